From an optimization exercise on the open Yosys and OpenROAD flow, aimed at a short achievable clock period and few clock cycles; shortcuts taken in it are not production practice. RTL that was checked went through simulation tests only; none was proved equivalent to the original. The runs stand in the order in which they began. Some may have run side by side, so a run need not build on the results above it, and the first need not be the original design. Some runs may be left out. An edit can pass the tests and still lose a function that they never use. No functional check of the RTL was part of run 1. No driver is modelled on the clock port, so clocking that relies on it looks cheaper here than on a real chip. Power is estimated from default activity; no workload was simulated.

$ cat flow/config.mk
export PLATFORM = sky130hd
export DESIGN_NAME = cpu16_core
export DESIGN_NICKNAME = cpu16_core
export VERILOG_FILES = /design/flow/design.v
export SDC_FILE = /design/flow/constraint.sdc
export NUM_CORES = 4
export LEC_CHECK = 0
export CAP_MARGIN = 20
export CORE_MARGIN = 2
export CORE_UTILIZATION = 40
export PLACE_DENSITY = 0.6
export SETUP_SLACK_MARGIN = 0.2
export SLEW_MARGIN = 20
$ cat flow/constraint.sdc
create_clock -name core_clock -period 8.0 [get_ports {clk}]
set_input_delay 1.6000 -clock core_clock [delete_from_list [all_inputs] [get_ports {clk}]]
set_output_delay 1.6000 -clock core_clock [all_outputs]
set_load 0.01 [all_outputs]
$ cat flow/design.v
`timescale 1ns / 1ps
module PC(
    input  wire        clk,
    input  wire        rst,
    input  wire        pc_write,
    input  wire        pc_en,
    input  wire [15:0] pc_next,
    output reg  [15:0] addr
);
    always @(posedge clk or posedge rst) begin
        if (rst) begin
            addr <= 16'h0000;
        end else if (pc_write) begin
            addr <= pc_next;
        end else if (pc_en) begin
            addr <= addr + 16'd2;
        end
    end
endmodule
`timescale 1ns / 1ps
module Decoder(
    input  wire [15:0] instr,
    output wire [3:0]  op_type,
    output wire [3:0]  RS1,
    output wire [3:0]  RS2,
    output wire [3:0]  RA,
    output wire [7:0]  imm,
    output wire        reg_imm,
    output wire        is_load,
    output wire        is_store,
    output wire        mode  
);
    assign op_type  = instr[15:12];
    assign RS1      = instr[11:8];
    assign RS2      = instr[7:4];
    assign RA       = instr[3:0];
    assign imm      = instr[7:0];
    assign reg_imm  = (op_type == 4'd5) || (op_type == 4'd7) || (op_type == 4'd8);
    assign is_load  = (op_type == 4'd9);
    assign is_store = (op_type == 4'd10);
    assign mode = instr[7];
endmodule
`timescale 1ns / 1ps
module Registers(
    input wire clk,
    input wire rst,
    input wire [3:0] RS1,  
    input wire [3:0] RS2,  
    input wire [3:0] RA,  
    input wire [15:0] write_data,  
    input wire reg_write,  
    input wire IType,
    output wire [15:0] SR1_OUT,  
    output wire [15:0] SR2_OUT  
);
    reg [15:0] Register [15:0];  
    reg [3:0] i;
    always @(posedge clk or posedge rst) begin
        if (rst) begin
            Register[0] <= 16'd0;
            Register[1] <= 16'd0;
            Register[2] <= 16'd0;
            Register[3] <= 16'd0;
            Register[4] <= 16'd0;
            Register[5] <= 16'd0;
            Register[6] <= 16'd0;
            Register[7] <= 16'd0;
            Register[8] <= 16'd0;
            Register[9] <= 16'd0;
            Register[10] <= 16'd0;
            Register[11] <= 16'd0;
            Register[12] <= 16'd0;
            Register[13] <= 16'd0;
            Register[14] <= 16'd0;
            Register[15] <= 16'd0;
        end else if (reg_write) begin
            if (IType) begin
                if (RS1 != 4'd0) begin
                    Register[RS1] <= write_data;
                end
            end else if (RA != 4'd0)begin
                Register[RA] <= write_data;
            end
        end
    end
    assign SR1_OUT = (RS1 == 4'd0) ? 16'd0 : Register[RS1];
    assign SR2_OUT = (RS2 == 4'd0) ? 16'd0 : Register[RS2];
endmodule
`timescale 1ns / 1ps
module ALU(
    input wire [15:0] a,
    input wire [15:0] b,
    input wire [3:0] op_type,  
    input wire one_zero,
    output reg [15:0] alu_result,  
    output reg Zero
);
    always @(*) begin
        case (op_type)
            4'd0: begin
                alu_result = a + b;
            end
            4'd1: begin
                alu_result = a - b;
            end
            4'd2: begin
                alu_result = a | b;
            end
            4'd3: begin
                alu_result = a & b;
            end
            4'd4: begin
                alu_result = (a < b) ? 16'd1 : 16'd0;
            end
            4'd5: begin
                if (one_zero) begin
                    alu_result = a >> b[3:0];
                end else begin
                    alu_result = a << b[3:0];
                end
            end
            4'd6: begin
                alu_result = 16'd0;
            end
            4'd7: begin
                alu_result = a + b;
            end
            4'd8: begin
                alu_result = a - b;
            end
            default: begin
                alu_result = 16'd0;
            end
        endcase
        Zero = (alu_result == 0) ? 1 : 0;
    end
endmodule
`timescale 1ns / 1ps
module Control_Unit (
    input wire clk,
    input wire rst,
    input wire [3:0] op_type,
    input wire reg_imm,
    output reg reg_write,
    output reg IType,
    output reg control_write,
    output reg pc_write,
    output reg pc_en,
    output reg ir_en
);
    reg [2:0] state;
    reg [2:0] next_state;
    parameter FETCH = 3'd0;
    parameter DECODE = 3'd1;
    parameter EXECUTE = 3'd2;
    parameter MEMORY = 3'd3;
    parameter WRITEBACK = 3'd4;
    always @(posedge clk or posedge rst) begin
        if (rst) begin
            state <= FETCH;
        end else begin
            state <= next_state;
        end
    end
    always @(*) begin
        next_state = state;
        reg_write = 0;
        IType = reg_imm;
        control_write = 0;
        pc_write = 0;
        pc_en = 0;
        ir_en = 0;
        case (state)
            FETCH: begin
                pc_en = 1;
                ir_en = 1;
                next_state = DECODE;
            end
            DECODE: begin
                next_state = EXECUTE;
            end
            EXECUTE: begin
                next_state = MEMORY;
            end
            MEMORY: begin
                reg_write = 1;  
                if (op_type == 4'd9) begin
                    next_state = WRITEBACK;
                end else begin
                    next_state = FETCH;
                end
            end
            WRITEBACK: begin
                next_state = FETCH;
            end
        endcase
    end
endmodule
`timescale 1ns / 1ps
module cpu16_core (
    input  wire        clk,
    input  wire        rst,
    output wire [15:0] imem_addr,
    input  wire [15:0] imem_data,
    output wire        retire_valid,
    output wire [3:0]  retire_rd,
    output wire [15:0] retire_data
);
    wire [15:0] addr;
    wire [15:0] instr_mem;
    reg  [15:0] instr;
    wire [3:0]  op_type;
    wire [3:0]  RS1, RS2, RA;
    wire [7:0]  imm;
    wire        reg_imm;
    wire        is_load, is_store;
    wire [15:0] SR1_OUT, SR2_OUT;
    wire [15:0] alu_result;
    wire pc_en;
    wire ir_en;
    wire mode;
    wire        reg_write, IType, control_write, pc_write;
    wire [15:0] pc_next = 16'd0;
    wire one_zero = (op_type == 4'd5) ? mode : 1'b0;
    wire [15:0] b = IType ? {8'd0, imm} : SR2_OUT;
    PC pc_inst (
        .clk(clk),
        .rst(rst),
        .pc_write(pc_write),
        .pc_en(pc_en),
        .pc_next(pc_next),
        .addr(addr)
    );
    assign imem_addr = addr;
    assign instr_mem = imem_data;
    always @(posedge clk or posedge rst) begin
        if (rst) begin
            instr <= 16'h0000;
        end else if (ir_en) begin
            instr <= instr_mem;
        end
    end
    Decoder dec_inst (
        .instr(instr),
        .op_type(op_type),
        .RS1(RS1),
        .RS2(RS2),
        .RA(RA),
        .imm(imm),
        .reg_imm(reg_imm),
        .is_load(is_load),
        .is_store(is_store),
        .mode(mode)
    );
    Registers reg_inst (
        .clk(clk),
        .rst(rst),
        .RS1(RS1),
        .RS2(RS2),
        .RA(RA),
        .IType(IType),
        .write_data(alu_result),
        .reg_write(reg_write),
        .SR1_OUT(SR1_OUT),
        .SR2_OUT(SR2_OUT)
    );
    ALU alu_inst (
        .a(SR1_OUT),
        .b(b),
        .op_type(op_type),
        .one_zero(one_zero),
        .alu_result(alu_result),
        .Zero()
    );
    Control_Unit ctrl_inst (
        .clk(clk),
        .rst(rst),
        .op_type(op_type),
        .reg_imm(reg_imm),
        .reg_write(reg_write),
        .IType(IType),
        .control_write(control_write),
        .pc_write(pc_write),
        .pc_en(pc_en),
        .ir_en(ir_en)
    );
    assign retire_valid = reg_write;
    assign retire_rd    = IType ? RS1 : RA;
    assign retire_data  = alu_result;
endmodule
$ cat flow/run.sh
#!/bin/bash
# synth_recipe.tcl (not shown) runs the flow's synth.tcl, then flattens the netlist and writes it again
# the make line also repeats each setting of config.mk as NAME=value (left out here)
make -C /OpenROAD-flow-scripts/flow DESIGN_CONFIG=/design/flow/config.mk WORK_HOME=/design/flow/orfs CLKGATE_MAP_FILE= SYNTH_SCRIPT=/design/flow/synth_recipe.tcl finish
==> metrics list, run 1 <==
* Total I/O pin count: 55
- In the synthesized netlist the async set-or-reset flop fraction comes to 100.0%.
- Of the cells placed in the final design, the portion with a size suffix greater than 1 is 15.69%.
- The layout has 4421 filler cells.
- Run status: no timing/DRC/antenna violations
* Most common flop cell mapped by yosys: sky130_fd_sc_hd__dfrtp_1
- Core footprint: 45380 µm²
* Total nets after synthesis: ~2200
- The H-tree generated during clock tree synthesis spans 2 levels.
- Initial drt markers: approximately 2400
* Clk Latency, worst-skew pair: 0.56 ns
- TritonCTS built the clock tree.
* Relative slew slack: between 20% and 30%
- The number of antenna diodes in the final layout is 0.
- Startpoint types: flip-flop
- The count of final hold-check violations is 0.
* Max Freq: 129.6 MHz
- Number of register bits inferred by synthesis: 274
- Final weighted congestion in routability-driven placement: 1.011
* Via count: 17960
* Sum of routed wire length over all layers: ~81000 µm
* Number of pins with negative max-slew slack in the final report: 0
- The tool flagged a number of max-cap violations equal to 0.
- Via/cell ratio: 6.474
- STA classifies the critical path endpoint as a primary output.
* Min-Delay Path Class: reg -> reg
- The net count of the finished layout is 2220.
* Count of antenna-violating nets left after detailed routing: 0
- Dominant cell type by area after synthesis: sky130_fd_sc_hd__dfrtp_1
- HPWL Detailed: 57030 µm
- Vias in the first global route: 17050
- For the pin with the worst max-slew slack, the measured transition is 1.172 ns.
* Post-Syn Area per Cell: around 8.7 µm²
- In this run, post-CTS hold repair placed 0 buffers.
- Counting along the longest clock path gives a buffer depth of 3.
- Post-synth EDFFs: 0
- Height of the die: around 220 µm
- Netlist area before placement: 18400 µm²
- In the post-synthesis netlist, the biggest area contributors are sky130_fd_sc_hd__dfrtp_1, sky130_fd_sc_hd__a21oi_1, sky130_fd_sc_hd__nor2_1, sky130_fd_sc_hd__mux2i_1, sky130_fd_sc_hd__mux2_2.
- The library cell used most frequently in the layout, excluding fill and tap cells, is sky130_fd_sc_hd__dfrtp_1.
- Count of yosys warnings during synthesis: 6
- Clock-pin slew was measured on the worst setup and hold paths at 0.07 ns.
- Capture instance of the worst register-to-register path: reg_inst.Register[4][11]
- Entering global routing, the biggest net connects 153 pins.
* Worst setup slack for register-to-register paths: 2.33 ns
- Die ar.: 47720 µm²
* Cts bufs inserted: 34
- Post-Syn Instances: around 2100
- For this run, design rule violations remaining after detail routing come to 0.
* Standard-cell row count: 78
* Proportion of synthesized chip area in sequential cells: between 30% and 40%
* Timing startpoint of the critical path: instr[5]
* Minimum period implied by the final worst setup slack: around 7.7 ns
* Max Clock Skew: 0.02073 ns
* Critical R2R Launch: instr[5]
* Final period utilization: between 90% and 100%
- Top cell type's share of synthesized area: 37.27%
- Number of input and output port buffers inserted: 53
- Setup Total Neg Slack: 0 ns
- The startpoint identified for the worst hold timing path is pc_inst.addr[5].
* Hold path endpoint: pc_inst.addr[5]
- Critical path type: reg -> out
- R2R cell count: 19
- Counting instances, the worst hold path has a depth of 1.
- Compared with the post-synthesis result, the final layout area differs by 15.02%.
* Starting utilization of the core area: 40.53%
- Chip Width: 218.4 µm
* Worst path required time: ~6.4 ns
- Along the worst path, the maximum fanout reaches 15.
* Total setup violations reported at the end of the flow: 0
- In the layout the commonest cells are sky130_fd_sc_hd__dfrtp_1, sky130_fd_sc_hd__nor2_1, sky130_fd_sc_hd__a21oi_1, sky130_fd_sc_hd__nand2_1, sky130_fd_sc_hd__buf_4.
* Distinct cell type count of the synthesized netlist: 100
* GRT overflow: 0
* Crit path arrival time: 6.12 ns
- Across every metal layer, demand over resource in global routing totals 33.75%.
- The clock drives 274 sinks.
- Before antenna repair, the detailed router went through 6 iterations.
- Antenna violations before repair: 1
- In the final routed layout, each cell accounts on average for 29.17 µm.
- Setup repair after global routing could not meet its margin everywhere.
- Wire length of the first global-routing pass: approximately 120000 µm
- Clock Tree Root: sky130_fd_sc_hd__clkbuf_16
[through the flow]
| stage | std cells | util (%) | area, µm² | setup slack (ns) | hold slack [ns] |
|---|---|---|---|---|---|
| global route | 2774 | 46.63 | 21160 | 0.1974 | 0.5342 |
| finish | 2774 | 46.63 | 21160 | 0.2837 | 0.4924 |
| detailed placement | 2708 | 43.60 | 19790 | 0.5283 | 0.4837 |
| floorplan | 2121 | - | 18400 | 1.925 | 0.4590 |
| global placement | 2708 | 43.60 | 19780 | 0.4843 | 0.4606 |
| CTS | 2772 | 46.31 | 21010 | 0.1936 | 0.4950 |
[worst max-delay path by stage]
stage	end	slack, ns
5_1_grt	retire_data[13]	0.20
3_3_place_gp	retire_data[15]	0.48
2_1_floorplan	retire_data[15]	1.93
6_report	retire_data[11]	0.28
4_1_cts	retire_data[15]	0.19
3_5_place_dp	retire_data[15]	0.53
[sequential cells by signal, indices dropped and copies added (netlist names)]
name,flops
reg_inst.Register,240
ctrl_inst.state,3
instr,16
pc_inst.addr,15
[layer usage]
layer | track usage [%] | share of wire [%]
met3 | 8.295 | 10
met5 | 0 | 0.016
met4 | 15.71 | 5.3
met2 | 51.59 | 43
met1 | 44.85 | 41
[cell usage after synthesis (8+ instances only)]
library cell and number:
sky130_fd_sc_hd__buf_4 13, sky130_fd_sc_hd__mux2_2 71, sky130_fd_sc_hd__or2_2 9, sky130_fd_sc_hd__a22oi_1 74
sky130_fd_sc_hd__and3_1 11, sky130_fd_sc_hd__a222oi_1 13, sky130_fd_sc_hd__a31oi_1 37, sky130_fd_sc_hd__nand2_1 167
sky130_fd_sc_hd__nor2_1 222, sky130_fd_sc_hd__ha_1 50, sky130_fd_sc_hd__a221oi_1 15, sky130_fd_sc_hd__buf_6 11
sky130_fd_sc_hd__o211ai_1 11, sky130_fd_sc_hd__dfrtp_1 274, sky130_fd_sc_hd__o21ai_0 110, sky130_fd_sc_hd__a211oi_1 13
sky130_fd_sc_hd__a22o_1 18, sky130_fd_sc_hd__a32oi_1 20, sky130_fd_sc_hd__nand2b_1 20, sky130_fd_sc_hd__inv_1 83
sky130_fd_sc_hd__mux2i_1 81, sky130_fd_sc_hd__nand3b_1 8, sky130_fd_sc_hd__a21o_1 12, sky130_fd_sc_hd__buf_2 56
sky130_fd_sc_hd__a221o_1 18, sky130_fd_sc_hd__o221ai_1 11, sky130_fd_sc_hd__nor2b_1 34, sky130_fd_sc_hd__xnor2_1 15
sky130_fd_sc_hd__o22ai_1 10, sky130_fd_sc_hd__o31ai_1 9, sky130_fd_sc_hd__nor3_1 33, sky130_fd_sc_hd__nand4_1 22
sky130_fd_sc_hd__nand3_1 91, sky130_fd_sc_hd__a21oi_1 218, sky130_fd_sc_hd__clkbuf_1 92
[timing repair]
item / CTS / global route
resized for setup: 3 / 27
endpoints found under the setup margin: 4 / 11
pin swaps: 1 / 2
setup buffers: 4 / 1
[critical path: stages, from the launching register on]
cell	delay, ns
sky130_fd_sc_hd__dfrtp_2	0.55
sky130_fd_sc_hd__nand2b_1	0.29
sky130_fd_sc_hd__nor3_2	0.06
sky130_fd_sc_hd__buf_4	0.23
sky130_fd_sc_hd__a222oi_1	0.38
sky130_fd_sc_hd__nand3_1	0.15
sky130_fd_sc_hd__o211ai_1	0.52
sky130_fd_sc_hd__o21ai_0	0.31
sky130_fd_sc_hd__ha_2	0.50
sky130_fd_sc_hd__nor2_1	0.09
sky130_fd_sc_hd__nor2_1	0.10
sky130_fd_sc_hd__o211ai_1	0.15
sky130_fd_sc_hd__o41ai_2	0.31
sky130_fd_sc_hd__buf_4	0.19
sky130_fd_sc_hd__nand2b_1	0.07
sky130_fd_sc_hd__a221o_1	0.30
sky130_fd_sc_hd__a21oi_1	0.44
sky130_fd_sc_hd__o21ai_2	0.33
sky130_fd_sc_hd__clkdlybuf4s50_1	0.57
[area by class of cell]
| type | instances | area [µm²] | share of cell area [%] |
|---|---|---|---|
| sequential | 274 | 6873 | 32.48 |
| clock buffer | 39 | 910.9 | 4.305 |
| inverter | 88 | 342.8 | 1.620 |
| tap | 600 | 750.7 | 3.548 |
| clock inverter | 21 | 279.0 | 1.319 |
| multi-input combinational | 1581 | 10520 | 49.70 |
| timing repair buffer | 171 | 1486 | 7.025 |
[cells by family after synthesis]
kind of cell | synth area share (%)
simple gates | 16.98
compound gates | 25.53
buf+inv | 6.550
xor+xnor | 0.9046
other cells | 0.02039
flops | 37.27
mux | 9.121
fa+ha+maj | 3.619
Power of run 1 is left out: the tool's default activity adds up to more than one toggle a clock period on the data nets, which glitch-free logic cannot reach.
==> run 2, diff against run 1 <==
==> flow/design.v (replaced) <==
`timescale 1ns / 1ps
module PC(
    input  wire        clk,
    input  wire        rst,
    output reg  [15:0] addr,
    output reg         go
);
    always @(posedge clk or posedge rst) begin
        if (rst) begin
            addr <= 16'h0000;
            go   <= 1'b0;
        end else begin
            addr <= addr + 16'd2;
            go   <= 1'b1;
        end
    end
endmodule
`timescale 1ns / 1ps
module Decoder(
    input  wire [15:0] instr,
    output wire [3:0]  src1,
    output wire [3:0]  src2,
    output wire [3:0]  rd,
    output wire        itype,
    output wire [7:0]  imm,
    output wire        sel_add,
    output wire        sel_sub,
    output wire        sel_or,
    output wire        sel_and,
    output wire        sel_slt,
    output wire        sel_shl,
    output wire        sel_shr
);
    wire [3:0] op = instr[15:12];
    assign src1  = instr[11:8];
    assign src2  = instr[7:4];
    assign imm   = instr[7:0];
    assign itype = (op == 4'd5) || (op == 4'd7) || (op == 4'd8);
    assign rd    = itype ? instr[11:8] : instr[3:0];
    assign sel_add = (op == 4'd0) || (op == 4'd7);
    assign sel_sub = (op == 4'd1) || (op == 4'd8);
    assign sel_or  = (op == 4'd2);
    assign sel_and = (op == 4'd3);
    assign sel_slt = (op == 4'd4);
    assign sel_shl = (op == 4'd5) && !instr[7];
    assign sel_shr = (op == 4'd5) &&  instr[7];
endmodule
`timescale 1ns / 1ps
module Registers(
    input  wire        clk,
    input  wire        rst,
    input  wire [3:0]  RS1,
    input  wire [3:0]  RS2,
    input  wire [3:0]  RA,
    input  wire [15:0] write_data,
    input  wire        reg_write,
    output wire [15:0] SR1_OUT,
    output wire [15:0] SR2_OUT
);
    wire [15:0] r [0:15];
    assign r[0] = 16'd0;
    genvar g;
    generate
        for (g = 1; g < 16; g = g + 1) begin : gr
            reg [15:0] q;
            always @(posedge clk or posedge rst) begin
                if (rst)
                    q <= 16'd0;
                else if (reg_write && RA == g)
                    q <= write_data;
            end
            assign r[g] = q;
        end
    endgenerate
    assign SR1_OUT = r[RS1];
    assign SR2_OUT = r[RS2];
endmodule
`timescale 1ns / 1ps
module ALU(
    input  wire [15:0] a,
    input  wire [15:0] b,
    input  wire [3:0]  shamt,
    input  wire        sel_add,
    input  wire        sel_sub,
    input  wire        sel_or,
    input  wire        sel_and,
    input  wire        sel_slt,
    input  wire        sel_shl,
    input  wire        sel_shr,
    output wire [15:0] alu_result
);
    wire [15:0] sum  = a + b;
    wire [15:0] diff = a - b;
    wire        lt   = a < b;
    wire [15:0] shl  = a << shamt;
    wire [15:0] shr  = a >> shamt;
    assign alu_result = ({16{sel_add}} & sum)
                      | ({16{sel_sub}} & diff)
                      | ({16{sel_or }} & (a | b))
                      | ({16{sel_and}} & (a & b))
                      | {15'd0, sel_slt & lt}
                      | ({16{sel_shl}} & shl)
                      | ({16{sel_shr}} & shr);
endmodule
`timescale 1ns / 1ps
module Control_Unit (
    input  wire [3:0] src,
    input  wire       src_used,
    input  wire       ex_v,
    input  wire [3:0] ex_rd,
    input  wire       wb_v,
    input  wire [3:0] wb_rd,
    output wire       fwd,
    output wire       byp
);
    wire nz = (src != 4'd0);
    assign fwd = src_used && nz && ex_v && (ex_rd == src);
    assign byp = nz && wb_v && (wb_rd == src);
endmodule
`timescale 1ns / 1ps
module cpu16_core (
    input  wire        clk,
    input  wire        rst,
    output wire [15:0] imem_addr,
    input  wire [15:0] imem_data,
    output wire        retire_valid,
    output wire [3:0]  retire_rd,
    output wire [15:0] retire_data
);
    wire go;
    PC pc_inst (
        .clk(clk),
        .rst(rst),
        .addr(imem_addr),
        .go(go)
    );
    reg [15:0] ir;
    reg        ir_v;
    always @(posedge clk or posedge rst) begin
        if (rst) ir_v <= 1'b0;
        else     ir_v <= go;
    end
    always @(posedge clk) ir <= imem_data;
    wire [3:0] src1, src2, rd;
    wire       itype;
    wire [7:0] imm;
    wire       d_add, d_sub, d_or, d_and, d_slt, d_shl, d_shr;
    Decoder dec_inst (
        .instr(ir),
        .src1(src1),
        .src2(src2),
        .rd(rd),
        .itype(itype),
        .imm(imm),
        .sel_add(d_add),
        .sel_sub(d_sub),
        .sel_or(d_or),
        .sel_and(d_and),
        .sel_slt(d_slt),
        .sel_shl(d_shl),
        .sel_shr(d_shr)
    );
    reg        ex_v;
    reg [3:0]  ex_rd;
    reg        wb_v;
    reg [3:0]  wb_rd;
    reg [15:0] res;
    wire [15:0] rf1, rf2;
    Registers reg_inst (
        .clk(clk),
        .rst(rst),
        .RS1(src1),
        .RS2(src2),
        .RA(wb_rd),
        .write_data(res),
        .reg_write(wb_v),
        .SR1_OUT(rf1),
        .SR2_OUT(rf2)
    );
    wire fwd1, byp1, fwd2, byp2;
    Control_Unit hz1 (
        .src(src1), .src_used(1'b1),
        .ex_v(ex_v), .ex_rd(ex_rd), .wb_v(wb_v), .wb_rd(wb_rd),
        .fwd(fwd1), .byp(byp1)
    );
    Control_Unit hz2 (
        .src(src2), .src_used(!itype),
        .ex_v(ex_v), .ex_rd(ex_rd), .wb_v(wb_v), .wb_rd(wb_rd),
        .fwd(fwd2), .byp(byp2)
    );
    wire [15:0] opa = byp1 ? res : rf1;
    wire [15:0] opb = itype ? {8'd0, imm} : (byp2 ? res : rf2);
    reg [15:0] ex_a, ex_b;
    reg        ex_fa, ex_fb;
    reg [3:0]  ex_sh;
    reg        ex_add, ex_sub, ex_or, ex_and, ex_slt, ex_shl, ex_shr;
    always @(posedge clk or posedge rst) begin
        if (rst) ex_v <= 1'b0;
        else     ex_v <= ir_v;
    end
    always @(posedge clk) begin
        ex_rd  <= rd;
        ex_a   <= opa;
        ex_b   <= opb;
        ex_fa  <= fwd1;
        ex_fb  <= fwd2;
        ex_sh  <= imm[3:0];
        ex_add <= d_add;
        ex_sub <= d_sub;
        ex_or  <= d_or;
        ex_and <= d_and;
        ex_slt <= d_slt;
        ex_shl <= d_shl;
        ex_shr <= d_shr;
    end
    wire [15:0] x = ex_fa ? res : ex_a;
    wire [15:0] y = ex_fb ? res : ex_b;
    wire [15:0] alu_result;
    ALU alu_inst (
        .a(x),
        .b(y),
        .shamt(ex_sh),
        .sel_add(ex_add),
        .sel_sub(ex_sub),
        .sel_or(ex_or),
        .sel_and(ex_and),
        .sel_slt(ex_slt),
        .sel_shl(ex_shl),
        .sel_shr(ex_shr),
        .alu_result(alu_result)
    );
    always @(posedge clk or posedge rst) begin
        if (rst) wb_v <= 1'b0;
        else     wb_v <= ex_v;
    end
    always @(posedge clk) begin
        wb_rd <= ex_rd;
        res   <= alu_result;
    end
    assign retire_valid = wb_v;
    assign retire_rd    = wb_rd;
    assign retire_data  = res;
endmodule
--- a/flow/config.mk
+++ b/flow/config.mk
@@ -6,8 +6,10 @@
 export NUM_CORES = 4
 export LEC_CHECK = 0
+export ABC_CLOCK_PERIOD_IN_PS = 2000
 export CAP_MARGIN = 20
 export CORE_MARGIN = 2
 export CORE_UTILIZATION = 40
 export PLACE_DENSITY = 0.6
-export SETUP_SLACK_MARGIN = 0.2
+export SETUP_SLACK_MARGIN = 5
 export SLEW_MARGIN = 20
+export TNS_END_PERCENT = 100
==> run 2 against run 1 <==
Effect of this change: flip-flop and latch count is 70 higher; synthesized cell count is 6.6% lower; wire length is 4.3% higher; clock-buffer cell count is 21 higher; design area is 13% higher; die area is 11% higher; clock skew hardly changed; fmax grew to 2.5 times the previous value; global-route usage is 2.4 points lower; via count is 1.0% higher; hold slack worse by 0.14 ns; utilization is 1.1 points higher.
==> metrics list, run 2 <==
- Actual slew at the worst max-slew pin: approximately 1.3 ns
- The register with the most flip-flops in the layout has 240 of them.
- Clock slew at the register clock pins of the worst setup and hold paths: 0.06 ns
- Buffers from clock root to sink, at most: 3
- Worst Hold Depth: 0
- Hold repair after CTS inserted 0 buffers.
- The count of pins over their slew limit was 0.
- The region available for standard cell placement spans 50270 µm².
- Height of the die: 229.8 µm
- Setup violations remaining at the end of the flow were counted as 0.
- Min-Delay Path Class: reg -> reg
- The top cell type by area accounts for 31.78% of the synthesized area.
* Worst setup slack for register-to-register paths: roughly 5.0 ns
- Overall power of the completed layout: 0.006942 W
* Final weighted congestion in routability-driven placement: 0.9542
* Crit path arrival time: roughly 3.5 ns
- The setup path with the least slack is of type reg -> reg.
- Cts bufs inserted: 41
- Number of nets in the final layout: 2082
- Final hold violation count: 0
- Initial drt markers: approximately 2700
- The cell sitting at the root of the clock tree is a sky130_fd_sc_hd__clkbuf_16.
- Wires add up to 84430 µm.
* HPWL Detailed: 52610 µm
* Leakage power: between 10 and 15 nW
* Critical path's largest stage delay: roughly 0.37 ns
- Via count: 18140
* Most instantiated cells after synthesis: sky130_fd_sc_hd__mux2_2, sky130_fd_sc_hd__dfrtp_1, sky130_fd_sc_hd__nor2_1, sky130_fd_sc_hd__nand2_1, sky130_fd_sc_hd__clkbuf_1
- Most common flop cell mapped by yosys: sky130_fd_sc_hd__dfrtp_1
- Max cap viols: 0
- Via/cell ratio: 6.665
- Synthesis handed over a netlist of 1982 instances.
* Run status: no timing/DRC/antenna violations
* Vias in the first global route: 17910
- Minimum period implied by the final worst setup slack: slightly above 3 ns
- Netlist area before placement: 20400 µm²
* Setup Total Neg Slack: 0 ns
- Maximum number of pins on one net before global-route repair: 181
- In this run the critical register-to-register path is launched from ex_fa.
- Number of levels the H-tree was split into: 2
* Clock tree from TritonCTS: built
- Distinct cell type count of the synthesized netlist: 79
* Detailed Routing Iterations Pass 1: 8
- The first global-routing pass estimated 122700 µm of wire.
- The initial antenna violation count came to 3.
* Top cells by area, synth: sky130_fd_sc_hd__dfrtp_1, sky130_fd_sc_hd__mux2_2, sky130_fd_sc_hd__dfxtp_1, sky130_fd_sc_hd__mux4_2, sky130_fd_sc_hd__mux2i_1
- Most frequent cell after synthesis: sky130_fd_sc_hd__mux2_2
- Once routing completed, OpenROAD measured the worst setup slack at 4.951 ns.
- The path with the worst hold slack has its endpoint at ir_v.
- The clock arrives with 0.02106 ns of skew.
- Clk Latency, worst-skew pair: 0.59 ns
- Pin placement for this block handled 55 I/O pins.
* Post-synth EDFFs: 0
* Number of register bits inferred by synthesis: 344
- Slowest cell on the critical path: sky130_fd_sc_hd__fa_2
- Average wire per standard cell: 31.02 µm
- Sequence of cells on the critical path: buf_12 -> mux2i_4 -> inv_2 -> ha_4 -> fa_2 -> a211oi_2 -> o21bai_2 -> a211o_2 -> a221o_1 -> a21oi_2 -> xnor2_1 -> a211o_1
- Input and output buffers added on the ports amount to 53.
* FILL cells: about 4600
- R2R cell count: 12
* Area overhead of the layout relative to synthesis: 17.70%
* Clk sinks: 344
- Pre-CTS WS: approximately 4.2 ns
* Capture instance of the worst register-to-register path: res[14]
* Highest net fanout along the worst path: 8
- From left edge to right edge, the die measures approximately 230 µm.
- Relative slew slack: 11.86%
- Fraction of registers with async set/reset: 75.29%
- Most frequent standard cell in the layout excluding fill and tap cells: sky130_fd_sc_hd__mux2_2
- Total power density per cell area: 289.2 nW/µm²
- Based on the critical path, the design can be clocked at up to 328.0 MHz.
- Post-Syn Area per Cell: 10.29 µm²
- Global-route total usage across every layer: 31.36%
- Count of antenna-violating nets left after detailed routing: 0
- Source of the worst hold timing path: pc_inst.go
* Post-layout util: between 40 and 50%
- When the netlist entered floorplanning its net count stood at 2051.
- Unrepaired setup endpoints after global routing: yes
- For this run the aggregate overflow at the end of global routing stands at 0.
- The biggest area contributor in the post-synthesis netlist is sky130_fd_sc_hd__dfrtp_1.
* Ratio of cells with drive above 1 in the final layout: 29.91%
* Die ar.: 52810 µm²
- Final period utilization: between 30% and 40%
- Once the floorplan was initialized, standard cells occupied about two fifths of the core.
- For this run, design rule violations remaining after detail routing come to 0.
- IR analysis of the VDD net gives a maximum drop of 163.1 µV.
* Startpoint types: flip-flop
* Count of yosys warnings during synthesis: 3
* Capturing element type of the critical path: flip-flop
* Commonest non-fill, non-tap cells in the layout: sky130_fd_sc_hd__mux2_2, sky130_fd_sc_hd__dfrtp_1, sky130_fd_sc_hd__nor2_1, sky130_fd_sc_hd__nand2_1, sky130_fd_sc_hd__a22oi_1
* Standard-cell row count: 82
- Worst path required time: 8.46 ns
- reg_inst.gr.q holds more flip-flops than any other register.
- Summing the sequential cell areas from Yosys gives 40.12% of the chip area.
-- run 2: how the worst max path moves through the flow --
stage                 from              to  cells after the start  slack, ns
floorplan              rst            ex_v                      1       2.99
global placement     ex_fb         res[14]                     11       4.17
detailed placement  res[1]         res[13]                     10       4.19
CTS                 res[9]  retire_data[9]                      1       4.93
global route         ex_fa         res[12]                     13       4.89
finish               ex_fa         res[14]                     12       4.95
-- run 2: what timing repair did --
| action | 4_1_cts | 5_1_grt |
|---|---|---|
| setup endpoints to repair | 67 | 36 |
| pin swaps | 9 | 9 |
| gates cloned | 4 | 1 |
| gates resized for setup | 138 | 45 |
| buffers inserted | 38 | 9 |
-- run 2: critical path, delay by kind of cell (launching register included) --
| kind | cells | cell delay (ns) |
|---|---|---|
| compound gates | 6 | 1.49 |
| fa+ha+maj | 2 | 0.55 |
| flops | 1 | 0.36 |
| mux | 1 | 0.26 |
| buf+inv | 2 | 0.20 |
| xor+xnor | 1 | 0.09 |
-- run 2: cells by family after synthesis --
logic type / synth area share, %
XOR/XNOR: 1.847
adder cells (fa/ha/maj): 3.202
buffers and inverters: 4.883
multiplexers: 23.37
other: 0.03682
flip-flops: 40.12
AND/OR/NAND/NOR: 9.914
AO/OA/AOI/OAI: 16.62
-- run 2: cell type report --
class                      instances  area (µm²)  share of cell area (%)
antenna                            4       10.01                 0.04169
multi-input combinational       1397       11640                   48.49
sequential                       344        8267                   34.43
clock buffer                      60        1240                   5.165
clock inverter                    16       142.6                  0.5942
inverter                          76       290.3                   1.209
tap                              672       840.8                   3.502
timing repair buffer             153        1575                   6.562
-- run 2: stage by stage --
step / instance area (µm²) / std cells / hold slack (ns)
3_3_place_gp: 21600 / 2589 / 0.3331
6_report: 24010 / 2722 / 0.3499
4_1_cts: 23700 / 2708 / 0.3531
5_1_grt: 24000 / 2718 / 0.3602
3_5_place_dp: 21600 / 2590 / 0.3402
2_1_floorplan: 20480 / 1982 / 0.3312
-- run 2: layer usage --
metal,wire (µm),vias up,GRT usage (%)
li1,-,7465,-
met1,32420,9028,39.47
met2,37450,1284,48.90
met3,9037,365,8.495
met4,5520,0,17.34
met5,0,-,0
-- run 2: power breakdown --
| group | internal [W] | switching (W) |
|---|---|---|
| Combinational | 0.00106 | 0.00133 |
| Clock | 0.00114 | 0.000780 |
| Sequential | 0.00219 | 0.000439 |
Testbench counts for the RTL of run 2, summed over its fixed seeds: cycles 48,024.
==> run 3, diff against run 2 <==
--- a/flow/design.v
+++ b/flow/design.v
@@ -24,11 +24,11 @@
     output wire        itype,
     output wire [7:0]  imm,
-    output wire        sel_add,
-    output wire        sel_sub,
-    output wire        sel_or,
-    output wire        sel_and,
-    output wire        sel_slt,
-    output wire        sel_shl,
-    output wire        sel_shr
+    output wire        is_add,    
+    output wire        is_sub,    
+    output wire        is_or,
+    output wire        is_and,
+    output wire        is_slt,
+    output wire        is_shl,
+    output wire        is_shr
 );
     wire [3:0] op = instr[15:12];
@@ -38,11 +38,11 @@
     assign itype = (op == 4'd5) || (op == 4'd7) || (op == 4'd8);
     assign rd    = itype ? instr[11:8] : instr[3:0];
-    assign sel_add = (op == 4'd0) || (op == 4'd7);
-    assign sel_sub = (op == 4'd1) || (op == 4'd8);
-    assign sel_or  = (op == 4'd2);
-    assign sel_and = (op == 4'd3);
-    assign sel_slt = (op == 4'd4);
-    assign sel_shl = (op == 4'd5) && !instr[7];
-    assign sel_shr = (op == 4'd5) &&  instr[7];
+    assign is_add = (op == 4'd0) || (op == 4'd7);
+    assign is_sub = (op == 4'd1) || (op == 4'd8);
+    assign is_or  = (op == 4'd2);
+    assign is_and = (op == 4'd3);
+    assign is_slt = (op == 4'd4);
+    assign is_shl = (op == 4'd5) && !instr[7];
+    assign is_shr = (op == 4'd5) &&  instr[7];
 endmodule
 `timescale 1ns / 1ps
@@ -78,28 +78,23 @@
 `timescale 1ns / 1ps
 module ALU(
-    input  wire [15:0] a,
-    input  wire [15:0] b,
+    input  wire [15:0] x,
+    input  wire [15:0] k,
+    input  wire [15:0] h,
+    input  wire        ci,
     input  wire [3:0]  shamt,
-    input  wire        sel_add,
-    input  wire        sel_sub,
-    input  wire        sel_or,
-    input  wire        sel_and,
-    input  wire        sel_slt,
-    input  wire        sel_shl,
-    input  wire        sel_shr,
-    output wire [15:0] alu_result
-);
-    wire [15:0] sum  = a + b;
-    wire [15:0] diff = a - b;
-    wire        lt   = a < b;
-    wire [15:0] shl  = a << shamt;
-    wire [15:0] shr  = a >> shamt;
-    assign alu_result = ({16{sel_add}} & sum)
-                      | ({16{sel_sub}} & diff)
-                      | ({16{sel_or }} & (a | b))
-                      | ({16{sel_and}} & (a & b))
-                      | {15'd0, sel_slt & lt}
-                      | ({16{sel_shl}} & shl)
-                      | ({16{sel_shr}} & shr);
+    output wire [15:0] sum,
+    output wire        co,
+    output wire [15:0] or_r,
+    output wire [15:0] and_r,
+    output wire [15:0] shl,
+    output wire [15:0] shr
+);
+    wire [16:0] s = {1'b0, x} + {1'b0, k} + {16'd0, ci};
+    assign sum   = x ^ h ^ (s[15:0] ^ x ^ k);
+    assign co    = s[16];
+    assign or_r  = x | k;
+    assign and_r = x & k;
+    assign shl   = x << shamt;
+    assign shr   = x >> shamt;
 endmodule
 `timescale 1ns / 1ps
@@ -153,11 +148,11 @@
         .itype(itype),
         .imm(imm),
-        .sel_add(d_add),
-        .sel_sub(d_sub),
-        .sel_or(d_or),
-        .sel_and(d_and),
-        .sel_slt(d_slt),
-        .sel_shl(d_shl),
-        .sel_shr(d_shr)
+        .is_add(d_add),
+        .is_sub(d_sub),
+        .is_or(d_or),
+        .is_and(d_and),
+        .is_slt(d_slt),
+        .is_shl(d_shl),
+        .is_shr(d_shr)
     );
     reg        ex_v;
@@ -191,8 +186,19 @@
     wire [15:0] opa = byp1 ? res : rf1;
     wire [15:0] opb = itype ? {8'd0, imm} : (byp2 ? res : rf2);
-    reg [15:0] ex_a, ex_b;
-    reg        ex_fa, ex_fb;
+    wire        both  = fwd1 & fwd2;
+    wire        fx    = fwd1 | fwd2;
+    wire        swap  = fwd2 & !fwd1;
+    wire [15:0] other = swap ? opa : opb;
+    wire        subl  = d_sub | d_slt;
+    wire [15:0] k     = subl ? ~other : other;
+    wire [15:0] h     = (d_sub & swap) ? other : k;
+    wire        ci    = subl & !swap;
+    reg [15:0] ex_a, ex_k, ex_h;
+    reg        ex_ci;
     reg [3:0]  ex_sh;
-    reg        ex_add, ex_sub, ex_or, ex_and, ex_slt, ex_shl, ex_shr;
+    reg        s_sum_r, s_sum_a, s_or_r, s_or_a, s_and_r, s_and_a;
+    reg        s_shl_r, s_shl_a, s_shr_r, s_shr_a;
+    reg        s_lt_r, s_lt_a, s_ltinv;
+    reg        s_dbl, s_same;
     always @(posedge clk or posedge rst) begin
         if (rst) ex_v <= 1'b0;
@@ -200,34 +206,50 @@
     end
     always @(posedge clk) begin
-        ex_rd  <= rd;
-        ex_a   <= opa;
-        ex_b   <= opb;
-        ex_fa  <= fwd1;
-        ex_fb  <= fwd2;
-        ex_sh  <= imm[3:0];
-        ex_add <= d_add;
-        ex_sub <= d_sub;
-        ex_or  <= d_or;
-        ex_and <= d_and;
-        ex_slt <= d_slt;
-        ex_shl <= d_shl;
-        ex_shr <= d_shr;
-    end
-    wire [15:0] x = ex_fa ? res : ex_a;
-    wire [15:0] y = ex_fb ? res : ex_b;
-    wire [15:0] alu_result;
-    ALU alu_inst (
-        .a(x),
-        .b(y),
-        .shamt(ex_sh),
-        .sel_add(ex_add),
-        .sel_sub(ex_sub),
-        .sel_or(ex_or),
-        .sel_and(ex_and),
-        .sel_slt(ex_slt),
-        .sel_shl(ex_shl),
-        .sel_shr(ex_shr),
-        .alu_result(alu_result)
-    );
+        ex_rd   <= rd;
+        ex_a    <= opa;
+        ex_k    <= k;
+        ex_h    <= h;
+        ex_ci   <= ci;
+        ex_sh   <= imm[3:0];
+        s_sum_r <= (d_add | d_sub) & fx & !both;
+        s_sum_a <= (d_add | d_sub) & !fx;
+        s_or_r  <= d_or  & fx & !both;
+        s_or_a  <= d_or  & !fx;
+        s_and_r <= d_and & fx & !both;
+        s_and_a <= d_and & !fx;
+        s_shl_r <= d_shl & fx;
+        s_shl_a <= d_shl & !fx;
+        s_shr_r <= d_shr & fx;
+        s_shr_a <= d_shr & !fx;
+        s_lt_r  <= d_slt & fx & !both;
+        s_lt_a  <= d_slt & !fx;
+        s_ltinv <= !swap;
+        s_dbl   <= d_add & both;
+        s_same  <= (d_or | d_and) & both;
+    end
+    wire [15:0] sum_r, or_r, and_r, shl_r, shr_r;
+    wire [15:0] sum_a, or_a, and_a, shl_a, shr_a;
+    wire        co_r, co_a;
+    ALU alu_r (
+        .x(res), .k(ex_k), .h(ex_h), .ci(ex_ci), .shamt(ex_sh),
+        .sum(sum_r), .co(co_r), .or_r(or_r), .and_r(and_r),
+        .shl(shl_r), .shr(shr_r)
+    );
+    ALU alu_a (
+        .x(ex_a), .k(ex_k), .h(ex_h), .ci(ex_ci), .shamt(ex_sh),
+        .sum(sum_a), .co(co_a), .or_r(or_a), .and_r(and_a),
+        .shl(shl_a), .shr(shr_a)
+    );
+    wire lt_r = co_r ^ s_ltinv;
+    wire lt_a = co_a ^ s_ltinv;
+    wire [15:0] alu_result =
+          ({16{s_sum_r}} & sum_r) | ({16{s_sum_a}} & sum_a)
+        | ({16{s_or_r }} & or_r ) | ({16{s_or_a }} & or_a )
+        | ({16{s_and_r}} & and_r) | ({16{s_and_a}} & and_a)
+        | ({16{s_shl_r}} & shl_r) | ({16{s_shl_a}} & shl_a)
+        | ({16{s_shr_r}} & shr_r) | ({16{s_shr_a}} & shr_a)
+        | {15'd0, (s_lt_r & lt_r) | (s_lt_a & lt_a)}
+        | ({16{s_dbl}} & {res[14:0], 1'b0})
+        | ({16{s_same}} & res);
     always @(posedge clk or posedge rst) begin
         if (rst) wb_v <= 1'b0;
==> run 3 against run 2 <==
Effect of this change: still clean on timing, DRC and antenna; sequential power increased by 23%; setup slack got worse by 0.030 ns; fmax decreased by 0.97%; utilization decreased by 1.5 points; critical path type unchanged; critical endpoint is now ex_k[6]; largest cell class unchanged; highest routed layer is now met5.
==> metrics list, run 3 <==
- Area overhead of the layout relative to synthesis: 14.47%
- Summed over all cells, the static leakage comes to 11.02 nW.
* Max reg flops: 240
* Number of pins with negative max-slew slack in the final report: 0
* Core footprint: 57700 µm²
- At the pin with the least slew margin, the transition time is 1.215 ns.
- Dividing the detail-routed wire length by the instance count gives just over 30 µm.
- Relative slew slack: 18.69%
- The average instance in the mapped netlist occupies 9.621 µm².
- In this run the worst path has a maximum fanout of 57.
* Initial drt markers: 3036
- Die ar.: between 60000 and 70000 µm²
- Cts bufs inserted: 42
- Crit path arrival time: 3.52 ns
- Most frequent cell after synthesis: sky130_fd_sc_hd__dfrtp_1
- After clock tree synthesis, the clock-pin slew on the worst setup and hold paths is 0.06 ns.
- The floorplan step set the die width to 245.4 µm.
- Commonest non-fill, non-tap cells in the layout: sky130_fd_sc_hd__dfrtp_1, sky130_fd_sc_hd__nand2_1, sky130_fd_sc_hd__mux2_2, sky130_fd_sc_hd__o21ai_0, sky130_fd_sc_hd__nor2_1
- Final period utilization: between 30% and 40%
* Combinational share of power: 40.6%
* Net switching share of the total power: 40.56%
- Buffers from clock root to sink, at most: 3
- Synthesis inferred around 370 register bits.
- The worst setup path is captured at a flip-flop.
* Max Freq: around 320 MHz
- Uppermost routed layer: met5
- Number of levels the H-tree was split into: 2
* Height of the die: roughly 250 µm
- In this run, flip-flops and latches consume between 30% and 40% of the power.
* Count of yosys warnings during synthesis: 3
- Most instantiated cells after synthesis: sky130_fd_sc_hd__dfrtp_1, sky130_fd_sc_hd__nand2_1, sky130_fd_sc_hd__mux2_2, sky130_fd_sc_hd__o21ai_0, sky130_fd_sc_hd__nor2_1
- Top cell type's share of synthesized area: between 20% and 30%
- Proportion of synthesized chip area in sequential cells: 37.09%
- The routed design uses 11830 µm of met3 wire.
- In this run the power density over the cells is between 300 and 400 nW/µm².
- Net load switching power: 0.003592 W
- Ratio of cells with drive above 1 in the final layout: between 20% and 30%
* Detailed Routing Iterations Pass 1: 7
- The net count of the finished layout is ~2500.
- For this design the top-level I/O count stands at 55.
- Worst vdd ir: 187.9 µV
* Most frequent standard cell in the layout excluding fill and tap cells: sky130_fd_sc_hd__dfrtp_1
- Counting flops with an async set or reset pin after synthesis yields a share of 70.57%.
* Number of input and output port buffers inserted: 53
- Dominant cell type by area after synthesis: sky130_fd_sc_hd__dfrtp_1
- Antenna violations before repair: 2
- In the final layout, the multi-input gates occupy 13610 µm².
- Unrepaired setup endpoints after global routing: yes
- The congestion estimate from routability-driven global placement came to roughly 1.1.
* Number of hold-repair buffers added at the cts stage: 0
* Global-route total usage across every layer: about a third
- HPWL Detailed: 66900 µm
- Metal-1 WL: 37190 µm
* Sequential cell area in the final layout: 8740 µm²
* Distinct cell type count of the synthesized netlist: 95
* Vias in the first global route: 20800
- FILL cells: 5426
- Once the floorplan was initialized, standard cells occupied 40.39% of the core.
- Clk sinks: 367
* Worst path required time: 8.45 ns
* Startpoint types: flip-flop
- Proportion of power drawn by the clock network: 22.8%
- Min-Delay Path Class: reg -> reg
* Setup Total Neg Slack: 0 ns
- After detailed routing, the number of remaining DRC violations is 0.
- Count of antenna-violating nets left after detailed routing: 0
- Setup violations remaining at the end of the flow were counted as 0.
- Synthesis produced a netlist whose cell count is 2422.
- Wire segments on met2 add up to 43010 µm in the final route.
* Max cap viols: 0
- After synthesis, the cell types taking the most area are sky130_fd_sc_hd__dfrtp_1, sky130_fd_sc_hd__dfxtp_1, sky130_fd_sc_hd__mux2_2, sky130_fd_sc_hd__mux2i_1, sky130_fd_sc_hd__ha_1.
- Final hold violation count: 0
- The internal portion of the total power is approximately 0.0053 W.
- Via count: 21630
- In this run the cell area of the synthesized design comes to 23300 µm².
- Wire length of the first global-routing pass: 143500 µm
- Most common flop cell mapped by yosys: sky130_fd_sc_hd__dfrtp_1
- After detailed routing, the number of vias per cell comes to 6.735.
- Entering global routing, the biggest net connects 142 pins.
* Clock tree from TritonCTS: built
* Max Clock Skew: ~0.028 ns
* GRT overflow: 0
- Setup slack on the critical path of the routed design comes to 4.921 ns.
- Post-synth EDFFs: 0
- The critical path is of the reg -> reg type.
- The routed design could run at a clock period as short as 3.079 ns.
- The run finished with no timing, DRC or antenna violations.
* Standard-cell row count: slightly below 90
* Pre-CTS WS: 4.168 ns
* Clk Latency, worst-skew pair: ~0.6 ns
* Sum of routed wire length over all layers: 99560 µm
- Largest reg by FF count: reg_inst.gr.q
- Counting every net in the synthesized netlist gives 2509.
- Clock tree synthesis selected as its root buffer the cell sky130_fd_sc_hd__clkbuf_16.
[run 3: changes by cell type after synthesis, sizes merged, moves of 16 or more]
cell | before | now
nand2 | 108 | 210
o21ai | 77 | 164
mux2 | 278 | 192
xnor2 | 34 | 89
o22ai | 15 | 50
xor2 | 9 | 43
nand3 | 47 | 75
buf | 60 | 87
mux2i | 78 | 102
dfxtp | 85 | 108
a222oi | 23 | 3
ha | 49 | 65
[run 3: layer usage]
metal / track usage [%] / up-vias
li1: - / 8934
met5: 0 / -
met1: 40.74 / 10490
met3: 8.469 / 527
met2: 49.34 / 1678
met4: 19.00 / 2
[run 3: area by class of cell]
type                       instances  area share [%]
sequential                       367           32.77
inverter                          74           1.112
clock inverter                    14          0.5348
clock buffer                      63           4.813
tap                              765           3.589
multi-input combinational       1781           51.01
antenna                            3         0.02815
timing repair buffer             144           6.145
[run 3: logic make-up (layout without fill, tap and decap cells)]
group,count (synthesis),after routing,share of synthesized area (%)
XOR/XNOR,132,132,4.962
adder cells (fa/ha/maj),69,69,3.834
other,2,5,0.03223
AO/OA/AOI/OAI,650,650,19.61
buffers and inverters,274,295,5.488
AND/OR/NAND/NOR,606,606,12.58
multiplexers,322,322,16.40
flip-flops,367,367,37.09
[run 3: final timing paths]
kind / slack [ns] / startpoint / end / cells after the start
worst max-delay path: 4.92 / ir[6] / ex_k[6] / 6
worst min-delay path: 0.35 / ir_v / ex_v / 0
worst max register to register: 4.92 / ir[6] / ex_k[6] / 6
worst min register to register: 0.35 / ir_v / ex_v / 0
max in group asynchronous: 5.40 / rst / pc_inst.addr[1] / 3
min in group asynchronous: 1.31 / rst / reg_inst.gr[12].q[9] / 2
[run 3: power groups by stage]
stage                     combinational, W  sequential, W  clock, W
after floorplan                    0.00228        0.00288         0
after global placement             0.00310        0.00320         0
after detailed placement           0.00315        0.00320         0
after CTS                          0.00338        0.00318   0.00204
after global routing               0.00382        0.00328   0.00212
final                              0.00360        0.00324   0.00202
[run 3: critical path, cell delays in order (launching register included)]
cell and delay [ns]:
sky130_fd_sc_hd__dfxtp_2 0.47, sky130_fd_sc_hd__buf_8 0.39, sky130_fd_sc_hd__nor2b_1 0.88, sky130_fd_sc_hd__a32oi_1 0.21, sky130_fd_sc_hd__a31oi_1 0.57, sky130_fd_sc_hd__o22ai_2 0.20
sky130_fd_sc_hd__xnor2_1 0.16
[run 3: what timing repair did]
item                       CTS  global route
buffers inserted            12            13
setup endpoints to repair   87            45
gates resized for setup    149            41
pin swaps                    1             0
gates cloned                 6             3
[run 3: per-stage QoR]
step	hold WS (ns)	total power [W]	instances	utilization, %	area, µm²
floorplan	0.3312	0.005158	2422	-	23300
global placement	0.3399	0.006296	3097	42.13	24310
detailed placement	0.3395	0.006356	3097	42.13	24310
CTS	0.3497	0.008607	3192	45.67	26350
global route	0.3599	0.009220	3208	46.22	26670
finish	0.3466	0.008858	3211	46.23	26670
Testbench counts for the RTL of run 3, summed over its fixed seeds: cycles 48,024.
==> run 4, diff against run 3 <==
--- a/flow/design.v
+++ b/flow/design.v
@@ -50,6 +50,6 @@
     input  wire        clk,
     input  wire        rst,
-    input  wire [3:0]  RS1,
-    input  wire [3:0]  RS2,
+    input  wire [15:1] sel1,
+    input  wire [15:1] sel2,
     input  wire [3:0]  RA,
     input  wire [15:0] write_data,
@@ -58,6 +58,8 @@
     output wire [15:0] SR2_OUT
 );
-    wire [15:0] r [0:15];
-    assign r[0] = 16'd0;
+    wire [15:0] t1 [0:15];
+    wire [15:0] t2 [0:15];
+    assign t1[0] = 16'd0;
+    assign t2[0] = 16'd0;
     genvar g;
     generate
@@ -70,9 +72,10 @@
                     q <= write_data;
             end
-            assign r[g] = q;
+            assign t1[g] = t1[g-1] | ({16{sel1[g]}} & q);
+            assign t2[g] = t2[g-1] | ({16{sel2[g]}} & q);
         end
     endgenerate
-    assign SR1_OUT = r[RS1];
-    assign SR2_OUT = r[RS2];
+    assign SR1_OUT = t1[15];
+    assign SR2_OUT = t2[15];
 endmodule
 `timescale 1ns / 1ps
@@ -100,16 +103,23 @@
 `timescale 1ns / 1ps
 module Control_Unit (
-    input  wire [3:0] src,
-    input  wire       src_used,
-    input  wire       ex_v,
-    input  wire [3:0] ex_rd,
-    input  wire       wb_v,
-    input  wire [3:0] wb_rd,
-    output wire       fwd,
-    output wire       byp
-);
-    wire nz = (src != 4'd0);
-    assign fwd = src_used && nz && ex_v && (ex_rd == src);
-    assign byp = nz && wb_v && (wb_rd == src);
+    input  wire [3:0]  src,
+    input  wire        src_used,
+    input  wire        v1,
+    input  wire [3:0]  rd1,
+    input  wire        v2,
+    input  wire [3:0]  rd2,
+    output wire        fwd,
+    output wire        byp,
+    output wire [15:1] sel
+);
+    wire nz = src_used && (src != 4'd0);
+    assign fwd = nz && v1 && (rd1 == src);
+    assign byp = nz && v2 && (rd2 == src);
+    genvar j;
+    generate
+        for (j = 1; j < 16; j = j + 1) begin : s
+            assign sel[j] = src_used && (src == j);
+        end
+    endgenerate
 endmodule
 `timescale 1ns / 1ps
@@ -130,11 +140,4 @@
         .go(go)
     );
-    reg [15:0] ir;
-    reg        ir_v;
-    always @(posedge clk or posedge rst) begin
-        if (rst) ir_v <= 1'b0;
-        else     ir_v <= go;
-    end
-    always @(posedge clk) ir <= imem_data;
     wire [3:0] src1, src2, rd;
     wire       itype;
@@ -142,5 +145,5 @@
     wire       d_add, d_sub, d_or, d_and, d_slt, d_shl, d_shr;
     Decoder dec_inst (
-        .instr(ir),
+        .instr(imem_data),
         .src1(src1),
         .src2(src2),
@@ -156,15 +159,59 @@
         .is_shr(d_shr)
     );
-    reg        ex_v;
-    reg [3:0]  ex_rd;
-    reg        wb_v;
-    reg [3:0]  wb_rd;
-    reg [15:0] res;
+    reg         ir_v;
+    reg  [3:0]  ir_rd;
+    reg         ex_v;
+    reg  [3:0]  ex_rd;
+    reg         wb_v;
+    reg  [3:0]  wb_rd;
+    reg  [15:0] res;
+    wire        fwd1, byp1, fwd2, byp2;
+    wire [15:1] sel1, sel2;
+    Control_Unit hz1 (
+        .src(src1), .src_used(1'b1),
+        .v1(ir_v), .rd1(ir_rd), .v2(ex_v), .rd2(ex_rd),
+        .fwd(fwd1), .byp(byp1), .sel(sel1)
+    );
+    Control_Unit hz2 (
+        .src(src2), .src_used(!itype),
+        .v1(ir_v), .rd1(ir_rd), .v2(ex_v), .rd2(ex_rd),
+        .fwd(fwd2), .byp(byp2), .sel(sel2)
+    );
+    wire swap = fwd2 & !fwd1;
+    reg  [15:1] ir_s1, ir_s2;      
+    reg         ir_b1, ir_b2;      
+    reg         ir_it;             
+    reg  [7:0]  ir_imm;
+    reg         ir_f1, ir_f2, ir_swap;
+    reg         ir_add, ir_sub, ir_or, ir_and, ir_slt, ir_shl, ir_shr;
+    always @(posedge clk or posedge rst) begin
+        if (rst) ir_v <= 1'b0;
+        else     ir_v <= go;
+    end
+    always @(posedge clk) begin
+        ir_rd   <= rd;
+        ir_s1   <= sel1;
+        ir_s2   <= sel2;
+        ir_b1   <= byp1;
+        ir_b2   <= byp2;
+        ir_it   <= itype;
+        ir_imm  <= imm;
+        ir_f1   <= fwd1;
+        ir_f2   <= fwd2;
+        ir_swap <= swap;
+        ir_add  <= d_add;
+        ir_sub  <= d_sub;
+        ir_or   <= d_or;
+        ir_and  <= d_and;
+        ir_slt  <= d_slt;
+        ir_shl  <= d_shl;
+        ir_shr  <= d_shr;
+    end
     wire [15:0] rf1, rf2;
     Registers reg_inst (
         .clk(clk),
         .rst(rst),
-        .RS1(src1),
-        .RS2(src2),
+        .sel1(ir_s1),
+        .sel2(ir_s2),
         .RA(wb_rd),
         .write_data(res),
@@ -173,25 +220,13 @@
         .SR2_OUT(rf2)
     );
-    wire fwd1, byp1, fwd2, byp2;
-    Control_Unit hz1 (
-        .src(src1), .src_used(1'b1),
-        .ex_v(ex_v), .ex_rd(ex_rd), .wb_v(wb_v), .wb_rd(wb_rd),
-        .fwd(fwd1), .byp(byp1)
-    );
-    Control_Unit hz2 (
-        .src(src2), .src_used(!itype),
-        .ex_v(ex_v), .ex_rd(ex_rd), .wb_v(wb_v), .wb_rd(wb_rd),
-        .fwd(fwd2), .byp(byp2)
-    );
-    wire [15:0] opa = byp1 ? res : rf1;
-    wire [15:0] opb = itype ? {8'd0, imm} : (byp2 ? res : rf2);
-    wire        both  = fwd1 & fwd2;
-    wire        fx    = fwd1 | fwd2;
-    wire        swap  = fwd2 & !fwd1;
-    wire [15:0] other = swap ? opa : opb;
-    wire        subl  = d_sub | d_slt;
-    wire [15:0] k     = subl ? ~other : other;
-    wire [15:0] h     = (d_sub & swap) ? other : k;
-    wire        ci    = subl & !swap;
+    wire [15:0] opa   = ir_b1 ? res : rf1;
+    wire [15:0] opb   = ir_it ? {8'd0, ir_imm} : (ir_b2 ? res : rf2);
+    wire [15:0] other = ir_swap ? opa : opb;
+    wire        subl  = ir_sub | ir_slt;
+    wire        both  = ir_f1 & ir_f2;
+    wire        fx    = ir_f1 | ir_f2;
+    wire [15:0] k     = other ^ {16{subl}};
+    wire [15:0] h     = other ^ {16{subl & !(ir_sub & ir_swap)}};
+    wire        ci    = subl & !ir_swap;
     reg [15:0] ex_a, ex_k, ex_h;
     reg        ex_ci;
@@ -206,25 +241,25 @@
     end
     always @(posedge clk) begin
-        ex_rd   <= rd;
+        ex_rd   <= ir_rd;
         ex_a    <= opa;
         ex_k    <= k;
         ex_h    <= h;
         ex_ci   <= ci;
-        ex_sh   <= imm[3:0];
-        s_sum_r <= (d_add | d_sub) & fx & !both;
-        s_sum_a <= (d_add | d_sub) & !fx;
-        s_or_r  <= d_or  & fx & !both;
-        s_or_a  <= d_or  & !fx;
-        s_and_r <= d_and & fx & !both;
-        s_and_a <= d_and & !fx;
-        s_shl_r <= d_shl & fx;
-        s_shl_a <= d_shl & !fx;
-        s_shr_r <= d_shr & fx;
-        s_shr_a <= d_shr & !fx;
-        s_lt_r  <= d_slt & fx & !both;
-        s_lt_a  <= d_slt & !fx;
-        s_ltinv <= !swap;
-        s_dbl   <= d_add & both;
-        s_same  <= (d_or | d_and) & both;
+        ex_sh   <= ir_imm[3:0];
+        s_sum_r <= (ir_add | ir_sub) & fx & !both;
+        s_sum_a <= (ir_add | ir_sub) & !fx;
+        s_or_r  <= ir_or  & fx & !both;
+        s_or_a  <= ir_or  & !fx;
+        s_and_r <= ir_and & fx & !both;
+        s_and_a <= ir_and & !fx;
+        s_shl_r <= ir_shl & fx;
+        s_shl_a <= ir_shl & !fx;
+        s_shr_r <= ir_shr & fx;
+        s_shr_a <= ir_shr & !fx;
+        s_lt_r  <= ir_slt & fx & !both;
+        s_lt_a  <= ir_slt & !fx;
+        s_ltinv <= !ir_swap;
+        s_dbl   <= ir_add & both;
+        s_same  <= (ir_or | ir_and) & both;
     end
     wire [15:0] sum_r, or_r, and_r, shl_r, shr_r;
==> flow/flow/run.sh (new file) <==
#!/bin/bash
set -euo pipefail
here=$(pwd)
bash standard.sh \
  SETUP_SLACK_MARGIN=5.7 \
  SYNTH_SCRIPT="$here/flow/synth.tcl" \
  ADDER_MAP_FILE= \
  PRE_CTS_TCL="$here/flow/cts_root.tcl" \
  finish > standard_flow.log 2>&1
==> flow/flow/abc_delay.script (new file) <==
strash
dch -f
map -D 100
buffer -c
upsize -c
dnsize -c
==> flow/flow/cts_root.tcl (new file) <==
rename clock_tree_synthesis my_orig_clock_tree_synthesis
proc clock_tree_synthesis {args} {
  my_orig_clock_tree_synthesis {*}$args
  remove_clock_root_buffer
}

proc crb_out_net {inst} {
  foreach it [$inst getITerms] {
    if {[$it isOutputSignal] && [$it getNet] ne "NULL"} { return [$it getNet] }
  }
  return "NULL"
}
proc crb_in_iterm {inst} {
  foreach it [$inst getITerms] {
    if {[$it isInputSignal] && [$it getNet] ne "NULL"} { return $it }
  }
  return "NULL"
}
proc crb_is_buf {inst} {
  return [string match "sky130_fd_sc_hd__clkbuf_*" [[$inst getMaster] getName]]
}

proc remove_clock_root_buffer {} {
  set block [ord::get_db_block]
  set port_net [$block findNet clk]
  if {$port_net eq "NULL"} { puts "remove_clock_root_buffer: no clock net"; return }
  set sinks [$port_net getITerms]
  if {[llength $sinks] != 1} { puts "remove_clock_root_buffer: clock port has [llength $sinks] sinks, skip"; return }
  set root [[lindex $sinks 0] getInst]
  if {![crb_is_buf $root]} { puts "remove_clock_root_buffer: root is not a buffer, skip"; return }
  set root_net [crb_out_net $root]
  set loads {}
  set dummies {}
  foreach it [$root_net getITerms] {
    if {[$it isOutputSignal]} continue
    set inst [$it getInst]
    if {[crb_out_net $inst] eq "NULL" && [string match "clkload*" [$inst getName]]} { lappend dummies $inst; continue }
    if {![crb_is_buf $inst]} { puts "remove_clock_root_buffer: root drives [$inst getName], skip"; return }
    lappend loads $it
  }
  if {[llength $loads] < 1 || [llength $loads] > 4} { puts "remove_clock_root_buffer: root drives [llength $loads] buffers, skip"; return }
  foreach d $dummies { odb::dbInst_destroy $d }
  foreach it $loads {
    $it disconnect
    $it connect $port_net
  }
  odb::dbInst_destroy $root
  odb::dbNet_destroy $root_net
  puts "remove_clock_root_buffer: clock port now drives [llength $loads] clock buffers directly; removed the root buffer and [llength $dummies] dummy loads"
}
==> flow/flow/synth.tcl (new file) <==
# The standard flow's synthesis (synth_recipe.tcl: ORFS synth.tcl without the fsm and
# share passes, flattened, function nets renamed), with one change: the
# final technology mapping runs ABC with a delay-driven script
# (abc_delay.script) in place of ORFS's abc_speed.script. Registers are
# untouched: ABC maps only the logic between them.
set ::own_abc_script [file join [file dirname [file normalize [info script]]] abc_delay.script]
proc synth {args} { yosys synth -nofsm -noshare {*}$args }
proc abc {args} {
  set i [lsearch -exact $args -script]
  if {$i >= 0} { lset args [expr {$i + 1}] $::own_abc_script }
  yosys abc {*}$args
}
source $::env(SCRIPTS_DIR)/synth.tcl
# left out here: clear keep_hierarchy, flatten, clean up, hide names made inside functions, write 1_2_yosys.v
==> flow/standard.sh (new file) <==
#!/bin/bash
# synth_recipe.tcl (not shown) runs the flow's synth.tcl, then flattens the netlist and writes it again
# the make line also repeats each setting of config.mk as NAME=value (left out here)
make -C /OpenROAD-flow-scripts/flow DESIGN_CONFIG=/design/flow/config.mk WORK_HOME=/design/flow/orfs CLKGATE_MAP_FILE= SYNTH_SCRIPT=/design/flow/synth_recipe.tcl "${@:-finish}"
--- a/flow/config.mk
+++ b/flow/config.mk
@@ -6,5 +6,4 @@
 export NUM_CORES = 4
 export LEC_CHECK = 0
-export ABC_CLOCK_PERIOD_IN_PS = 2000
 export CAP_MARGIN = 20
 export CORE_MARGIN = 2
removed: flow/run.sh
==> run 4 against run 3 <==
Effect of this change: still clean on timing, DRC and antenna; combinational power is 31% lower; first-iteration DRC count shrank 6.3%; clock power increased by 5%; wire length is 1.2% higher; flip-flop and latch count grew 39; fmax rose by 20%; via count increased by 7.7%; sequential share of layout area rose by 3.2 points; utilization is 1.7 points higher.
==> metrics list, run 4 <==
- Max reg flops: 240
- Average wire per standard cell: 26.70 µm
- Overall power of the completed layout: a little under 0.008 W
* Capturing element type of the critical path: primary output
- Net load switching power: 0.003095 W
- From synthesis to final layout, the design area changed by 18.32%.
* Leakage power: 11.09 nW
- STA puts the critical path data required time at between 6 and 7 ns.
- After detailed placement, the design holds a cell count of 3605.
- Across all register-to-register paths, the minimum setup slack is about 5.5 ns.
- Before antenna repair, the detailed router went through 9 iterations.
- Largest reg by FF count: reg_inst.gr.q
- Clock tree from TritonCTS: built
- Top cells by area, synth: sky130_fd_sc_hd__dfrtp_1, sky130_fd_sc_hd__dfxtp_1, sky130_fd_sc_hd__nand2_1, sky130_fd_sc_hd__nor2_1, sky130_fd_sc_hd__o21ai_0
- Starting utilization of the core area: 40.51%
* Clk Latency, worst-skew pair: about 0.43 ns
- For the worst flop-to-flop path, the logic depth is 8.
* Post-Syn Area per Cell: 7.588 µm²
- Drc violations: 0
* Hold path endpoint: ir_v
- For this run, asynchronously set or reset flops after synthesis account for 63.79%.
- Startpoint types: flip-flop
- Run status: no timing/DRC/antenna violations
- Cell internal power was estimated by the tool at 0.004684 W.
- Final weighted congestion in routability-driven placement: approximately 1
- Unrepaired setup endpoints after global routing: yes
* Initial drt markers: 2846
* Count of non-filler cells in the finished layout: between 3000 and 4000
- Most common flop cell mapped by yosys: sky130_fd_sc_hd__dfrtp_1
* Cts bufs inserted: 46
* Total power density per cell area: slightly below 300 nW/µm²
- Worst vdd ir: slightly above 200 µV
- Standard-cell row count: 86
- At the end of the flow, the number of nets in the layout was between 3000 and 4000.
- Max cap viols: 0
- The count of final hold-check violations is 0.
* Height of the die: between 200 and 250 µm
- Chip Width: around 240 µm
* HPWL Detailed: 68160 µm
- Total nets after synthesis: about 3000
* Via/cell ratio: 6.170
- The worst path uses 32.14% of the clock period.
* Max Freq: a little under 400 MHz
- Setup Total Neg Slack: 0 ns
* Actual slew at the worst max-slew pin: roughly 1.1 ns
- Worst Hold Depth: 0
- The endpoint identified for the worst register-to-register timing path is res[12].
- Proportion of power drawn by the clock network: 27.4%
- Most frequent standard cell in the layout excluding fill and tap cells: sky130_fd_sc_hd__nand2_1
* Netlist area before placement: 22320 µm²
- Number of input and output port buffers inserted: 53
* Net switching share of the total power: 39.78%
* Global-route total usage across every layer: around 34%
- Source of the worst hold timing path: pc_inst.go
* Die ar.: 57700 µm²
- Sum of routed wire length over all layers: slightly above 100000 µm
- Setup violations remaining at the end of the flow were counted as 0.
- GRT overflow: 0
- Post-synth EDFFs: 0
* Count of antenna-violating nets left after detailed routing: 0
- Via count: 23280
- In the synthesized netlist, the cells that appear most often are sky130_fd_sc_hd__nand2_1, sky130_fd_sc_hd__nor2_1, sky130_fd_sc_hd__dfrtp_1, sky130_fd_sc_hd__o21ai_0, sky130_fd_sc_hd__a21oi_1.
- The Yosys step of the flow raised 3 warnings.
- Synthesis produced a netlist whose cell count is 2941.
* Commonest non-fill, non-tap cells in the layout: sky130_fd_sc_hd__nand2_1, sky130_fd_sc_hd__nor2_1, sky130_fd_sc_hd__dfrtp_1, sky130_fd_sc_hd__o21ai_0, sky130_fd_sc_hd__a21oi_1
- Most frequent cell after synthesis: sky130_fd_sc_hd__nand2_1
- Vias in the first global route: 22100
- Combinational logic burns 32.0% of the power.
- Entering global routing, the biggest net connects 94 pins.
- Core footprint: 55090 µm²
* Min-Delay Path Class: reg -> reg
* Proportion of synthesized chip area in sequential cells: 42.23%
- After layout, the minimum clock period comes to 2.571 ns.
- The first global-routing pass estimated 145200 µm of wire.
- Post-layout util: 47.93%
- Top cell type's share of synthesized area: 29.04%
- Synthesis inferred 406 register bits.
* Clk sinks: 406
- Relative contribution of sequential cells to total power: 40.6%
- For the final database, setup skew stands at between 0.03 and 0.04 ns.
* Dominant cell type by area after synthesis: sky130_fd_sc_hd__dfrtp_1
- After clock tree synthesis, the clock-pin slew on the worst setup and hold paths is 0.06 ns.
- Along the worst path, the maximum fanout reaches 3.
- Ratio of cells with drive above 1 in the final layout: 15.08%
- 55 I/O pins were placed.
- The count of pins over their slew limit came to 0.
* Number of hold-repair buffers added at the cts stage: 0
- The worst register-to-register path begins at res[11].
- Relative slew slack: between 20% and 30%
- The setup path with the least slack is of type reg -> out.
* Crit path arrival time: a little under 1 ns
- The initial antenna violation count is 0.
- FILL cells: around 5500
- Distinct cell type count of the synthesized netlist: 75
-- run 4: metal layers --
layer  wire length [µm]  global-route usage, %  vias to the layer above
met4               7243                  20.37                        0
li1                   -                      -                    10320
met2              45430                  54.99                     1504
met1              38280                  42.69                    11100
met5                  0                      0                        -
met3               9799                  6.751                      356
-- run 4: worst max path at each step --
stage	from	endpoint	slack, ns	cells past startpoint
after floorplan	rst	ex_v	2.99	1
after global placement	rst	reg_inst.gr[13].q[13]	4.08	4
after detailed placement	rst	reg_inst.gr[14].q[14]	4.01	4
after CTS	res[11]	retire_data[11]	5.41	2
after global routing	res[11]	retire_data[11]	5.41	2
final	res[11]	retire_data[11]	5.43	2
-- run 4: critical path, cell delays in order, from the launching register on --
cell                      delay [ns]
sky130_fd_sc_hd__dfxtp_2        0.33
sky130_fd_sc_hd__buf_12         0.13
sky130_fd_sc_hd__buf_6          0.12
-- run 4: power groups by stage --
stage | logic, W | clock network, W | registers [W]
final | 0.00249 | 0.00213 | 0.00316
after global routing | 0.00271 | 0.00223 | 0.00321
after CTS | 0.00234 | 0.00214 | 0.00312
after detailed placement | 0.00216 | 0 | 0.00319
after global placement | 0.00212 | 0 | 0.00318
after floorplan | 0.00154 | 0 | 0.00296
-- run 4: metrics by stage --
stage          cell area [µm²]  hold WS [ns]  setup WS (ns)
3_3_place_gp             23380        0.3351          4.081
5_1_grt                  26400        0.3639          5.414
4_1_cts                  25830        0.3610          5.410
3_5_place_dp             23380        0.3462          4.012
2_1_floorplan            22380        0.3311          2.986
6_report                 26400        0.3619          5.429
-- run 4: cell families after synthesis --
kind of cell	Yosys count	synth area share, %
compound gates	921	25.76
xor+xnor	62	2.433
buf+inv	427	8.208
flops	406	42.23
mux	4	0.1794
other cells	2	0.03365
simple gates	1119	21.16
-- run 4: area by class of cell --
cell class	count	area, µm²	share of cell area, %
well taps	748	935.9	3.545
multi-input cells	2108	11500	43.54
diodes	1	2.502	0.009477
clock buffers	66	1400	5.303
flip-flops and latches	406	9502	35.99
repair buffers	194	1912	7.241
repair inverters	1	7.507	0.02843
inverters	233	984.7	3.729
clock inverters	16	162.7	0.6160
-- run 4: timing repair --
| action | in CTS | in global routing |
|---|---|---|
| resized for setup | 320 | 108 |
| pin swaps | 3 | 14 |
| setup endpoints to repair | 355 | 267 |
| buffers inserted | 52 | 23 |
| cloned | 5 | 5 |
Testbench counts for the RTL of run 4, summed over its fixed seeds: cycles 48,024.
==> run 5, diff against run 4 <==
--- a/flow/design.v
+++ b/flow/design.v
@@ -3,15 +3,16 @@
     input  wire        clk,
     input  wire        rst,
-    output reg  [15:0] addr,
+    output wire [15:0] addr,
     output reg         go
 );
+    reg [15:1] a;
+    always @(posedge clk) begin
+        if (rst) a <= 15'd0;
+        else     a <= a + 15'd1;
+    end
+    assign addr = {a, 1'b0};
     always @(posedge clk or posedge rst) begin
-        if (rst) begin
-            addr <= 16'h0000;
-            go   <= 1'b0;
-        end else begin
-            addr <= addr + 16'd2;
-            go   <= 1'b1;
-        end
+        if (rst) go <= 1'b0;
+        else     go <= 1'b1;
     end
 endmodule
@@ -52,7 +53,6 @@
     input  wire [15:1] sel1,
     input  wire [15:1] sel2,
-    input  wire [3:0]  RA,
+    input  wire [15:1] we,
     input  wire [15:0] write_data,
-    input  wire        reg_write,
     output wire [15:0] SR1_OUT,
     output wire [15:0] SR2_OUT
@@ -69,5 +69,5 @@
                 if (rst)
                     q <= 16'd0;
-                else if (reg_write && RA == g)
+                else if (we[g])
                     q <= write_data;
             end
@@ -165,5 +165,8 @@
     reg         wb_v;
     reg  [3:0]  wb_rd;
-    reg  [15:0] res;
+    reg  [15:0] res;        
+    reg  [15:0] wb_data;    
+    reg  [15:0] out_data;   
+    reg  [15:1] wb_we;      
     wire        fwd1, byp1, fwd2, byp2;
     wire [15:1] sel1, sel2;
@@ -214,12 +217,11 @@
         .sel1(ir_s1),
         .sel2(ir_s2),
-        .RA(wb_rd),
-        .write_data(res),
-        .reg_write(wb_v),
+        .we(wb_we),
+        .write_data(wb_data),
         .SR1_OUT(rf1),
         .SR2_OUT(rf2)
     );
-    wire [15:0] opa   = ir_b1 ? res : rf1;
-    wire [15:0] opb   = ir_it ? {8'd0, ir_imm} : (ir_b2 ? res : rf2);
+    wire [15:0] opa   = ir_b1 ? wb_data : rf1;
+    wire [15:0] opb   = ir_it ? {8'd0, ir_imm} : (ir_b2 ? wb_data : rf2);
     wire [15:0] other = ir_swap ? opa : opb;
     wire        subl  = ir_sub | ir_slt;
@@ -287,4 +289,11 @@
         | ({16{s_dbl}} & {res[14:0], 1'b0})
         | ({16{s_same}} & res);
+    wire [15:1] we_n;
+    genvar j;
+    generate
+        for (j = 1; j < 16; j = j + 1) begin : wdec
+            assign we_n[j] = ex_v && (ex_rd == j);
+        end
+    endgenerate
     always @(posedge clk or posedge rst) begin
         if (rst) wb_v <= 1'b0;
@@ -293,8 +302,11 @@
     always @(posedge clk) begin
         wb_rd <= ex_rd;
+        wb_we <= we_n;
         res   <= alu_result;
+        wb_data  <= alu_result & {16{|we_n}};
+        out_data <= alu_result & {16{ex_v}};
     end
     assign retire_valid = wb_v;
     assign retire_rd    = wb_rd;
-    assign retire_data  = res;
+    assign retire_data  = out_data;
 endmodule
==> run 5 against run 4 <==
Effect of this change: still clean; sequential power up 14%; largest power group unchanged; clock power up 9%; highest routed layer is now met5; hold slack worse by 0.0057 ns; via count up 4.6%; synthesized area up 4.2%; first-iteration DRC count up 37%; register-to-register slack better by 0.15 ns; flip-flop and latch count up 47; power up 8.1%; sequential share of layout area up 1.6 points; combinational power about the same.
==> metrics list, run 5 <==
- The synthesized netlist devotes 25.74% of its cell area to compound gates.
- Number of register bits inferred by synthesis: 453
- Number of nets in the final layout: between 3000 and 4000
- The count of pins over their slew limit was 0.
- After layout, the worst path uses 32.46% of the clock period.
- Once routing completed, OpenROAD measured the worst setup slack at 5.403 ns.
* Count of yosys warnings during synthesis: 3
- Clock slew at the register clock pins of the worst setup and hold paths: 0.06 ns
- Area share of and/or/nand/nor cells after synthesis: 19.30%
- Maximum number of pins on one net before global-route repair: 67
- Height of the die: about 250 µm
- Post-synthesis mux area share: less than 1%
- Critical R2R Launch: s_or_a
- Timing startpoint of the critical path: wb_v
- Post-synth EDFFs: 0
- The floorplan step set the die width to 245.1 µm.
* Design area: 27860 µm²
- Max cap viols: 0
- Prior to clock tree synthesis, the placed netlist has a worst setup slack of roughly 4.3 ns.
* Max reg flops: 240
- Clk Latency, worst-skew pair: 0.44 ns
- Yosys attributes the largest share of cell area to sky130_fd_sc_hd__dfrtp_1, sky130_fd_sc_hd__dfxtp_1, sky130_fd_sc_hd__nand2_1, sky130_fd_sc_hd__o21ai_0, sky130_fd_sc_hd__nor2_1.
- In the final layout, the share of cells above drive strength 1 is 17.18%.
- Run status: no timing/DRC/antenna violations
- Combinational share of power: 29.5%
- Synthesized-area fraction occupied by adder cells: 0%
- Post-Syn Area per Cell: 7.630 µm²
* Post-Syn Instances: 3047
- Minimum period implied by the final worst setup slack: 2.597 ns
- Die ar.: around 60000 µm²
- Min-Delay Path Class: reg -> reg
* Clk sinks: 453
- Unrepaired setup endpoints after global routing: yes
* Most instantiated cells after synthesis: sky130_fd_sc_hd__nand2_1, sky130_fd_sc_hd__nor2_1, sky130_fd_sc_hd__o21ai_0, sky130_fd_sc_hd__inv_1, sky130_fd_sc_hd__a21oi_1
- Across the routed clock network, the largest skew measured is 0.05772 ns.
* Net load switching power: 0.003307 W
* Cts bufs inserted: 49
- STA classifies the critical path endpoint as a primary output.
- In this run the power density over the cells is 302.0 nW/µm².
- For the worst setup path, the data required time is 6.40 ns.
* Proportion of synthesized chip area in sequential cells: 44.26%
* Starting utilization of the core area: just over 40%
- Antenna violations before repair: 2
* Total setup violations reported at the end of the flow: 0
* Dominant cell type by area after synthesis: sky130_fd_sc_hd__dfrtp_1
- Worst vdd ir: approximately 210 µV
- Sequence of cells on the critical path: buf_6
- Standard-cell row count: 88
- The congestion estimate from routability-driven global placement came to 1.015.
- After routing, the total negative slack on setup checks comes to 0 ns.
- Family with the most delay on the worst path: flip-flops
* Main combinational cell family by area after synthesis: compound AO/OA/AOI/OAI gates
- Source of the worst hold timing path: pc_inst.go
- The count of final hold-check violations is 0.
* Clock tree from TritonCTS: built
- The worst pin sits at a relative slew slack of 37.05%.
* Number of hold-repair buffers added at the cts stage: 0
* Actual slew at the worst max-slew pin: around 0.94 ns
* Total I/O pin count: 55
* Critical path type: reg -> out
* Worst setup slack for register-to-register paths: ~5.6 ns
* Drc violations: 0
- Count of non-filler cells in the finished layout: 3915
- Slowest cell on the critical path: sky130_fd_sc_hd__dfrtp_2
* XOR/XNOR Fraction of Synth Area: 2.217%
* Netlist area before placement: 23250 µm²
- For this run the aggregate overflow at the end of global routing stands at 0.
- In this run the biggest area consumer among cell types represents 26.26% of the synthesized area.
- After floorplanning, the core was sized to cover 57590 µm².
- Via count: 24360
* Largest reg by FF count: reg_inst.gr.q
- Commonest non-fill, non-tap cells in the layout: sky130_fd_sc_hd__nand2_1, sky130_fd_sc_hd__nor2_1, sky130_fd_sc_hd__inv_1, sky130_fd_sc_hd__o21ai_0, sky130_fd_sc_hd__dfrtp_1
- Placed cell count: 3745
- Highest net fanout along the worst path: 1
- Post-placement cell area: 24550 µm²
* Buffers and inverters on the worst path: 1
* Average wire per standard cell: 27.25 µm
- Across every metal layer, demand over resource in global routing totals 34.61%.
- Sum of routed wire length over all layers: 106700 µm
- Internal power consumption: just over 0.005 W
- sky130_fd_sc_hd__nand2_1 is the most common cell in the netlist.
- Initial drt markers: 3908
- Relative to the synthesized area, the layout overhead comes to 19.82%.
- On the worst path, the slowest cell contributes a delay of 0.45 ns.
- Most frequent standard cell in the layout excluding fill and tap cells: sky130_fd_sc_hd__nand2_1
* Relative contribution of sequential cells to total power: 42.9%
- The worst setup path is launched from a flip-flop.
- Net switching is between 30% and 40% of the power.
- Crit path arrival time: 1.00 ns
- Distinct cell type count of the synthesized netlist: 67
- The count of nets left with antenna violations once routing finished came out at 0.
* Fraction of registers with async set/reset: between 50 and 60%
* Proportion of power drawn by the clock network: 27.6%
- Vias in the first global route: 22770
- Number of input and output port buffers inserted: 53
- Once detailed placement completed, the half-perimeter wirelength came to 73140 µm.
- The first global-routing pass estimated ~150000 µm of wire.
* Max Freq: 385.1 MHz
* Most common flop cell mapped by yosys: sky130_fd_sc_hd__dfrtp_1
- For this run, the detailed router's first-pass iteration total came to 6.
* Total nets after synthesis: 3065
- Using the TritonRoute via totals, the vias-per-cell ratio works out to 6.221.
- The analysis attributes to cell leakage a power of approximately 12 nW.
[run 5: cell families (layout without fill, tap and decap cells)]
| kind of cell | after synthesis | in the layout |
|---|---|---|
| AO/OA/AOI/OAI | 966 | 966 |
| XOR/XNOR | 58 | 58 |
| buffers and inverters | 467 | 569 |
| flip-flops | 453 | 453 |
| AND/OR/NAND/NOR | 1090 | 1090 |
| other | 2 | 3 |
| multiplexers | 11 | 11 |
[run 5: per-stage QoR]
stage / total power (W) / utilization [%] / hold WS (ns)
after floorplan: 0.004876 / - / 0.3290
after global placement: 0.005733 / 42.63 / 0.3425
after detailed placement: 0.005777 / 42.63 / 0.3442
after CTS: 0.008177 / 47.03 / 0.3577
after global routing: 0.008813 / 48.37 / 0.3694
final: 0.008413 / 48.37 / 0.3562
[run 5: cell type report]
type / count / area [µm²]
timing repair inverter: 4 / 40.04
tap: 765 / 957.2
clock inverter: 20 / 229.0
inverter: 297 / 1222
multi-input combinational: 2127 / 11770
antenna: 1 / 2.502
fill: 5571 / 29730
timing repair buffer: 178 / 1723
sequential: 453 / 10470
clock buffer: 70 / 1446
[run 5: timing repair]
| action | 4_1_cts | 5_1_grt |
|---|---|---|
| gates cloned | 8 | 3 |
| setup buffers | 29 | 39 |
| resized for setup | 387 | 167 |
| pin swaps | 8 | 38 |
| setup endpoints to repair | 406 | 124 |
[run 5: power by group through the flow]
stage	logic, W	clock network, W	registers, W
final	0.00248	0.00232	0.00361
after detailed placement	0.00221	0	0.00357
after CTS	0.00228	0.00234	0.00355
after global placement	0.00217	0	0.00356
after floorplan	0.00162	0	0.00326
after global routing	0.00270	0.00245	0.00366
[run 5: path summary, 6_finish.rpt]
path	cells after the start	endpoint
setup / recovery	1	retire_valid
hold / removal	0	ir_v
setup reg to reg	9	wb_data[6]
hold reg to reg	0	ir_v
max in group asynchronous	3	reg_inst.gr[1].q[1]
min in group asynchronous	2	reg_inst.gr[7].q[3]
[run 5: per-layer routing]
metal / wire length (µm) / up-vias / global-route usage, %
met5: 24 / - / 0
met4: 5208 / 4 / 14.26
met3: 13550 / 342 / 9.053
met2: 43500 / 1679 / 49.68
met1: 44400 / 11640 / 49.02
li1: - / 10690 / -
Testbench counts for the RTL of run 5, summed over its fixed seeds: cycles 48,024.
==> run 6, diff against run 5 <==
--- a/flow/design.v
+++ b/flow/design.v
@@ -82,4 +82,5 @@
 module ALU(
     input  wire [15:0] x,
+    input  wire [15:0] xs,
     input  wire [15:0] k,
     input  wire [15:0] h,
@@ -98,6 +99,6 @@
     assign or_r  = x | k;
     assign and_r = x & k;
-    assign shl   = x << shamt;
-    assign shr   = x >> shamt;
+    assign shl   = xs << shamt;
+    assign shr   = xs >> shamt;
 endmodule
 `timescale 1ns / 1ps
@@ -166,4 +167,5 @@
     reg  [3:0]  wb_rd;
     reg  [15:0] res;        
+    reg  [15:0] res_sh;     
     reg  [15:0] wb_data;    
     reg  [15:0] out_data;   
@@ -269,10 +271,10 @@
     wire        co_r, co_a;
     ALU alu_r (
-        .x(res), .k(ex_k), .h(ex_h), .ci(ex_ci), .shamt(ex_sh),
+        .x(res), .xs(res_sh), .k(ex_k), .h(ex_h), .ci(ex_ci), .shamt(ex_sh),
         .sum(sum_r), .co(co_r), .or_r(or_r), .and_r(and_r),
         .shl(shl_r), .shr(shr_r)
     );
     ALU alu_a (
-        .x(ex_a), .k(ex_k), .h(ex_h), .ci(ex_ci), .shamt(ex_sh),
+        .x(ex_a), .xs(ex_a), .k(ex_k), .h(ex_h), .ci(ex_ci), .shamt(ex_sh),
         .sum(sum_a), .co(co_a), .or_r(or_a), .and_r(and_a),
         .shl(shl_a), .shr(shr_a)
@@ -304,4 +306,5 @@
         wb_we <= we_n;
         res   <= alu_result;
+        res_sh   <= alu_result & {16{(ir_shl | ir_shr) & (ir_f1 | ir_f2)}};
         wb_data  <= alu_result & {16{|we_n}};
         out_data <= alu_result & {16{ex_v}};
--- a/flow/flow/run.sh
+++ b/flow/flow/run.sh
@@ -3,5 +3,5 @@
 here=$(pwd)
 bash standard.sh \
-  SETUP_SLACK_MARGIN=5.7 \
+  SETUP_SLACK_MARGIN=6.0 \
   SYNTH_SCRIPT="$here/flow/synth.tcl" \
   ADDER_MAP_FILE= \
==> run 6 against run 5 <==
Effect of this change: still clean on timing, DRC and antenna; setup slack better by 0.058 ns; cell count is 4.1% higher; flip-flop and latch count is 16 higher; synthesized area is 1.8% higher; largest cell class unchanged; largest power group unchanged.
==> metrics list, run 6 <==
- The worst setup path is captured at a primary output.
* Distinct cell type count of the synthesized netlist: 75
- Antenna violations before repair: 2
* Actual slew at the worst max-slew pin: 0.9052 ns
* Total nets after synthesis: 3077
- TritonCTS built the clock tree.
* Standard-cell row count: a little under 90
- The floorplan step set the die width to about 250 µm.
- Highest net fanout along the worst path: 1
- Most instantiated cells after synthesis: sky130_fd_sc_hd__nand2_1, sky130_fd_sc_hd__nor2_1, sky130_fd_sc_hd__a21oi_1, sky130_fd_sc_hd__inv_1, sky130_fd_sc_hd__o21ai_0
- Counting I/O delays and the setup requirement, the final critical path takes 2.539 ns.
* Max Freq: 393.9 MHz
* Count of yosys warnings during synthesis: 3
* Clk sinks: 469
- Worst path required time: 6.40 ns
- Dominant cell type by area after synthesis: sky130_fd_sc_hd__dfrtp_1
* Number of pins with negative max-slew slack in the final report: 0
- The congestion estimate from routability-driven global placement came to 1.024.
* Detailed Routing Iterations Pass 1: 7
- Area overhead of the layout relative to synthesis: 35.47%
* Crit path arrival time: 0.94 ns
- Starting utilization of the core area: 40.25%
* Via count: between 20000 and 30000
* Post-Syn Area per Cell: just under 8 µm²
- Initial drt markers: 3393
* Commonest non-fill, non-tap cells in the layout: sky130_fd_sc_hd__nand2_1, sky130_fd_sc_hd__nor2_1, sky130_fd_sc_hd__a21oi_1, sky130_fd_sc_hd__dfrtp_1, sky130_fd_sc_hd__inv_1
- reg_inst.gr.q holds more flip-flops than any other register.
- Setup slack of the critical path after layout: 5.461 ns
- After synthesis, flip-flops and latches occupy roughly 45% of the total area.
* Clock slew at the register clock pins of the worst setup and hold paths: 0.06 ns
* Post-Syn Instances: 3059
- Via/cell ratio: around 6.3
- Family with the most delay on the worst path: flip-flops
- The later pin in the worst-skew pair is clocked with a latency of 0.43 ns.
* Design area: 32060 µm²
- After synthesis the netlist holds a flip-flop and latch count of about 470.
- Core footprint: 58800 µm²
- After detailed routing, the total wire length is 110900 µm.
* Total I/O pin count: 55
- FILL cells: between 5000 and 6000
- After synthesis, the largest area contributor takes up 25.80% of total cell area.
- After global routing the overflow that remains totals 0.
* Sequential cell area in the final layout: 10850 µm²
* Slowest cell on the critical path: sky130_fd_sc_hd__dfxtp_4
- Netlist area before placement: 23660 µm²
- Max-cap violations in this run came to 0.
* Critical path type: reg -> out
- The floorplan step defined a die boundary enclosing 61120 µm².
- In this run the worst hold path is classified as reg -> reg.
* Top cells by area, synth: sky130_fd_sc_hd__dfrtp_1, sky130_fd_sc_hd__dfxtp_1, sky130_fd_sc_hd__nand2_1, sky130_fd_sc_hd__nor2_1, sky130_fd_sc_hd__a21oi_1
- In this run the static leakage power is about 13 nW.
- IR analysis of the VDD net gives a maximum drop of 180.4 µV.
- In this run the cell area measured after placement is 25000 µm².
* Unrepaired setup endpoints after global routing: yes
- The via count of the first global-routing pass is 24240.
- Traced cell by cell, the critical path runs through buf_6.
- Critical path's largest stage delay: 0.40 ns
- Total setup violations reported at the end of the flow: 0
* Total area of multi-input combinational cells: 13730 µm²
- Setup Total Neg Slack: 0 ns
- Max reg flops: 240
- For this run, the total global-route usage over all layers was measured as 35.35%.
- Average wire per standard cell: 27.22 µm
- Cts bufs inserted: 51
* Post-synth EDFFs: 0
* Count of antenna-violating nets left after detailed routing: 0
- Final hold violation count: 0
* Fraction of registers with async set/reset: 52.03%
- Once detailed placement completed, the half-perimeter wirelength came to 69300 µm.
* Buffers and inverters on the worst path: 1
- By instance count, the leading cell after synthesis is sky130_fd_sc_hd__nand2_1.
- Across the routed clock network, the largest skew measured is around 0.025 ns.
- Relative slew slack: 39.65%
* Final period utilization: 31.73%
- In this run the vertical extent of the chip is 247.2 µm.
- Ratio of cells with drive above 1 in the final layout: 28.96%
* Overall power of the completed layout: 0.008925 W
- The final layout contains 3276 nets.
- Most frequent standard cell in the layout excluding fill and tap cells: sky130_fd_sc_hd__nand2_1
- Dividing total power by cell area gives a power density of 278.4 nW/µm².
* Number of input and output port buffers inserted: 53
* Pre-CTS WS: 4.083 ns
* Wire length of the first global-routing pass: 159600 µm
- The worst setup path is launched from a flip-flop.
* Most common flop cell mapped by yosys: sky130_fd_sc_hd__dfrtp_1
- The run finished with no timing, DRC or antenna violations.
- For this run, design rule violations remaining after detail routing come to 0.
* Maximum number of pins on one net before global-route repair: between 60 and 70
[run 6: area by class of cell]
type	instances	share of cell area, %
Clock buffer	81	4.840
Multi-Input combinational cell	2134	42.84
Inverter	280	3.934
Sequential cell	469	33.85
Tap cell	773	3.017
Clock inverter	14	0.5855
Timing Repair Buffer	316	10.68
Antenna cell	2	0.01561
Timing Repair inverter	7	0.2459
[run 6: power breakdown]
part	leakage, nW	switching, W	internal [W]
clock network	0.853	0.000997	0.00143
logic	7.56	0.00172	0.00104
registers	4.88	0.000726	0.00301
[run 6: metal layers]
metal,global-route usage [%],wire length [µm],vias up
met5,0,13,-
met4,23.88,8425,2
met3,7.217,12000,475
met2,55.03,49030,1800
met1,44.19,41460,12110
li1,-,-,11100
[run 6: what timing repair did]
item | CTS | global route
setup buffers | 128 | 67
gates cloned | 21 | 4
endpoints found under the setup margin | 453 | 162
resized for setup | 826 | 290
pin swaps | 130 | 132
endpoints found under the hold margin | 0 | 0
hold buffers | 0 | 0
[run 6: worst paths after layout]
check | end | cells past startpoint | start | slack, ns
hold / removal | ex_sh[3] | 0 | ir_imm[3] | 0.35
hold reg to reg | ex_sh[3] | 0 | ir_imm[3] | 0.35
setup reg to reg | wb_data[10] | 11 | ex_sh[0] | 5.70
setup / recovery | retire_data[15] | 1 | out_data[15] | 5.46
max in group asynchronous | reg_inst.gr[3].q[9] | 3 | rst | 6.16
min in group asynchronous | reg_inst.gr[9].q[1] | 2 | rst | 1.18
[run 6: per-stage QoR]
stage | hold slack, ns | util (%) | instances
floorplan | 0.3290 | - | 3059
global placement | 0.3359 | 42.52 | 3759
detailed placement | 0.3395 | 42.52 | 3759
CTS | 0.3499 | 51.29 | 4003
global route | 0.3569 | 54.51 | 4074
finish | 0.3466 | 54.52 | 4076
[run 6: kinds of logic (layout without fill, tap and decap cells)]
logic type             after synthesis  in the layout  share of synthesized area, %
AND/OR/NAND/NOR                   1068           1068                         18.80
AO/OA/AOI/OAI                      998            998                         26.22
flip-flops                         469            469                         44.84
buffers and inverters              456            698                         7.656
XOR/XNOR                            63             63                         2.332
multiplexers                         3              3                        0.1269
other                                2              4                       0.03174
Testbench counts for the RTL of run 6, summed over its fixed seeds: cycles 48,024.
==> run 7, diff against run 6 <==
--- a/flow/flow/cts_root.tcl
+++ b/flow/flow/cts_root.tcl
@@ -48,3 +48,31 @@
   odb::dbNet_destroy $root_net
   puts "remove_clock_root_buffer: clock port now drives [llength $loads] clock buffers directly; removed the root buffer and [llength $dummies] dummy loads"
+  swap_clock_tree_buffers $port_net
 }
+
+# The buffers the clock port drives become buf_16, which switch faster
+# than clkbuf_16 at these loads.
+proc swap_clock_tree_buffers {port_net} {
+  set db [ord::get_db]
+  set master [$db findMaster sky130_fd_sc_hd__buf_16]
+  if {$master eq "NULL"} { puts "swap_clock_tree_buffers: no buf_16"; return }
+  set n 0
+  set todo [list $port_net]
+  while {[llength $todo]} {
+    set net [lindex $todo 0]
+    set todo [lrange $todo 1 end]
+    foreach it [$net getITerms] {
+      if {[$it isOutputSignal]} continue
+      set inst [$it getInst]
+      if {![crb_is_buf $inst]} continue
+      set out [crb_out_net $inst]
+      if {$out eq "NULL"} continue
+      # only the first level, the buffers the port drives
+      if {$net eq $port_net} {
+        $inst swapMaster $master
+        incr n
+      }
+    }
+  }
+  puts "swap_clock_tree_buffers: $n clock buffers now buf_16"
+}
==> run 7 against run 6 <==
Effect of this change: first-iteration DRC count is 2.4% lower; fmax rose by 1.1%; synthesized cell count is the same; flip-flop and latch count is the same; critical endpoint unchanged; cell count shrank 0.22%; combinational power down 2%.
==> metrics list, run 7 <==
* Run status: no timing/DRC/antenna violations
* Via count: between 20000 and 30000
- Overall power of the completed layout: 0.008907 W
- Unrepaired setup endpoints after global routing: yes
* Max cap viols: 0
- Worst setup slack for register-to-register paths: about 5.5 ns
- Most common flop cell mapped by yosys: sky130_fd_sc_hd__dfrtp_1
- The first TritonRoute pass finished after 9 iterations.
- Post-Syn Instances: approximately 3000
* Total setup violations reported at the end of the flow: 0
* Cts bufs inserted: 51
* Number of input and output port buffers inserted: 53
* Clk sinks: around 470
- The register with the most flip-flops in the final layout is reg_inst.gr.q.
- The largest single stage delay on the critical path is 0.40 ns.
* Combinational share of power: 30.4%
* Highest net fanout along the worst path: 1
* Number of pins with negative max-slew slack in the final report: 0
* Global-route total usage across every layer: 35.50%
* Maximum number of pins on one net before global-route repair: 46
* Most instantiated cells after synthesis: sky130_fd_sc_hd__nand2_1, sky130_fd_sc_hd__nor2_1, sky130_fd_sc_hd__a21oi_1, sky130_fd_sc_hd__inv_1, sky130_fd_sc_hd__o21ai_0
- Routability-driven placement finished with a final weighted congestion of 1.024.
* Post-Syn Area per Cell: 7.736 µm²
* Top cells by area, synth: sky130_fd_sc_hd__dfrtp_1, sky130_fd_sc_hd__dfxtp_1, sky130_fd_sc_hd__nand2_1, sky130_fd_sc_hd__nor2_1, sky130_fd_sc_hd__a21oi_1
- Commonest non-fill, non-tap cells in the layout: sky130_fd_sc_hd__nand2_1, sky130_fd_sc_hd__nor2_1, sky130_fd_sc_hd__a21oi_1, sky130_fd_sc_hd__dfrtp_1, sky130_fd_sc_hd__inv_1
- Most frequent cell after synthesis: sky130_fd_sc_hd__nand2_1
* Chip Width: ~250 µm
- Initial drt markers: 3311
* Top cell type's share of synthesized area: 25.80%
* Min-Delay Path Class: reg -> reg
* Proportion of power drawn by the clock network: 27.4%
- In this run the vertical extent of the chip is roughly 250 µm.
- After clock tree synthesis, the clock-pin slew on the worst setup and hold paths is 0.06 ns.
* Worst path required time: 6.40 ns
- Capture instance of the worst register-to-register path: wb_data[10]
* Fraction of registers with async set/reset: 52.03%
- The synthesized design contains 469 register bits.
* Clock tree from TritonCTS: built
* Sum of routed wire length over all layers: between 100000 and 150000 µm
- Net load switching power: 0.003438 W
- Internal power consumption: between 0.005 and 0.006 W
* Wire length of the first global-routing pass: 160100 µm
- The worst setup path is captured at a primary output.
* Net switching share of the total power: just under 40%
- Hold path endpoint: ir_v
- The register with the most flip-flops in the layout has 240 of them.
* Core footprint: 58800 µm²
* Post-synth EDFFs: 0
- Total area of multi-input combinational cells: 13830 µm²
* Most frequent standard cell in the layout excluding fill and tap cells: sky130_fd_sc_hd__nand2_1
- Proportion of synthesized chip area in sequential cells: 44.84%
- Vias in the first global route: between 20000 and 25000
* Buffers and inverters on the worst path: 1
* Relative slew slack: approximately two fifths
- Global routing finished with a remaining overflow of 0.
* Max Clock Skew: 0.02432 ns
- Critical path type: reg -> out
- The worst hold path was traced through 0 stages.
* R2R cell count: 12
- Final hold violation count: 0
- Dividing the detail-routed via count by the number of cells gives ~6.3.
* HPWL Detailed: ~69000 µm
- Clock latency on the worst-skew pair, taken at its later pin, is slightly above 0.4 ns.
- Across all setup checks in the final design, the least slack found is about 5.5 ns.
- Number of hold-repair buffers added at the cts stage: 0
* Number of nets in the final layout: 3267
* Standard-cell row count: 89
- Counting I/O delays and the setup requirement, the final critical path takes 2.512 ns.
* Drc violations: 0
- Synthesis instantiated 75 different standard cells from the library.
- Setup Total Neg Slack: 0 ns
* Dominant cell type by area after synthesis: sky130_fd_sc_hd__dfrtp_1
- Sequential cell area in the final layout: 10830 µm²
* Ratio of cells with drive above 1 in the final layout: 28.28%
- Actual slew at the worst max-slew pin: 0.9046 ns
- FILL cells: 5304
* Sequence of cells on the critical path: buf_6
* Final period utilization: 31.39%
* Slowest cell on the critical path: sky130_fd_sc_hd__dfxtp_4
* Total I/O pin count: 55
- Source of the worst hold timing path: pc_inst.go
* Netlist area before placement: 23660 µm²
- Die ar.: 61120 µm²
- Relative contribution of sequential cells to total power: a little over two fifths
- Max Freq: between 300 and 400 MHz
* Leakage power: 13.28 nW
- The worst setup path is launched from a flip-flop.
* Count of antenna-violating nets left after detailed routing: 0
- The number of nets handed over by synthesis was between 3000 and 4000.
* Starting utilization of the core area: 40.25%
- Area overhead of the layout relative to synthesis: 35.61%
- The worst-case IR drop observed on VDD is 183.4 µV.
- The startpoint identified for the worst register-to-register timing path is ex_sh[0].
* Average wire per standard cell: 27.46 µm
- Family with the most delay on the worst path: flip-flops
* Antenna violations before repair: 3
* Total power density per cell area: 277.6 nW/µm²
- OpenSTA, run right after detailed placement, puts the worst setup slack at ~4.1 ns.
* Crit path arrival time: 0.91 ns
- Yosys printed 3 warnings.
## run 7: worst max path at each step
stage,start,to,slack [ns],depth (start not counted)
2_1_floorplan,rst,pc_inst.a[11],5.46,4
3_3_place_gp,rst,reg_inst.gr[5].q[5],4.16,3
3_5_place_dp,rst,reg_inst.gr[1].q[5],4.08,3
4_1_cts,out_data[15],retire_data[15],5.47,1
5_1_grt,ex_sh[0],wb_data[10],5.44,12
6_report,out_data[15],retire_data[15],5.49,1
## run 7: cells by family after synthesis
family | share of synthesized area (%)
muxes | 0.1269
other | 0.03174
DFF | 44.84
and+or+nand+nor | 18.80
xor gates and xnor gates | 2.332
buffers and inverters | 7.656
AOI/OAI and AO/OA | 26.22
## run 7: power by group through the flow
stage | clock network (W) | logic (W) | registers [W]
floorplan | 0 | 0.00155 | 0.00338
global placement | 0 | 0.00203 | 0.00367
detailed placement | 0 | 0.00207 | 0.00368
CTS | 0.00247 | 0.00247 | 0.00368
global route | 0.00257 | 0.00295 | 0.00379
finish | 0.00244 | 0.00271 | 0.00375
## run 7: through the flow
stage | utilization, % | cells | hold WS, ns | instance area [µm²]
3_5_place_dp | 42.52 | 3759 | 0.3395 | 25000
6_report | 54.58 | 4067 | 0.3482 | 32090
2_1_floorplan | - | 3059 | 0.3290 | 23900
4_1_cts | 51.44 | 4005 | 0.3499 | 30240
5_1_grt | 54.57 | 4065 | 0.3557 | 32080
3_3_place_gp | 42.52 | 3759 | 0.3359 | 25000
## run 7: area by class of cell
type / instances / share of cell area [%]
multi-input cells: 2134 / 43.10
flip-flops and latches: 469 / 33.76
repair buffers: 308 / 10.54
clock buffers: 81 / 4.866
inverters: 280 / 3.899
well taps: 773 / 3.014
clock inverters: 14 / 0.5849
repair inverters: 6 / 0.2183
diodes: 2 / 0.01560
## run 7: metal layers
metal	GRT usage [%]	part of all wire [%]
met3	7.782	11
met5	0	0.0081
met1	44.21	37
met4	22.68	7.7
met2	55.68	44
## run 7: repair_timing
action | 4_1_cts | 5_1_grt
resized for setup | 830 | 305
gates cloned | 20 | 1
pin swaps | 146 | 154
setup endpoints to repair | 453 | 167
buffers inserted | 131 | 59
==> run 8, diff against run 7 <==
--- a/flow/design.v
+++ b/flow/design.v
@@ -86,5 +86,6 @@
     input  wire [15:0] h,
     input  wire        ci,
-    input  wire [3:0]  shamt,
+    input  wire [3:0]  shl_amt,
+    input  wire [3:0]  shr_amt,
     output wire [15:0] sum,
     output wire        co,
@@ -99,6 +100,6 @@
     assign or_r  = x | k;
     assign and_r = x & k;
-    assign shl   = xs << shamt;
-    assign shr   = xs >> shamt;
+    assign shl   = xs << shl_amt;
+    assign shr   = xs >> shr_amt;
 endmodule
 `timescale 1ns / 1ps
@@ -235,5 +236,5 @@
     reg [15:0] ex_a, ex_k, ex_h;
     reg        ex_ci;
-    reg [3:0]  ex_sh;
+    reg [3:0]  ex_shl_r, ex_shr_r, ex_shl_a, ex_shr_a;    
     reg        s_sum_r, s_sum_a, s_or_r, s_or_a, s_and_r, s_and_a;
     reg        s_shl_r, s_shl_a, s_shr_r, s_shr_a;
@@ -250,5 +251,8 @@
         ex_h    <= h;
         ex_ci   <= ci;
-        ex_sh   <= ir_imm[3:0];
+        ex_shl_r <= ir_imm[3:0] & {4{ir_shl & fx}};
+        ex_shr_r <= ir_imm[3:0] & {4{ir_shr & fx}};
+        ex_shl_a <= ir_imm[3:0] & {4{ir_shl & !fx}};
+        ex_shr_a <= ir_imm[3:0] & {4{ir_shr & !fx}};
         s_sum_r <= (ir_add | ir_sub) & fx & !both;
         s_sum_a <= (ir_add | ir_sub) & !fx;
@@ -271,10 +275,10 @@
     wire        co_r, co_a;
     ALU alu_r (
-        .x(res), .xs(res_sh), .k(ex_k), .h(ex_h), .ci(ex_ci), .shamt(ex_sh),
+        .x(res), .xs(res_sh), .k(ex_k), .h(ex_h), .ci(ex_ci), .shl_amt(ex_shl_r), .shr_amt(ex_shr_r),
         .sum(sum_r), .co(co_r), .or_r(or_r), .and_r(and_r),
         .shl(shl_r), .shr(shr_r)
     );
     ALU alu_a (
-        .x(ex_a), .xs(ex_a), .k(ex_k), .h(ex_h), .ci(ex_ci), .shamt(ex_sh),
+        .x(ex_a), .xs(ex_a), .k(ex_k), .h(ex_h), .ci(ex_ci), .shl_amt(ex_shl_a), .shr_amt(ex_shr_a),
         .sum(sum_a), .co(co_a), .or_r(or_a), .and_r(and_a),
         .shl(shl_a), .shr(shr_a)
@@ -310,6 +314,17 @@
         out_data <= alu_result & {16{ex_v}};
     end
-    assign retire_valid = wb_v;
-    assign retire_rd    = wb_rd;
-    assign retire_data  = out_data;
+    reg        rt_v;
+    reg [3:0]  rt_rd;
+    reg [15:0] rt_data;
+    always @(posedge clk or posedge rst) begin
+        if (rst) rt_v <= 1'b0;
+        else     rt_v <= wb_v;
+    end
+    always @(posedge clk) begin
+        rt_rd   <= wb_rd;
+        rt_data <= out_data;
+    end
+    assign retire_valid = rt_v;
+    assign retire_rd    = rt_rd;
+    assign retire_data  = rt_data;
 endmodule
==> run 8 against run 7 <==
Effect of this change: via count shrank 1.7%; synthesized area grew 3.6%; flip-flop and latch count grew 33; critical path depth is the same; design area is essentially flat; power grew 5.4%; clock-buffer cell count grew 1.
==> metrics list, run 8 <==
- Leaving out fill and tap cells, the most frequent cells in the layout are sky130_fd_sc_hd__nand2_1, sky130_fd_sc_hd__nor2_1, sky130_fd_sc_hd__a21oi_1, sky130_fd_sc_hd__dfrtp_1, sky130_fd_sc_hd__buf_4.
- Area overhead of the layout relative to synthesis: 31.06%
- At the worst endpoint, the required time is 6.40 ns.
- Sequence of cells on the critical path: buf_6
- Summed over all layers, the global routing overflow is 0.
- The congestion estimate from routability-driven global placement came to 1.044.
- TritonCTS built the clock tree.
- Summing over every cut layer, the via total after detailed routing is 25180.
- Post-placement cell area: 25830 µm²
- Total setup violations reported at the end of the flow: 0
- Startpoint types: flip-flop
* Critical path type: reg -> out
- Minimum period implied by the final worst setup slack: 2.514 ns
* Max cap viols: 0
* Dominant cell type by area after synthesis: sky130_fd_sc_hd__dfrtp_1
- Top cell type's share of synthesized area: 25.02%
- Drc violations: 0
- Count of non-filler cells in the finished layout: 4139
* Largest reg by FF count: reg_inst.gr.q
* Number of pins with negative max-slew slack in the final report: 0
- On the worst path, the slowest cell contributes a delay of 0.37 ns.
- Net load switching power: between 0.003 and 0.004 W
- Clock slew at the register clock pins of the worst setup and hold paths: 0.06 ns
* Initial drt markers: 2975
- The initial utilization of the core area, before any placement, comes to 40.53%.
- With fillers left out, the area of the finished cells amounts to 32120 µm².
- Setup slack of the critical path after layout: 5.486 ns
* Ratio of cells with drive above 1 in the final layout: between 20% and 30%
- Fraction of registers with async set/reset: about 50%
- The die is 251.5 µm wide.
- Counting flops and latches in the post-synthesis netlist gives 502.
* Actual slew at the worst max-slew pin: approximately 0.96 ns
- In this run, flip-flops and latches consume 42.4% of the power.
- Synthesis handed over a netlist of ~3100 instances.
- The count of final hold-check violations came to 0.
- Summed over all nets, the half-perimeter wirelength after detailed placement is 70530 µm.
* Combinational share of power: 30.7%
- Min-Delay Path Class: reg -> reg
* Vias in the first global route: 23670
- Antenna violations before repair: 2
- Height of the die: 251.5 µm
* Most frequent standard cell in the layout excluding fill and tap cells: sky130_fd_sc_hd__nand2_1
- Entering global routing, the biggest net connects 45 pins.
- VDD sags by at most 208.9 µV.
* Proportion of synthesized chip area in sequential cells: 46.01%
- Global-route total usage across every layer: 32.36%
- In this run the worst path has a maximum fanout of 1.
* Max reg flops: 240
- Placed cell count: 3826
* Distinct cell type count of the synthesized netlist: 73
* Run status: no timing/DRC/antenna violations
- Slowest cell on the critical path: sky130_fd_sc_hd__dfrtp_1
- In the synthesized netlist the dominant register cell turns out to be sky130_fd_sc_hd__dfxtp_1.
- The first TritonRoute pass finished after 9 iterations.
- Top cells by area, synth: sky130_fd_sc_hd__dfrtp_1, sky130_fd_sc_hd__dfxtp_1, sky130_fd_sc_hd__nand2_1, sky130_fd_sc_hd__nor2_1, sky130_fd_sc_hd__a21oi_1
* Count of antenna-violating nets left after detailed routing: 0
- Clk Latency, worst-skew pair: 0.42 ns
* Buffers and inverters on the worst path: 1
* Post-synth EDFFs: 0
- Crit path arrival time: 0.91 ns
- Number of nets in the final layout: 3334
- Cts bufs inserted: 55
* Total I/O pin count: 55
* Post-Syn Area per Cell: 7.849 µm²
- Unrepaired setup endpoints after global routing: yes
* Netlist area before placement: 24510 µm²
* Wire length of the first global-routing pass: 152600 µm
- Max Freq: around 400 MHz
* Most instantiated cells after synthesis: sky130_fd_sc_hd__nand2_1, sky130_fd_sc_hd__nor2_1, sky130_fd_sc_hd__a21oi_1, sky130_fd_sc_hd__dfxtp_1, sky130_fd_sc_hd__inv_1
* Clk sinks: 502
- Leakage power: 13.02 nW
- Core footprint: 60470 µm²
- Via/cell ratio: 6.084
- Cell internal power was estimated by the tool at 0.005753 W.
- Average wire per standard cell: 25.84 µm
- Number of input and output port buffers inserted: 53
- Standard-cell row count: 90
* Family with the most delay on the worst path: flip-flops
- On the final layout, the worst clock skew is between 0.04 and 0.05 ns.
- Summed over all failing endpoints, the final setup total negative slack is 0 ns.
* Final period utilization: 31.43%
- Capturing element type of the critical path: primary output
- Pre-CTS WS: 4.022 ns
* Total power density per cell area: 292.4 nW/µm²
* Sum of routed wire length over all layers: 106900 µm
- The Yosys step of the flow raised 3 warnings.
- In this run the tightest slew margin relative to its limit is between 30% and 40%.
- Die ar.: ~63000 µm²
* Proportion of power drawn by the clock network: between 20% and 30%
- The number of antenna diodes in the final layout is 0.
* Most frequent cell after synthesis: sky130_fd_sc_hd__nand2_1
* Number of hold-repair buffers added at the cts stage: 0
- Net switching is about 39% of the power.
* Total nets after synthesis: 3140
run 8: final cells by class:
class	count	area, µm²
clock buffers	82	1568
clock inverters	15	201.4
fillers	5514	28350
inverters	264	1212
multi-input cells	2181	13680
flip-flops and latches	502	11530
well taps	782	978.4
repair buffers	307	2890
repair inverters	6	62.56
run 8: worst paths after layout:
path                                  start               endpoint  slack (ns)  cells past startpoint
worst max-delay path                   rt_v           retire_valid        5.49                      1
max in group asynchronous               rst  reg_inst.gr[15].q[15]        6.20                      3
worst min-delay path            out_data[6]             rt_data[6]        0.32                      0
worst max register to register  ex_shl_a[0]            wb_data[14]        5.92                      8
min in group asynchronous               rst                   wb_v        1.18                      2
worst min register to register  out_data[6]             rt_data[6]        0.32                      0
run 8: timing repair:
item	CTS	global route
pin swaps	64	137
gates cloned	6	3
setup buffers	108	99
endpoints found under the setup margin	445	148
gates resized for setup	633	425
run 8: per-layer routing:
metal  vias to the layer above  routed length (µm)  global-route usage, %  share of wire (%)
met5                         -                  13                      0              0.012
met4                         2                8224                  21.79                7.7
met3                       433                9065                  5.354                8.5
met2                      1485               48870                  52.10                 46
met1                     12000               40770                  39.99                 38
li1                      11260                   -                      -                  -
run 8: logic make-up after synthesis:
| group | Yosys count | synth area share, % |
|---|---|---|
| AOI/OAI and AO/OA | 985 | 24.97 |
| muxes | 10 | 0.4085 |
| DFF | 502 | 46.01 |
| xor gates and xnor gates | 66 | 2.420 |
| buffers and inverters | 439 | 7.163 |
| other | 2 | 0.03065 |
| and+or+nand+nor | 1118 | 19.00 |
run 8: metrics by stage:
stage | hold slack [ns] | power, W | utilization, %
after floorplan | 0.3096 | 0.005196 | -
after detailed placement | 0.3121 | 0.006047 | 42.71
after global routing | 0.3287 | 0.009831 | 53.11
final | 0.3246 | 0.009391 | 53.11
after CTS | 0.3253 | 0.008870 | 49.13
after global placement | 0.3104 | 0.005980 | 42.71
run 8: power groups by stage:
stage                     clock (W)  combinational [W]  sequential, W
after floorplan                   0            0.00161        0.00359
after CTS                   0.00254            0.00245        0.00389
after global routing        0.00266            0.00313        0.00404
after global placement            0            0.00210        0.00388
final                       0.00252            0.00289        0.00399
after detailed placement          0            0.00215        0.00389
Testbench counts for the RTL of run 8, summed over its fixed seeds: cycles 48,032.
==> run 9, diff against run 8 <==
--- a/flow/flow/cts_root.tcl
+++ b/flow/flow/cts_root.tcl
@@ -51,10 +51,14 @@
 }
 
-# The buffers the clock port drives become buf_16, which switch faster
-# than clkbuf_16 at these loads.
+# The buffers the clock port drives become buf_16, and the buffers below
+# them (the leaves, which drive the registers) become buf_8, or buf_12 for
+# a leaf with more than 16 loads: at these loads they switch faster than
+# clkbuf_16, and buf_8 loads the level above less.
 proc swap_clock_tree_buffers {port_net} {
   set db [ord::get_db]
-  set master [$db findMaster sky130_fd_sc_hd__buf_16]
-  if {$master eq "NULL"} { puts "swap_clock_tree_buffers: no buf_16"; return }
+  set b16 [$db findMaster sky130_fd_sc_hd__buf_16]
+  set b12 [$db findMaster sky130_fd_sc_hd__buf_12]
+  set b8 [$db findMaster sky130_fd_sc_hd__buf_8]
+  if {$b16 eq "NULL" || $b12 eq "NULL" || $b8 eq "NULL"} { puts "swap_clock_tree_buffers: missing buffer"; return }
   set n 0
   set todo [list $port_net]
@@ -68,11 +72,14 @@
       set out [crb_out_net $inst]
       if {$out eq "NULL"} continue
-      # only the first level, the buffers the port drives
       if {$net eq $port_net} {
-        $inst swapMaster $master
-        incr n
+        lappend todo $out
+        $inst swapMaster $b16
+      } else {
+        set loads [expr {[llength [$out getITerms]] - 1}]
+        if {$loads > 16} { $inst swapMaster $b12 } else { $inst swapMaster $b8 }
       }
+      incr n
     }
   }
-  puts "swap_clock_tree_buffers: $n clock buffers now buf_16"
+  puts "swap_clock_tree_buffers: $n clock buffers swapped"
 }
==> run 9 against run 8 <==
Effect of this change: still clean; synthesized cell count unchanged; synthesized area unchanged; combinational power up 2%; power down 4.1%; clock-buffer cell count unchanged; sequential power about the same; hold slack worse by 0.0028 ns; clock skew up 0.0061 ns; clock power down 17%; cell count about the same; critical endpoint unchanged.
==> metrics list, run 9 <==
* Netlist area before placement: roughly 25000 µm²
* Max cap viols: 0
- The number of clock buffers added by TritonCTS is 55.
- Cells with a size suffix above 1 make up 28.90% of the layout.
* Core footprint: slightly above 60000 µm²
* Inserted Diodes: 0
- Highest net fanout along the worst path: 1
- From left edge to right edge, the die measures 251.5 µm.
- The initialized floorplan defines 90 standard-cell rows.
- For this run, the register share of the synthesized area comes to between 40% and 50%.
- Total power density per cell area: 282.5 nW/µm²
* Worst setup slack for register-to-register paths: between 5 and 6 ns
- Initial drt markers: 2880
- Dominant cell type by area after synthesis: sky130_fd_sc_hd__dfrtp_1
* Number of hold-repair buffers added at the cts stage: 0
- The commonest cells after synthesis are sky130_fd_sc_hd__nand2_1, sky130_fd_sc_hd__nor2_1, sky130_fd_sc_hd__a21oi_1, sky130_fd_sc_hd__dfxtp_1, sky130_fd_sc_hd__inv_1.
- In this run the number of cells on the critical path is 1.
* Number of register bits inferred by synthesis: roughly 500
* Actual slew at the worst max-slew pin: about 1 ns
- The count of pins over their slew limit came to 0.
* Critical R2R Launch: ex_a[5]
* Via count: roughly 25000
- For this run, the slowest stage of the critical path takes 0.38 ns.
- Minimum period implied by the final worst setup slack: 2.483 ns
- From synthesis to final layout, the design area changed by 30.12%.
- Count of yosys warnings during synthesis: 3
* Unrepaired setup endpoints after global routing: yes
- Worst vdd ir: 199.6 µV
- Final hold slack: 0.3218 ns
* Post-synth EDFFs: 0
- Summed over all nets, the half-perimeter wirelength after detailed placement is between 70000 and 80000 µm.
- The slowest stage of the critical path belongs to the cell sky130_fd_sc_hd__dfrtp_1.
- The internal power of the cells totals 0.005364 W.
* Crit path arrival time: 0.88 ns
- The count of cells in the finished layout, fillers not included, comes to 4138.
- Distinct cell type count of the synthesized netlist: 73
* Clk sinks: between 500 and 600
* Final weighted congestion in routability-driven placement: 1.044
- Buffers and inverters on the worst path: 1
* Starting utilization of the core area: 40.53%
* Startpoint types: flip-flop
- FILL cells: about 5600
* Most frequent standard cell in the layout excluding fill and tap cells: sky130_fd_sc_hd__nand2_1
- Destination of the critical timing path: retire_valid
- Dividing the final minimum period by the clock period gives between 30% and 40%.
- Family with the most delay on the worst path: flip-flops
- After synthesis, the cell types taking the most area are sky130_fd_sc_hd__dfrtp_1, sky130_fd_sc_hd__dfxtp_1, sky130_fd_sc_hd__nand2_1, sky130_fd_sc_hd__nor2_1, sky130_fd_sc_hd__a21oi_1.
* Min-Delay Path Class: reg -> reg
- Total nets after synthesis: 3140
* Design area: 31890 µm²
* Antenna violations before repair: 3
- Number of nets in the final layout: between 3000 and 4000
* Most common flop cell mapped by yosys: sky130_fd_sc_hd__dfxtp_1
* Post-Syn Instances: 3122
* Maximum number of pins on one net before global-route repair: 45
- Setup Total Neg Slack: 0 ns
* Relative contribution of sequential cells to total power: 44.3%
- Critical path type: reg -> out
* Via/cell ratio: 6.082
* Final hold violation count: 0
* Wire length of the first global-routing pass: around 150000 µm
- The floorplan step defined a die boundary enclosing 63260 µm².
* R2R cell count: 9
* Most frequent cell after synthesis: sky130_fd_sc_hd__nand2_1
* Timing startpoint of the critical path: rt_v
* Total setup violations reported at the end of the flow: 0
- Clock slew at the register clock pins of the worst setup and hold paths: 0.08 ns
* Detailed Routing Iterations Pass 1: 7
* Capture instance of the worst register-to-register path: wb_data[10]
* Max Clock Skew: 0.05039 ns
- Commonest non-fill, non-tap cells in the layout: sky130_fd_sc_hd__nand2_1, sky130_fd_sc_hd__nor2_1, sky130_fd_sc_hd__a21oi_1, sky130_fd_sc_hd__dfrtp_1, sky130_fd_sc_hd__inv_1
- Capturing element type of the critical path: primary output
- Net switching is 40.46% of the power.
* Run status: no timing/DRC/antenna violations
- Drc violations: 0
* Leakage power: about 13 nW
- Pin placement for this block handled 55 I/O pins.
- Clock tree from TritonCTS: built
- Port buffering added 53 buffers.
- Summed over all layers, the routed wires come to 106900 µm.
- Post-layout util: a little over half
- Post-placement cell area: 25830 µm²
- In the synthesized netlist the async set-or-reset flop fraction comes to 48.80%.
- After global routing the overflow that remains totals 0.
- After detailed placement, the design holds a cell count of 3826.
- Vias in the first global route: 23580
* Average wire per standard cell: 25.84 µm
* Top cell type's share of synthesized area: between 20% and 30%
- The clock reaches the later pin of the worst-skew pair after 0.39 ns.
- Proportion of power drawn by the clock network: between 20% and 30%
- For this run, the top clock speed supported by timing is roughly 400 MHz.
* Worst path required time: 6.40 ns
* Combinational share of power: about 33%
- From bottom edge to top edge, the die measures 251.5 µm.
* Largest reg by FF count: reg_inst.gr.q
- Sequence of cells on the critical path: buf_6
- Global routing consumed, over all layers together, 32.43% of the routing resources.
* Max reg flops: 240
- For this design the total switching power over the nets is 0.003645 W.
- In this run the remaining antenna-violating nets after routing total 0.
* Post-Syn Area per Cell: approximately 8 µm²
* Relative slew slack: 35.05%
## run 9: changes by cell type in the layout (fill, tap and decap cells not counted), sizes merged
cell and change:
clkbuf -53, buf +51, clkinv +1
## run 9: worst reg2reg max path, delay by kind of cell (launching register included)
| kind | cells | cell delay, ns |
|---|---|---|
| and+or+nand+nor | 3 | 0.55 |
| DFF | 1 | 0.39 |
| buffers and inverters | 1 | 0.16 |
| AOI/OAI and AO/OA | 5 | 0.89 |
## run 9: power by group through the flow
stage	clock, W	sequential (W)	combinational [W]
CTS	0.00211	0.00390	0.00246
finish	0.00208	0.00399	0.00294
floorplan	0	0.00359	0.00161
global placement	0	0.00388	0.00210
detailed placement	0	0.00389	0.00215
global route	0.00222	0.00405	0.00318
## run 9: area by class of cell
type	instances	area, µm²	share of cell area (%)
clock buffers	82	1067	3.347
clock inverters	15	201.4	0.6317
inverters	264	1220	3.826
multi-input cells	2181	13890	43.57
flip-flops and latches	502	11530	36.17
well taps	782	978.4	3.068
repair buffers	305	2914	9.139
repair inverters	7	78.83	0.2472
## run 9: worst min-delay path by stage
stage	from	end	slack, ns	cells past startpoint
6_report	out_data[1]	rt_data[1]	0.32	0
5_1_grt	wb_rd[2]	rt_rd[2]	0.33	0
4_1_cts	out_data[6]	rt_data[6]	0.33	0
3_5_place_dp	out_data[6]	rt_data[6]	0.31	0
3_3_place_gp	out_data[1]	rt_data[1]	0.31	0
2_1_floorplan	out_data[0]	rt_data[0]	0.31	0
## run 9: stage by stage
step	worst slack, ns	total power (W)
2_1_floorplan	5.460	0.005196
3_3_place_gp	4.083	0.005980
3_5_place_dp	4.022	0.006047
4_1_cts	5.506	0.008460
5_1_grt	5.478	0.009455
6_report	5.517	0.009010
## run 9: logic make-up (layout without fill, tap and decap cells)
group	after synthesis	count (layout)	synth area share [%]
flip-flops	502	502	46.01
XOR/XNOR	66	66	2.420
other	2	2	0.03065
multiplexers	10	10	0.4085
AND/OR/NAND/NOR	1118	1118	19.00
buffers and inverters	439	673	7.163
AO/OA/AOI/OAI	985	985	24.97
## run 9: timing repair
action | in CTS | in global routing
cloned | 7 | 1
pin swaps | 68 | 134
gates resized for setup | 652 | 447
setup buffers | 104 | 103
setup endpoints to repair | 447 | 161
## run 9: layer usage
layer	vias to the layer above	track usage (%)	part of all wire, %
li1	11250	-	-
met4	2	21.43	7.9
met3	452	5.550	8.6
met1	11960	40.08	38
met2	1499	52.26	45
met5	-	0	0.014
==> run 10, diff against run 9 <==
--- a/flow/design.v
+++ b/flow/design.v
@@ -314,17 +314,6 @@
         out_data <= alu_result & {16{ex_v}};
     end
-    reg        rt_v;
-    reg [3:0]  rt_rd;
-    reg [15:0] rt_data;
-    always @(posedge clk or posedge rst) begin
-        if (rst) rt_v <= 1'b0;
-        else     rt_v <= wb_v;
-    end
-    always @(posedge clk) begin
-        rt_rd   <= wb_rd;
-        rt_data <= out_data;
-    end
-    assign retire_valid = rt_v;
-    assign retire_rd    = rt_rd;
-    assign retire_data  = rt_data;
+    assign retire_valid = wb_v;
+    assign retire_rd    = wb_rd;
+    assign retire_data  = out_data;
 endmodule
==> run 10 against run 9 <==
Effect of this change: flip-flop and latch count fell by 21; cell count grew 0.97%; synthesized cell count grew 0.35%; critical endpoint unchanged.
==> metrics list, run 10 <==
* Run status: no timing/DRC/antenna violations
- Max Freq: 401.6 MHz
- Counting distinct cell types in the post-synthesis netlist gives 68.
- Buffers and inverters on the worst path: 1
- In this run, synthesis produced a sequential element count of 481.
- For the final database, setup skew stands at 0.02390 ns.
- Proportion of synthesized chip area in sequential cells: 45.03%
- In this design, the stage delay of the slowest critical-path cell is 0.40 ns.
- Crit path arrival time: 0.89 ns
* Dominant cell type by area after synthesis: sky130_fd_sc_hd__dfrtp_1
- Total area of multi-input combinational cells: 13900 µm²
* Sequential cell area in the final layout: 11110 µm²
- Global-route total usage across every layer: between 30% and 40%
- Averaged over all synthesized cells, the footprint is 7.691 µm².
* Most frequent standard cell in the layout excluding fill and tap cells: sky130_fd_sc_hd__nand2_1
- Max cap viols: 0
- Once detailed placement completed, the half-perimeter wirelength came to 72070 µm.
- Maximum number of pins on one net before global-route repair: 67
- At the pin with the least slew margin, the transition time is ~1 ns.
- Post-Syn Instances: 3133
- Compared with the post-synthesis result, the final layout area differs by 31.82%.
- Fraction of registers with async set/reset: 50.73%
- Among cell families on the critical path, the largest total delay comes from flip-flops.
- TritonCTS built the clock tree.
- After detailed placement, the design holds a cell count of between 3000 and 4000.
* Number of hold-repair buffers added at the cts stage: 0
* Count of non-filler cells in the finished layout: ~4200
- Final hold violation count: 0
- GRT overflow: 0
* Slowest cell on the critical path: sky130_fd_sc_hd__dfrtp_1
* Height of the die: roughly 250 µm
* Setup Total Neg Slack: 0 ns
- The final critical path takes up 31.13% of the cycle.
* Clk Latency, worst-skew pair: 0.38 ns
* Total nets after synthesis: 3151
- The first routing iteration left 3200 violations.
- Largest reg by FF count: reg_inst.gr.q
- Cts bufs inserted: 51
* Most common flop cell mapped by yosys: sky130_fd_sc_hd__dfrtp_1
* Via/cell ratio: 6.104
- Starting utilization of the core area: 40.67%
* Die ar.: 62220 µm²
- Highest net fanout along the worst path: 1
- In this run the tightest slew margin relative to its limit is about a third.
* Sum of routed wire length over all layers: 107500 µm
- Design area: 31760 µm²
- During synthesis, Yosys emitted a total of 3 warnings.
- Vias in the first global route: 23520
- sky130_fd_sc_hd__nand2_1 is the most common cell in the netlist.
- Antenna violations before repair: 2
- At the end of routability-driven placement, the weighted congestion stood at 1.032.
* Drc violations: 0
* Min-Delay Path Class: reg -> reg
- Max reg flops: 240
* Count of antenna-violating nets left after detailed routing: 0
- Capturing element type of the critical path: primary output
* Worst vdd ir: 193.8 µV
- Minimum period implied by the final worst setup slack: 2.490 ns
* Total I/O pin count: 55
- Setup violations remaining at the end of the flow were counted as 0.
- In the final routed layout, each cell accounts on average for 25.72 µm.
* Number of pins with negative max-slew slack in the final report: 0
- The first global-routing pass estimated 153300 µm of wire.
* Unrepaired setup endpoints after global routing: yes
- Port buffering added 53 buffers.
* Core footprint: 59240 µm²
- The placed instances occupy a cell area of 25470 µm².
* Clock slew at the register clock pins of the worst setup and hold paths: 0.08 ns
- In the final layout, the share of cells above drive strength 1 is 29.62%.
- FILL cells: 5502
- Total power density per cell area: roughly 280 nW/µm²
- Top cell type's share of synthesized area: 25.34%
* Post-synth EDFFs: 0
* Via count: 25500
- Ranked by total cell area, the synthesized netlist is headed by sky130_fd_sc_hd__dfrtp_1, sky130_fd_sc_hd__dfxtp_1, sky130_fd_sc_hd__nand2_1, sky130_fd_sc_hd__nor2_1, sky130_fd_sc_hd__a21oi_1.
* Worst path required time: 6.40 ns
- CTS saw 481 sinks.
* Commonest non-fill, non-tap cells in the layout: sky130_fd_sc_hd__nand2_1, sky130_fd_sc_hd__nor2_1, sky130_fd_sc_hd__dfrtp_1, sky130_fd_sc_hd__a21oi_1, sky130_fd_sc_hd__buf_4
- Most instantiated cells after synthesis: sky130_fd_sc_hd__nand2_1, sky130_fd_sc_hd__nor2_1, sky130_fd_sc_hd__inv_1, sky130_fd_sc_hd__a21oi_1, sky130_fd_sc_hd__o21ai_0
- Sequence of cells on the critical path: buf_6
- The setup path with the least slack is of type reg -> out.
- In this run the static leakage power is roughly 13 nW.
- Chip Width: between 200 and 250 µm
* Startpoint types: flip-flop
- Netlist area before placement: approximately 24000 µm²
- Standard-cell row count: 89
* Detailed Routing Iterations Pass 1: 6
- Number of nets in the final layout: 3378
run 10: cell types whose count changed after synthesis, moves of 6 or more:
| cell | change |
|---|---|
| sky130_fd_sc_hd__a211oi_1 | -6 |
| sky130_fd_sc_hd__a21oi_1 | -26 |
| sky130_fd_sc_hd__a221oi_1 | +17 |
| sky130_fd_sc_hd__a22oi_1 | -16 |
| sky130_fd_sc_hd__a31oi_1 | -8 |
| sky130_fd_sc_hd__buf_2 | -6 |
| sky130_fd_sc_hd__dfxtp_1 | -20 |
| sky130_fd_sc_hd__inv_1 | +27 |
| sky130_fd_sc_hd__nand2_1 | +33 |
| sky130_fd_sc_hd__nand3_1 | -8 |
| sky130_fd_sc_hd__nand4_1 | +9 |
| sky130_fd_sc_hd__o21ai_0 | +19 |
run 10: cells by family (layout without fill, tap and decap cells):
logic type / after synthesis / in the layout / share of synthesized area (%)
buf+inv: 458 / 728 / 7.467
compound gates: 963 / 963 / 24.70
xor+xnor: 65 / 65 / 2.394
simple gates: 1150 / 1150 / 19.79
flops: 481 / 481 / 45.03
other cells: 2 / 4 / 0.03117
mux: 14 / 14 / 0.5816
run 10: path summary, 6_finish.rpt:
kind	slack [ns]	cells past startpoint	endpoint	start
max in group asynchronous	6.21	3	reg_inst.gr[1].q[8]	rst
worst min register to register	0.36	0	ir_v	pc_inst.go
worst min-delay path	0.36	0	ir_v	pc_inst.go
worst max register to register	5.84	9	out_data[0]	ex_k[9]
worst max-delay path	5.51	1	retire_valid	wb_v
min in group asynchronous	1.20	2	reg_inst.gr[9].q[2]	rst
run 10: per-layer routing:
metal  part of all wire, %  vias up  global-route usage (%)
met1                    39    12290                   41.70
met2                    46     1520                   52.98
met5                 0.021        -                       0
met3                   9.0      363                   6.174
met4                   6.0        4                   17.18
li1                      -    11330                       -
run 10: timing repair:
item | 4_1_cts | 5_1_grt
buffers inserted | 131 | 105
gates resized for setup | 745 | 415
pin swaps | 62 | 145
cloned | 4 | 2
endpoints found under the setup margin | 444 | 158
run 10: worst register-to-register path, stage by stage (launching register included):
cell and delay, ns:
sky130_fd_sc_hd__dfxtp_4 0.39, sky130_fd_sc_hd__nand2_4 0.10, sky130_fd_sc_hd__inv_1 0.06, sky130_fd_sc_hd__nor2_2 0.12
sky130_fd_sc_hd__nand2_2 0.10, sky130_fd_sc_hd__nor2_4 0.14, sky130_fd_sc_hd__nand4_1 0.21, sky130_fd_sc_hd__o211ai_1 0.44
sky130_fd_sc_hd__nand3_2 0.27, sky130_fd_sc_hd__a31oi_4 0.24
run 10: cell type report:
| cell class | instances | share of cell area [%] |
|---|---|---|
| clock buffers | 82 | 3.447 |
| clock inverters | 13 | 0.4530 |
| multi-input cells | 2194 | 43.75 |
| well taps | 773 | 3.045 |
| repair buffers | 339 | 10.01 |
| inverters | 290 | 4.144 |
| flip-flops and latches | 481 | 34.97 |
| repair inverters | 4 | 0.1576 |
| diodes | 2 | 0.01576 |
run 10: power breakdown:
part / leakage, nW / internal (W) / switching [W]
combinational: 7.39 / 0.00113 / 0.00189
clock: 0.601 / 0.000999 / 0.00100
sequential: 4.98 / 0.00308 / 0.000762
run 10: stage by stage:
step / power, W / setup WS (ns) / util [%] / hold WS (ns)
final: 0.008859 / 5.510 / 53.61 / 0.3570
after global routing: 0.009258 / 5.493 / 53.61 / 0.3718
after CTS: 0.008326 / 5.488 / 49.53 / 0.3559
after detailed placement: 0.005920 / 4.259 / 42.99 / 0.3394
after global placement: 0.005871 / 4.309 / 42.98 / 0.3339
after floorplan: 0.005019 / 5.461 / - / 0.3290
Testbench counts for the RTL of run 10, summed over its fixed seeds: cycles 48,024.
==> run 11, diff against run 10 <==
--- a/flow/design.v
+++ b/flow/design.v
@@ -314,6 +314,17 @@
         out_data <= alu_result & {16{ex_v}};
     end
-    assign retire_valid = wb_v;
-    assign retire_rd    = wb_rd;
-    assign retire_data  = out_data;
+    reg        rt_v;
+    reg [3:0]  rt_rd;
+    reg [15:0] rt_data;
+    always @(posedge clk or posedge rst) begin
+        if (rst) rt_v <= 1'b0;
+        else     rt_v <= wb_v;
+    end
+    always @(posedge clk) begin
+        rt_rd   <= wb_rd;
+        rt_data <= out_data;
+    end
+    assign retire_valid = rt_v;
+    assign retire_rd    = rt_rd;
+    assign retire_data  = rt_data;
 endmodule
--- a/flow/config.mk
+++ b/flow/config.mk
@@ -9,4 +9,6 @@
 export CORE_MARGIN = 2
 export CORE_UTILIZATION = 40
+export CTS_CLUSTER_DIAMETER = 80
+export CTS_CLUSTER_SIZE = 24
 export PLACE_DENSITY = 0.6
 export SETUP_SLACK_MARGIN = 5
==> run 11 against run 10 <==
Effect of this change: register-to-register slack better by 0.09 ns; global-route usage down 0.64 points; via count down 3.5%; sequential share of layout area up 2.3 points; design area down 2.8%; critical endpoint unchanged; clock-buffer cell count down 43; fmax up 1.6%; setup slack better by 0.038 ns; synthesized cell count down 0.35%; power down 3.3%; still clean on timing, DRC and antenna; die area up 1.7%; critical path type unchanged; clock power down about 10%.
==> metrics list, run 11 <==
- Unrepaired setup endpoints after global routing: yes
* Sequence of cells on the critical path: buf_6
- Once detailed placement completed, the half-perimeter wirelength came to 70530 µm.
- Total setup violations reported at the end of the flow: 0
* Most instantiated cells after synthesis: sky130_fd_sc_hd__nand2_1, sky130_fd_sc_hd__nor2_1, sky130_fd_sc_hd__a21oi_1, sky130_fd_sc_hd__dfxtp_1, sky130_fd_sc_hd__inv_1
- Critical path type: reg -> out
* Largest reg by FF count: reg_inst.gr.q
* Slowest cell on the critical path: sky130_fd_sc_hd__dfrtp_1
- The clock net in this run drives a total of roughly 500 sinks.
* Via/cell ratio: 6.056
- Global routing consumed, over all layers together, 32.12% of the routing resources.
- The number of nets handed over by synthesis was between 3000 and 4000.
- After layout, the worst path uses 30.65% of the clock period.
* Count of non-filler cells in the finished layout: 4062
- Fraction of registers with async set/reset: 48.80%
- The first detailed-routing pass took 7 iterations.
- Critical path's largest stage delay: 0.39 ns
- STA classifies the critical path endpoint as a primary output.
* Number of nets in the final layout: 3272
- Wire length of the first global-routing pass: 151500 µm
- Min-Delay Path Class: reg -> reg
- STA puts the critical path data required time at 6.40 ns.
* Max reg flops: 240
- Derived from the worst setup path, the maximum achievable clock frequency is 407.9 MHz.
- Number of register bits inferred by synthesis: 502
- The number of placed instances, taps included, is between 3000 and 4000.
- Once the floorplan was initialized, standard cells occupied between 40% and 50% of the core.
- Entering global routing, the biggest net connects 46 pins.
- Measured against its own limit, the worst slew margin works out to 37.75%.
* Most frequent standard cell in the layout excluding fill and tap cells: sky130_fd_sc_hd__nand2_1
- In this run the vertical extent of the chip is 251.5 µm.
- Total I/O pin count: 55
- Most common flop cell mapped by yosys: sky130_fd_sc_hd__dfxtp_1
- The count of pins over their slew limit is 0.
- The later pin in the worst-skew pair is clocked with a latency of 0.35 ns.
- Summing the sequential cell areas from Yosys gives 46.01% of the chip area.
- After clock tree synthesis, the clock-pin slew on the worst setup and hold paths is 0.10 ns.
- Startpoint types: flip-flop
- Final weighted congestion in routability-driven placement: between 1 and 1.5
- Counting both buffers and inverters, the worst setup path holds a total of 1.
- Max Clock Skew: 0.02854 ns
- Summing over every cut layer, the via total after detailed routing is 24600.
* Run status: no timing/DRC/antenna violations
- The via count of the first global-routing pass is approximately 23000.
* Count of yosys warnings during synthesis: 3
- In the layout the commonest cells are sky130_fd_sc_hd__nand2_1, sky130_fd_sc_hd__nor2_1, sky130_fd_sc_hd__a21oi_1, sky130_fd_sc_hd__dfrtp_1, sky130_fd_sc_hd__inv_1.
* Final hold violation count: 0
- Most frequent cell after synthesis: sky130_fd_sc_hd__nand2_1
* Max cap viols: 0
- Adding up every negative setup slack in the final design gives 0 ns.
* Distinct cell type count of the synthesized netlist: 73
* Crit path arrival time: 0.85 ns
* Die ar.: 63260 µm²
* GRT overflow: 0
* Highest net fanout along the worst path: 1
- Post-Syn Instances: 3122
- The total area inside the core boundary comes to 60470 µm².
- In this run, the number of DRC markers left after iteration 0 of detailed routing was about 2800.
* Average wire per standard cell: 25.90 µm
* Post-synth EDFFs: 0
- Among cell families on the critical path, the largest total delay comes from flip-flops.
* Top cell type's share of synthesized area: 25.02%
- Counting I/O delays and the setup requirement, the final critical path takes 2.452 ns.
* Count of antenna-violating nets left after detailed routing: 0
- Dominant cell type by area after synthesis: sky130_fd_sc_hd__dfrtp_1
- TritonCTS created 34 clock buffers.
- Summed over all cells, the static leakage comes to roughly 12 nW.
* Antenna violations before repair: 0
- Yosys attributes the largest share of cell area to sky130_fd_sc_hd__dfrtp_1, sky130_fd_sc_hd__dfxtp_1, sky130_fd_sc_hd__nand2_1, sky130_fd_sc_hd__nor2_1, sky130_fd_sc_hd__a21oi_1.
- Once placement finished, the instance area stood at 25830 µm².
- During placement, the flow inserted port buffers numbering 53.
- The final layout contains routed wiring with a total length of about 110000 µm.
- Power spread over the standard cell area amounts to 277.3 nW/µm².
* Clock tree from TritonCTS: built
- Design area: 30880 µm²
* Ratio of cells with drive above 1 in the final layout: about a quarter
- Netlist area before placement: 24510 µm²
- Drc violations: 0
- Chip Width: about 250 µm
* Worst vdd ir: 227.9 µV
- Area overhead of the layout relative to synthesis: 26.03%
- Post-layout util: 51.07%
* Actual slew at the worst max-slew pin: about 0.93 ns
* Post-Syn Area per Cell: between 7 and 8 µm²
- After filler insertion, the fill cell instance count of the layout stands at 5714.
- After floorplanning, the core was divided into 90 placement rows.
run 11: cell count changes after synthesis, moves of 6 or more:
cell / previous run / this run
sky130_fd_sc_hd__inv_1: 274 / 247
sky130_fd_sc_hd__a221oi_1: 44 / 27
sky130_fd_sc_hd__a211oi_1: 3 / 9
sky130_fd_sc_hd__o21ai_0: 259 / 240
sky130_fd_sc_hd__a21oi_1: 267 / 293
sky130_fd_sc_hd__buf_2: 40 / 46
sky130_fd_sc_hd__nand4_1: 68 / 59
sky130_fd_sc_hd__a31oi_1: 43 / 51
sky130_fd_sc_hd__nand2_1: 520 / 487
sky130_fd_sc_hd__dfxtp_1: 237 / 257
sky130_fd_sc_hd__a22oi_1: 136 / 152
sky130_fd_sc_hd__nand3_1: 93 / 101
run 11: report_power, final:
part           internal (W)  leakage (nW)  switching [W]
logic               0.00104          6.75        0.00176
registers           0.00320          5.13       0.000765
clock network      0.000788         0.463        0.00101
run 11: layout make-up:
type	count	area, µm²	share of cell area [%]
antenna	1	2.502	0.008102
clock buffer	39	689.4	2.232
clock inverter	21	296.5	0.9601
inverter	264	1217	3.942
multi-input combinational	2181	13580	43.96
sequential	502	11530	37.32
tap	782	978.4	3.168
timing repair buffer	267	2519	8.155
timing repair inverter	5	78.83	0.2552
run 11: worst paths after layout:
| path | from | to | slack [ns] | cells past startpoint |
|---|---|---|---|---|
| worst max-delay path | rt_v | retire_valid | 5.55 | 1 |
| worst min-delay path | wb_rd[1] | rt_rd[1] | 0.33 | 0 |
| worst max register to register | ex_shl_a[0] | wb_data[0] | 5.93 | 9 |
| worst min register to register | wb_rd[1] | rt_rd[1] | 0.33 | 0 |
| max in group asynchronous | rst | reg_inst.gr[5].q[15] | 6.13 | 3 |
| min in group asynchronous | rst | reg_inst.gr[9].q[3] | 1.23 | 2 |
run 11: cell families (layout without fill, tap and decap cells):
kind of cell	after synthesis	in the layout	synth area share, %
other	2	3	0.03065
XOR/XNOR	66	66	2.420
buffers and inverters	439	596	7.163
AND/OR/NAND/NOR	1118	1118	19.00
flip-flops	502	502	46.01
multiplexers	10	10	0.4085
AO/OA/AOI/OAI	985	985	24.97
run 11: stage by stage:
| stage | hold WS, ns | setup slack, ns | power, W |
|---|---|---|---|
| CTS | 0.3320 | 5.542 | 0.008146 |
| detailed placement | 0.3121 | 4.022 | 0.006047 |
| floorplan | 0.3096 | 5.460 | 0.005196 |
| global placement | 0.3104 | 4.083 | 0.005980 |
| finish | 0.3278 | 5.548 | 0.008563 |
| global route | 0.3342 | 5.508 | 0.008986 |
run 11: routing by layer:
layer | share of wire [%] | vias to the layer above | track usage [%] | wire length, µm
met5 | 0 | - | 0 | 0
met4 | 7.4 | 0 | 20.24 | 7762
met3 | 8.2 | 403 | 5.004 | 8644
met2 | 46 | 1360 | 52.53 | 48390
met1 | 38 | 11740 | 39.74 | 40390
li1 | - | 11100 | - | -
run 11: repair_timing:
item,4_1_cts,5_1_grt
setup buffers,102,67
hold buffers,0,0
gates cloned,6,0
pin swaps,67,118
setup endpoints to repair,446,159
gates resized for setup,645,377
Testbench counts for the RTL of run 11, summed over its fixed seeds: cycles 48,032.

==> afterwards: timing with drivers on the ports <==
No port has a modelled driver above. Below, the same layouts with a new extraction and two added sets of constraints.
Step 1 assumes that a clkbuf_16 drives the clock port and a buf_2 every other input.
Step 2 times the ports against the registers' clock, not the clock port: input delays grow and output delays shrink by t, the midpoint of the rising clock arrivals with the driver on.
Three values: no drivers, after step 1, after step 2; two values: the first two.
run	shift t [ns]	setup slack, ns	worst setup path at the end
run 1	0.608	0.284 / 0.226 / 0.834	register to output
run 2	0.635	4.951 / 4.951 / 4.599	input, reset recovery
run 3	0.633	4.921 / 4.921 / 4.804	input, reset recovery
run 4	0.528	5.429 / 5.313 / 5.289	input to register
run 5	0.532	5.403 / 5.282 / 5.319	input to register
run 6	0.540	5.461 / 5.343 / 5.394	input to register
run 7	0.528	5.488 / 5.352 / 5.399	input to register
run 8	0.548	5.486 / 5.338 / 5.486	input to register
run 9	0.514	5.517 / 5.369 / 5.399	input to register
run 10	0.511	5.510 / 5.362 / 5.348	input to register
run 11	0.483	5.548 / 5.405 / 5.480	input to register
After both steps every run listed still meets setup and hold. For run 2, which loses most, drivers alone change the setup slack by 0.000 ns; drivers and shift together by -0.352 ns. Setup slack includes reset recovery checks.
